What follows belongs to an exercise in optimizing a design on an open flow for small area; a production flow would make more cautious choices. Where RTL was checked, it was by simulation tests only, not by an equivalence proof against the original. Runs are listed by start time; runs that overlapped did not see each other's results, and the first one shown may already differ from the original design. Some runs may be left out. An edit can pass the tests and still lose a function that they never use. Only the layout flow was run in runs 2, 3, 5 and 6; the RTL was not checked for function there.

### flow/design.v
`timescale 1ns / 1ps
module DOWN_CNT #(
  parameter MODULO = 10,
  parameter INIT_VAL = MODULO - 1,
  parameter BITS_NUM = $clog2(MODULO < INIT_VAL ? INIT_VAL : MODULO)
) (
  input CLK,
  input CLR,
  input CE,
  output reg [BITS_NUM-1:0] Q,
  output CEO
);
  always @(posedge CLK or posedge CLR) begin
    if (CLR)
      Q <= INIT_VAL;
    else begin
      if (CE) begin
        if ((|Q))
          Q <= Q - 1;
        else
          Q <= MODULO - 1;
      end
    end
  end
  assign CEO = CE & (~|Q);
endmodule
`timescale 1ns / 1ps
module SWITCH_DEBOUNCER #(
  parameter BITS_NUM = 4,
  parameter REPEAT_PRESC_CNT_MODULO = 100,
  parameter REPEAT_START_DELAY = REPEAT_PRESC_CNT_MODULO - 1
) (
  input CLK, 
  input CLR, 
  input CE,
  input REP_CE,
  input S_IN, 
  output KEY_EN, 
  output KEY_UP
);
  reg [BITS_NUM-1:0] P_OUT;
  wire repeat_presc_cnt_ceo;
  wire key_up_loc;
  wire key_up_repeat;
  localparam REP_BITS_NUM = $clog2(REPEAT_PRESC_CNT_MODULO < REPEAT_START_DELAY ? REPEAT_START_DELAY : REPEAT_PRESC_CNT_MODULO);
  reg [REP_BITS_NUM-1:0] repeat_presc_cnt_q;
  always @(posedge CLK or posedge CLR) begin
    if (CLR)
      repeat_presc_cnt_q <= REPEAT_START_DELAY;
    else begin
      if (key_up_loc)
        repeat_presc_cnt_q <= REPEAT_START_DELAY;  
      else if (REP_CE) begin
        if (|repeat_presc_cnt_q)
          repeat_presc_cnt_q <= repeat_presc_cnt_q - 1;
        else
          repeat_presc_cnt_q <= REPEAT_PRESC_CNT_MODULO - 1;
      end
    end
  end
  assign repeat_presc_cnt_ceo = REP_CE & (~|repeat_presc_cnt_q);
  always @(posedge CLK or posedge CLR) begin
    if (CLR)
      P_OUT <= {BITS_NUM{1'b0}};
    else begin
      if (CE)
        P_OUT <= {P_OUT[BITS_NUM-2:0], S_IN};  
    end
  end
  assign key_up_loc = ((&P_OUT[BITS_NUM-2:0]) & ~P_OUT[BITS_NUM-1] & CE); 
  assign key_up_repeat = ((&P_OUT[BITS_NUM-1:0]) & repeat_presc_cnt_ceo);
  assign KEY_UP = (key_up_loc | key_up_repeat);
  assign KEY_EN = (&P_OUT[BITS_NUM-1:0]);
endmodule
`timescale 1ns / 1ps
module RING_CNT #(
  parameter BITS_NUM = 8,
  parameter ACT_STATE = 1'b1
) (
  input CLK,
  input CLR,
  input CE,
  output reg [BITS_NUM-1:0] Q
);    
  always @(posedge CLK or posedge CLR) begin
    if (CLR)
      Q <= {BITS_NUM{~ACT_STATE}};
    else begin
      if (CE) begin
        if (ACT_STATE)
          Q <= {Q[BITS_NUM-2:0], ~|Q[BITS_NUM-2:0]};  
        else
          Q <= {Q[BITS_NUM-2:0], ~&Q[BITS_NUM-2:0]};  
      end
    end
  end
endmodule
`timescale 1ns / 1ps
module HEX_TO_7SEG(
  input [3:0] IN, 
  input DP, 
  output reg [7:0] Q
);
  always @(IN or DP) begin
    case(IN)
      4'h0: Q = {DP, 7'b1000000};
      4'h1: Q = {DP, 7'b1111001};
      4'h2: Q = {DP, 7'b0100100};
      4'h3: Q = {DP, 7'b0110000};
      4'h4: Q = {DP, 7'b0011001};
      4'h5: Q = {DP, 7'b0010010};
      4'h6: Q = {DP, 7'b0000010};
      4'h7: Q = {DP, 7'b1111000};
      4'h8: Q = {DP, 7'b0000000};
      4'h9: Q = {DP, 7'b0010000};
      4'hA: Q = {DP, 7'b0001000};
      4'hB: Q = {DP, 7'b0000011};
      4'hC: Q = {DP, 7'b1000110};
      4'hD: Q = {DP, 7'b0100001};
      4'hE: Q = {DP, 7'b0000110};
      4'hF: Q = {DP, 7'b0001110};
      default: Q = 8'b01111111;
    endcase 
  end
endmodule
`timescale 1ns / 1ps
module DISP_7SEG_DRV(
  input CLK, 
  input CLR, 
  input CE, 
  input [7:0] E,
  input [7:0] DP,
  input [31:0] IN, 
  output [7:0] EO,
  output [7:0] Q
);
  wire [7:0] zero_hot_q;
  reg [3:0] data;
  reg a_dp;
  RING_CNT #(
    .BITS_NUM(8),
    .ACT_STATE(0)
  ) zero_hot (
    .CLK(CLK),
    .CLR(CLR),
    .CE(CE),
    .Q(zero_hot_q)
  );
  HEX_TO_7SEG hex_to_7seg(
    .IN(data),
    .DP(a_dp),
    .Q(Q)
  );
  always @(posedge CLK) begin
    case (zero_hot_q)
      8'b11111110 : {a_dp, data} = {~DP[0], IN[3:0]};
      8'b11111101 : {a_dp, data} = {~DP[1], IN[7:4]};
      8'b11111011 : {a_dp, data} = {~DP[2], IN[11:8]};
      8'b11110111 : {a_dp, data} = {~DP[3], IN[15:12]};
      8'b11101111 : {a_dp, data} = {~DP[4], IN[19:16]};
      8'b11011111 : {a_dp, data} = {~DP[5], IN[23:20]};
      8'b10111111 : {a_dp, data} = {~DP[6], IN[27:24]};
      8'b01111111 : {a_dp, data} = {~DP[7], IN[31:28]};
      default: {a_dp, data} = {1'b0, 4'b1111};
    endcase
  end
  assign EO = ~(E & ~zero_hot_q);
endmodule
`timescale 1ns / 1ps
module INC_DEC_REG #(
  parameter BITS_NUM = 8
) (
  input CLK,
  input CLR,
  input INC_CE,
  input DEC_CE,
  output reg [BITS_NUM-1:0] Q
);
  always @(posedge CLK or posedge CLR) begin
    if (CLR)
      Q <= {BITS_NUM{1'b0}};
    else begin
      if (INC_CE)
        Q <= Q + 1;
      else if (DEC_CE)
        Q <= Q - 1;
      else
        Q <= Q;
    end
  end
endmodule
`timescale 1ns / 1ps
module DEMUX_1_4 #(
  parameter BITS_NUM = 1
) (
  input [BITS_NUM-1:0] X,
  input [1:0] SEL,
  output reg [BITS_NUM-1:0] Y0,
  output reg [BITS_NUM-1:0] Y1,
  output reg [BITS_NUM-1:0] Y2,
  output reg [BITS_NUM-1:0] Y3
);
  always @(X or SEL)
    case (SEL)
      2'b00   : {Y0, Y1, Y2, Y3} = {X, {3*BITS_NUM{1'b0}}};
      2'b01   : {Y0, Y1, Y2, Y3} = {{BITS_NUM{1'b0}}, X, {2*BITS_NUM{1'b0}}};
      2'b10   : {Y0, Y1, Y2, Y3} = {{2*BITS_NUM{1'b0}}, X, {BITS_NUM{1'b0}}};
      2'b11   : {Y0, Y1, Y2, Y3} = {{3*BITS_NUM{1'b0}}, X};
      default : {Y0, Y1, Y2, Y3} = {4*BITS_NUM{1'b0}};
    endcase
endmodule
`timescale 1ns / 1ps
module PWM_CHANNEL #(
  parameter ACT_STATE = 1,
  parameter FILL_FACTOR_MAX = 255,
  parameter FILL_FACTOR_BITS_NUM = $clog2(FILL_FACTOR_MAX)
) (
  input CLK,
  input CLR,
  input CE,
  input [FILL_FACTOR_BITS_NUM-1:0] FILL_FACTOR,
  output Q
);
  wire [FILL_FACTOR_BITS_NUM-1:0] pwm_cnt_q;
  DOWN_CNT #(
    .MODULO(FILL_FACTOR_MAX),
    .BITS_NUM(FILL_FACTOR_BITS_NUM)
  ) pwm_cnt (
    .CLK(CLK),
    .CLR(CLR),
    .CE(CE),
    .Q(pwm_cnt_q)
  );
  assign Q = ~CLR & (~ACT_STATE ^ (
    (pwm_cnt_q < FILL_FACTOR) | (FILL_FACTOR == FILL_FACTOR_MAX)
  ));
endmodule
`timescale 1ns / 1ps
module RGB_DRIVER #(
  parameter ACT_STATE = 1,
  parameter FILL_FACTOR_MAX = 255,
  parameter FILL_FACTOR_BITS_NUM = $clog2(FILL_FACTOR_MAX)
) (
  input CLK,
  input CLR,
  input CE,
  input [FILL_FACTOR_BITS_NUM-1:0] R_FILL_FACTOR,
  input [FILL_FACTOR_BITS_NUM-1:0] G_FILL_FACTOR,
  input [FILL_FACTOR_BITS_NUM-1:0] B_FILL_FACTOR,
  output R,
  output G,
  output B
);
  PWM_CHANNEL #(
    .ACT_STATE(ACT_STATE),
    .FILL_FACTOR_MAX(FILL_FACTOR_MAX)
  ) red_pwm_ch (
    .CLK(CLK),
    .CLR(CLR),
    .CE(CE),
    .FILL_FACTOR(R_FILL_FACTOR),
    .Q(R)
  );
  PWM_CHANNEL #(
    .ACT_STATE(ACT_STATE),
    .FILL_FACTOR_MAX(FILL_FACTOR_MAX)
  ) green_pwm_ch (
    .CLK(CLK),
    .CLR(CLR),
    .CE(CE),
    .FILL_FACTOR(G_FILL_FACTOR),
    .Q(G)
  );
  PWM_CHANNEL #(
    .ACT_STATE(ACT_STATE),
    .FILL_FACTOR_MAX(FILL_FACTOR_MAX)
  ) blue_pwm_ch (
    .CLK(CLK),
    .CLR(CLR),
    .CE(CE),
    .FILL_FACTOR(B_FILL_FACTOR),
    .Q(B)
  );
endmodule
`timescale 1ns / 1ps
module APP (
  input CLK,
  input CLR,
  input CE,
  input BTN_FILL_FACTOR_INC,
  input BTN_FILL_FACTOR_DEC,
  input BTN_SEL_INC,
  input BTN_SEL_DEC,
  output [7:0] DISP_7SEG_DATA,
  output [7:0] DISP_7SEG_EN,
  output RGB_R_CH,
  output RGB_G_CH,
  output RGB_B_CH
);
  parameter FILL_FACTOR_MAX = 255;
  parameter FILL_FACTOR_BITS_NUM = $clog2(FILL_FACTOR_MAX);
  parameter BTN_START_DELAY_MS = 1500;  
  parameter BTN_REPEAT_INTVAL_MS = 70;  
  parameter REFRESH_PRESC_MODULO = 100;  
  parameter RGB_PRESC_MODULO = 2;  
  parameter BLINK_PRESC_MODULO = 50000;  
  wire refresh_disp_btn_ceo;
  wire refresh_rgb_ceo;
  wire [FILL_FACTOR_BITS_NUM-1:0] rgb_r_fill_factor;
  wire [FILL_FACTOR_BITS_NUM-1:0] rgb_g_fill_factor;
  wire [FILL_FACTOR_BITS_NUM-1:0] rgb_b_fill_factor;
  wire btn_fill_fact_inc_act;
  wire btn_fill_fact_inc_ceo;
  wire btn_fill_fact_dec_act;
  wire btn_fill_fact_dec_ceo;
  wire btn_sel_inc_act;
  wire btn_sel_inc_ceo;
  wire btn_sel_dec_act;
  wire btn_sel_dec_ceo;
  wire mod_fill_factor_r_inc_ce;
  wire mod_fill_factor_r_dec_ce;
  wire mod_fill_factor_g_inc_ce;
  wire mod_fill_factor_g_dec_ce;
  wire mod_fill_factor_b_inc_ce;
  wire mod_fill_factor_b_dec_ce;
  wire [1:0] rgb_selected_color;
  wire blink_act_color_ce;
  wire blink_act_color;
  wire blink_act_color_r;
  wire blink_act_color_g;
  wire blink_act_color_b;
  DOWN_CNT #(
    .MODULO(REFRESH_PRESC_MODULO)
  ) refresh_disp_btn_cnt (
    .CLK(CLK),
    .CLR(CLR),
    .CE(CE),
    .CEO(refresh_disp_btn_ceo)
  );
  DOWN_CNT #(
    .MODULO(RGB_PRESC_MODULO)
  ) refresh_rgb_cnt (
    .CLK(CLK),
    .CLR(CLR),
    .CE(CE),
    .CEO(refresh_rgb_ceo)
  );
  DOWN_CNT #(
    .MODULO(BLINK_PRESC_MODULO)
  ) blink_dp_cnt (
    .CLK(CLK),
    .CLR(CLR),
    .CE(CE),
    .CEO(blink_act_color_ce)
  );
  DOWN_CNT #(
    .MODULO(2'd2)
  ) blink_cnt (
    .CLK(CLK),
    .CLR(CLR),
    .CE(blink_act_color_ce),
    .Q(blink_act_color)
  );
  SWITCH_DEBOUNCER #(
    .REPEAT_PRESC_CNT_MODULO(BTN_REPEAT_INTVAL_MS),
    .REPEAT_START_DELAY(BTN_START_DELAY_MS)
  ) btn_fill_fact_inc_debouncer (
    .CLK(CLK),
    .CLR(CLR),
    .CE(refresh_disp_btn_ceo),
    .REP_CE(refresh_disp_btn_ceo),
    .S_IN(BTN_FILL_FACTOR_INC),
    .KEY_EN(btn_fill_fact_inc_act),
    .KEY_UP(btn_fill_fact_inc_ceo)
  );
  SWITCH_DEBOUNCER #(
    .REPEAT_PRESC_CNT_MODULO(BTN_REPEAT_INTVAL_MS),
    .REPEAT_START_DELAY(BTN_START_DELAY_MS)
  ) btn_fill_fact_dec_debouncer (
    .CLK(CLK),
    .CLR(CLR),
    .CE(refresh_disp_btn_ceo),
    .REP_CE(refresh_disp_btn_ceo),
    .S_IN(BTN_FILL_FACTOR_DEC),
    .KEY_EN(btn_fill_fact_dec_act),
    .KEY_UP(btn_fill_fact_dec_ceo)
  );
  SWITCH_DEBOUNCER #(
    .REPEAT_PRESC_CNT_MODULO(BTN_REPEAT_INTVAL_MS),
    .REPEAT_START_DELAY(BTN_START_DELAY_MS)
  ) btn_sel_inc_debouncer (
    .CLK(CLK),
    .CLR(CLR),
    .CE(refresh_disp_btn_ceo),
    .REP_CE(1'b0),
    .S_IN(BTN_SEL_INC),
    .KEY_EN(btn_sel_inc_act),
    .KEY_UP(btn_sel_inc_ceo)
  );
  SWITCH_DEBOUNCER #(
    .REPEAT_PRESC_CNT_MODULO(BTN_REPEAT_INTVAL_MS),
    .REPEAT_START_DELAY(BTN_START_DELAY_MS)
  ) btn_sel_dec_debouncer (
    .CLK(CLK),
    .CLR(CLR),
    .CE(refresh_disp_btn_ceo),
    .REP_CE(1'b0),
    .S_IN(BTN_SEL_DEC),
    .KEY_EN(btn_sel_dec_act),
    .KEY_UP(btn_sel_dec_ceo)
  );
  INC_DEC_REG #(
    .BITS_NUM(2'd2)
  ) rgb_color_sel_reg (
    .CLK(CLK),
    .CLR(CLR),
    .INC_CE(btn_sel_inc_ceo & ~btn_sel_dec_act),
    .DEC_CE(btn_sel_dec_ceo & ~btn_sel_inc_act),
    .Q(rgb_selected_color)
  );
  DEMUX_1_4  #(
    .BITS_NUM(2'd2)
  ) mod_fill_factor_ce_demux (
    .X({btn_fill_fact_inc_ceo & ~btn_fill_fact_dec_act, btn_fill_fact_dec_ceo & ~btn_fill_fact_inc_act}),
    .SEL(rgb_selected_color),
    .Y1({mod_fill_factor_r_inc_ce, mod_fill_factor_r_dec_ce}),
    .Y2({mod_fill_factor_g_inc_ce, mod_fill_factor_g_dec_ce}),
    .Y3({mod_fill_factor_b_inc_ce, mod_fill_factor_b_dec_ce})
  );
  INC_DEC_REG #(
    .BITS_NUM(FILL_FACTOR_BITS_NUM)
  ) rgb_red_fill_factor_reg (
    .CLK(CLK),
    .CLR(CLR),
    .INC_CE(mod_fill_factor_r_inc_ce),
    .DEC_CE(mod_fill_factor_r_dec_ce),
    .Q(rgb_r_fill_factor)
  );
  INC_DEC_REG #(
    .BITS_NUM(FILL_FACTOR_BITS_NUM)
  ) rgb_green_fill_factor_reg (
    .CLK(CLK),
    .CLR(CLR),
    .INC_CE(mod_fill_factor_g_inc_ce),
    .DEC_CE(mod_fill_factor_g_dec_ce),
    .Q(rgb_g_fill_factor)
  );
  INC_DEC_REG #(
    .BITS_NUM(FILL_FACTOR_BITS_NUM)
  ) rgb_blue_fill_factor_reg (
    .CLK(CLK),
    .CLR(CLR),
    .INC_CE(mod_fill_factor_b_inc_ce),
    .DEC_CE(mod_fill_factor_b_dec_ce),
    .Q(rgb_b_fill_factor)
  );
  RGB_DRIVER #(
    .ACT_STATE(1'b1),
    .FILL_FACTOR_MAX(FILL_FACTOR_MAX)
  ) rgb_driver (
    .CLK(CLK),
    .CLR(CLR),
    .CE(refresh_rgb_ceo),
    .R_FILL_FACTOR(rgb_r_fill_factor),
    .G_FILL_FACTOR(rgb_g_fill_factor),
    .B_FILL_FACTOR(rgb_b_fill_factor),
    .R(RGB_R_CH),
    .G(RGB_G_CH),
    .B(RGB_B_CH)
  );
  DEMUX_1_4 blink_act_color_ce_demux (
    .X(blink_act_color),
    .SEL(rgb_selected_color),
    .Y1(blink_act_color_r),
    .Y2(blink_act_color_g),
    .Y3(blink_act_color_b)
  );
  DISP_7SEG_DRV disp_7seg_drv (
    .CLK(CLK),
    .CLR(CLR),
    .CE(refresh_disp_btn_ceo),
    .E(8'b00111111 & {8{CE}}),
    .DP({2'b0, {2{blink_act_color_r}}, {2{blink_act_color_g}}, {2{blink_act_color_b}}}),
    .IN({8'h00, rgb_r_fill_factor, rgb_g_fill_factor, rgb_b_fill_factor}),
    .EO(DISP_7SEG_EN),
    .Q(DISP_7SEG_DATA)
  );
endmodule
### flow/run.sh
#!/bin/bash
# synth_recipe.tcl (not shown) runs the flow's synth.tcl, then flattens the netlist and writes it again
# the make line also repeats each setting of config.mk as NAME=value (left out here)
make -C /OpenROAD-flow-scripts/flow DESIGN_CONFIG=/design/flow/config.mk WORK_HOME=/design/flow/orfs CLKGATE_MAP_FILE= SYNTH_SCRIPT=/design/flow/synth_recipe.tcl finish
### flow/config.mk
export PLATFORM = sky130hd
export DESIGN_NAME = APP
export DESIGN_NICKNAME = APP
export VERILOG_FILES = /design/flow/design.v
export SDC_FILE = /design/flow/constraint.sdc
export NUM_CORES = 4
export LEC_CHECK = 0
export CAP_MARGIN = 20
export CORE_MARGIN = 2
export CORE_UTILIZATION = 40
export SLEW_MARGIN = 20
### flow/constraint.sdc
create_clock -name core_clock -period 10.0 [get_ports {CLK}]
set_input_delay 2.0000 -clock core_clock [delete_from_list [all_inputs] [get_ports {CLK}]]
set_output_delay 2.0000 -clock core_clock [all_outputs]
set_load 0.01 [all_outputs]
==> results_dict.tcl, run 1 <==
set metrics [dict create \
    fillers 1899 \
    cts_setup_buffers 0 \
    synthTopCellsByArea "dfrtp_1 20%, dfstp_2 19%, ha_1 9.4%" \
    max_clock_freq_mhz 161.1 \
    firstDrtPassIters 5 \
    fp.dieH_um 143.8 \
    cp-start-kind "input port" \
    drtIter0Drc 256 \
    avgViaCountPerCell 5.122 \
    dp_hpwl_mm 11.33 \
    yosysWarnings 13 \
    cts_buffers 17 \
    yosys.area.top_type "dfrtp_1" \
    rsz0062_at_grt "no" \
    num_vias 5982 \
    holdWs_ns 0.4799 \
    ctsResizeCount 0 \
    critPathKind "input port to primary output" \
    ys_ff_latch 126 \
    cts_hold_buffers 0 \
    fin_area_um2 8914 \
    fin_nets 959 \
    antenna_found_initial 0 \
    multi_input_area_um2 4314 \
    drive_above_1_share_pct 13.62 \
    drc 0 \
    gp_congestion 0.7843 \
    synth-main-ff-cell "dfrtp_1" \
    synth_area_um2 7820 \
    cts_max_level 4 \
    ant_nets 0 \
    synth.top_cell.area_share_pct 20.16 \
    dpl_cell_area_um2 8308 \
    synth_cell_types 67 \
    core_area_um2 19330 \
    fin_crit_sh_pct 62.06 \
    syn_to_final_growth_pct 13.98 \
    slowest_delay_ns 0.57 \
    rrSetupSlack_ns 6.07 \
    crit_required_ns 8.00 \
    grt_start_max_net_pins 57 \
    ys_seq_area_share_pct 40.93 \
    cts.clk_slew.worst_paths_ns 0.05 \
    synth.most_common_cell "nand2_1" \
    clk_latency_ns 0.42 \
    grt_overflow 0 \
    maxCapViolCount 0 \
    cts.sinks 126 \
    cts_tree "built" \
    io_pins 26 \
    crit_arrival_ns 4.21 \
    layout.area.seq_um2 3201 \
    setup_tns_ns 0 \
    initial_core_util_pct 40.45 \
    synth_common_cells "136 x nand2_1, 73 x nor2_1, 63 x dfrtp_1" \
    synthArstFlopShare_pct 96.03 \
    row_count 51 \
    n_antenna_cell 0 \
    slowest_stage "clkdlybuf4s50_1" \
    worst_pin_slew_ns 0.8380 \
    cp_common_cell "clkdlybuf4s50_1" \
    wirelength_mm 16.03 \
    dieArea_um2 20680 \
    die_w_um 143.8 \
    end_kind "primary output" \
    status "finished clean" \
    path_cells "clkdlybuf4s50_1, inv_4, buf_4, o21ai_0, a21oi_1, clkdlybuf4s50_1" \
    synth_edf_count 0 \
    hold_viol 0 \
    setup_viol 0 \
    hold_path.class "register to register" \
    io_buffers 23 \
    grt_pass1_wl_mm 27.88 \
    grtUsageTotal_pct 16.88 \
    path_delay_family "buffers and inverters" \
    path_buf_inv 4 \
    drv_slew 0 \
    max-slew-margin-rel_pct 44.02 \
    netlist_instances 866 \
    crit_path_max_fanout 45 \
    final_core_utilization_pct 46.10 \
    skew_ns 0.008090 \
    synth.avg_cell_area_um2 9.030 \
    wl_per_cell_um 13.73 \
    grt_pass1_vias 5733 \
    min_period_ns 6.206 \
    clockBufferDepth 2 \
    cts-root-buf "clkbuf_16" \
]
-- cell families (layout without fill, tap and decap cells) --
| group | Yosys count | in the layout | share of synthesized area, % |
|---|---|---|---|
| DFF | 126 | 126 | 40.93 |
| other | 1 | 2 | 0.04795 |
| xor gates and xnor gates | 55 | 55 | 6.160 |
| adders and majority gates | 62 | 62 | 10.21 |
| AOI/OAI and AO/OA | 186 | 186 | 14.86 |
| buffers and inverters | 75 | 111 | 3.952 |
| muxes | 11 | 11 | 1.664 |
| and+or+nand+nor | 350 | 350 | 22.18 |
-- registers in the layout, indices dropped and copies added, names as in the netlist, 7 cells and up --
name / cells
rgb_driver.red_pwm_ch.pwm_cnt.Q: 8
rgb_driver.blue_pwm_ch.pwm_cnt.Q: 8
blink_dp_cnt.Q: 16
rgb_red_fill_factor_reg.Q: 8
btn_fill_fact_dec_debouncer.repeat_presc_cnt_q: 11
rgb_driver.green_pwm_ch.pwm_cnt.Q: 8
refresh_disp_btn_cnt.Q: 7
rgb_green_fill_factor_reg.Q: 8
btn_fill_fact_inc_debouncer.repeat_presc_cnt_q: 11
rgb_blue_fill_factor_reg.Q: 8
disp_7seg_drv.zero_hot.Q: 8
-- cell usage in the layout (no fill, tap or decap), drive strengths merged, types with 6 or more instances in the layout --
cell type and instances:
a21o 12, a21oi 51, a22oi 10, a31oi 10, clkbuf 23, clkdlybuf4s50 23, dfrtp 63, dfstp 58
ha 59, inv 51, mux2 7, nand2 137, nand2b 16, nand3 23, nand4 14, nor2 75
nor2b 16, nor3 23, nor4 8, o211ai 7, o21ai 53, o21bai 8, o31ai 10, or3 6
xnor2 37, xor2 18
-- path summary, 6_finish.rpt --
check | to | startpoint | cells after the start
max in group asynchronous | rgb_color_sel_reg.Q[1]$_DFFE_PP0P_ | CLR | 3
worst max-delay path | RGB_B_CH | CLR | 6
worst min register to register | register | register | 2
min in group asynchronous | blink_dp_cnt.Q[4]$_DFFE_PP0P_ | CLR | 2
worst min-delay path | register | register | 2
worst max register to register | rgb_green_fill_factor_reg.Q[7]$_DFFE_PP0P_ | register | 13
-- metal layers --
layer,share of wire (%),track usage (%)
met1,51,23.40
met2,47,26.59
met3,2.2,4.332
met4,0.74,3.870
met5,0,0
-- layout make-up --
cell class / count / share of cell area (%)
multi-input cells: 666 / 48.40
clock inverters: 9 / 1.207
flip-flops and latches: 126 / 35.91
repair buffers: 28 / 3.004
well taps: 265 / 3.720
clock buffers: 23 / 5.587
inverters: 51 / 2.176
-- worst register-to-register path: stages (launching register included) --
cell and delay [ns]:
dfrtp_1 0.40, inv_1 0.09, ha_1 0.17, nor2b_1 0.19, nand3_2 0.18, a2111oi_2 0.84
nand2_1 0.46, ha_1 0.42, a21oi_1 0.20, o211ai_1 0.14, o41ai_1 0.34, xnor2_1 0.22
nor2_4 0.05, xnor2_1 0.12
-- stage by stage --
stage,cells,worst slack (ns)
after detailed placement,1136,3.721
final,1168,3.794
after CTS,1168,3.722
after global placement,1136,3.742
after global routing,1168,3.547
after floorplan,867,2.876
Power of run 1 is not shown: the default activity estimate is doubtful for this run.
==> run 2: changes to the inputs <==
==> flow/design.v (replaced) <==
`timescale 1ns / 1ps
module APP (
  input CLK,
  input CLR,
  input CE,
  input BTN_FILL_FACTOR_INC,
  input BTN_FILL_FACTOR_DEC,
  input BTN_SEL_INC,
  input BTN_SEL_DEC,
  output [7:0] DISP_7SEG_DATA,
  output [7:0] DISP_7SEG_EN,
  output RGB_R_CH,
  output RGB_G_CH,
  output RGB_B_CH
);
  reg [6:0] pre;
  reg [2:0] dig;
  reg [6:0] grp;
  wire pre_end = pre[6] & pre[5] & pre[1] & pre[0];    
  wire tick = CE & pre_end;                             
  wire tick_rgb = CE & pre[0];                          
  wire grp_end = &grp;
  always @(posedge CLK or posedge CLR) begin
    if (CLR) begin
      pre <= 7'd0;
      dig <= 3'd0;
      grp <= 7'd2;
    end else begin
      if (CE)
        pre <= pre_end ? 7'd0 : pre + 7'd1;
      if (tick) begin
        dig <= dig + 3'd1;
        if (&dig)
          grp <= grp_end ? 7'd3 : grp + 7'd1;
      end
    end
  end
  wire blink = ~(grp[6] & (|grp[5:0] | dig[2]) & ~grp_end);
  wire init = ~|{grp[6:2], grp[0]};
  reg [2:0] d_fi, d_fd, d_si, d_sd;
  always @(posedge CLK or posedge CLR) begin
    if (CLR) begin
      d_fi <= 3'b000;
      d_fd <= 3'b000;
      d_si <= 3'b000;
      d_sd <= 3'b000;
    end else if (tick) begin
      d_fi <= {3{BTN_FILL_FACTOR_INC}} & {d_fi[1], d_fi[1] | d_fi[0], ~d_fi[2]};
      d_fd <= {3{BTN_FILL_FACTOR_DEC}} & {d_fd[1], d_fd[1] | d_fd[0], ~d_fd[2]};
      d_si <= {3{BTN_SEL_INC}} & {d_si[1], d_si[1] | d_si[0], ~d_si[2]};
      d_sd <= {3{BTN_SEL_DEC}} & {d_sd[1], d_sd[1] | d_sd[0], ~d_sd[2]};
    end
  end
  wire fi_en = d_fi[2] & ~d_fi[0];
  wire fd_en = d_fd[2] & ~d_fd[0];
  wire si_en = d_si[2] & ~d_si[0];
  wire sd_en = d_sd[2] & ~d_sd[0];
  wire fi_press = tick & d_fi[2] & d_fi[0];
  wire fd_press = tick & d_fd[2] & d_fd[0];
  wire si_press = tick & d_si[2] & d_si[0];
  wire sd_press = tick & d_sd[2] & d_sd[0];
  reg [10:0] rep_i, rep_d;
  wire rep_i_end = rep_i[10] & rep_i[8] & rep_i[7] & rep_i[6] & rep_i[4] & rep_i[3] & rep_i[2];  
  wire rep_d_end = rep_d[10] & rep_d[8] & rep_d[7] & rep_d[6] & rep_d[4] & rep_d[3] & rep_d[2];
  always @(posedge CLK or posedge CLR) begin
    if (CLR) begin
      rep_i <= 11'd0;
      rep_d <= 11'd0;
    end else begin
      if (~fi_en)
        rep_i <= 11'd0;
      else if (tick)
        rep_i <= rep_i_end ? 11'd1431 : rep_i + 11'd1;
      if (~fd_en)
        rep_d <= 11'd0;
      else if (tick)
        rep_d <= rep_d_end ? 11'd1431 : rep_d + 11'd1;
    end
  end
  wire fi_up = fi_press | (fi_en & tick & rep_i_end);
  wire fd_up = fd_press | (fd_en & tick & rep_d_end);
  reg [1:0] sel;
  wire sel_inc = si_press & ~sd_en;
  wire sel_dec = sd_press & ~si_en;
  always @(posedge CLK or posedge CLR) begin
    if (CLR)
      sel <= 2'd0;
    else if (sel_inc)
      sel <= sel + 2'd1;
    else if (sel_dec)
      sel <= sel - 2'd1;
  end
  wire ff_inc = fi_up & ~fd_en;
  wire ff_dec = fd_up & ~fi_en;
  reg [7:0] ff_r, ff_g, ff_b;
  always @(posedge CLK or posedge CLR) begin
    if (CLR) begin
      ff_r <= 8'd0;
      ff_g <= 8'd0;
      ff_b <= 8'd0;
    end else begin
      if (sel == 2'd1) begin
        if (ff_inc) ff_r <= ff_r + 8'd1;
        else if (ff_dec) ff_r <= ff_r - 8'd1;
      end
      if (sel == 2'd2) begin
        if (ff_inc) ff_g <= ff_g + 8'd1;
        else if (ff_dec) ff_g <= ff_g - 8'd1;
      end
      if (sel == 2'd3) begin
        if (ff_inc) ff_b <= ff_b + 8'd1;
        else if (ff_dec) ff_b <= ff_b - 8'd1;
      end
    end
  end
  reg [7:0] pwm;    
  wire pwm_end = &pwm[7:1];
  always @(posedge CLK or posedge CLR) begin
    if (CLR)
      pwm <= 8'd0;
    else if (tick_rgb)
      pwm <= pwm_end ? 8'd0 : pwm + 8'd1;
  end
  assign RGB_R_CH = ~CLR & (~pwm <= ff_r);
  assign RGB_G_CH = ~CLR & (~pwm <= ff_g);
  assign RGB_B_CH = ~CLR & (~pwm <= ff_b);
  assign DISP_7SEG_EN = {2'b11, ~({6{CE}} & {dig == 3'd6, dig == 3'd5, dig == 3'd4,
                                             dig == 3'd3, dig == 3'd2, dig == 3'd1})};
  reg [3:0] data;
  reg a_dp;
  always @(posedge CLK) begin
    case (dig)
      3'd1: {a_dp, data} <= {~(blink & (sel == 2'd3)), ff_b[3:0]};
      3'd2: {a_dp, data} <= {~(blink & (sel == 2'd3)), ff_b[7:4]};
      3'd3: {a_dp, data} <= {~(blink & (sel == 2'd2)), ff_g[3:0]};
      3'd4: {a_dp, data} <= {~(blink & (sel == 2'd2)), ff_g[7:4]};
      3'd5: {a_dp, data} <= {~(blink & (sel == 2'd1)), ff_r[3:0]};
      3'd6: {a_dp, data} <= {~(blink & (sel == 2'd1)), ff_r[7:4]};
      default: {a_dp, data} <= {~init, {4{init}}};
    endcase
  end
  localparam [15:0] SEG_A = 16'b0010_1000_0001_0010;
  localparam [15:0] SEG_B = 16'b1101_1000_0110_0000;
  localparam [15:0] SEG_C = 16'b1101_0000_0000_0100;
  localparam [15:0] SEG_D = 16'b1000_0100_1001_0010;
  localparam [15:0] SEG_E = 16'b0000_0010_1011_1010;
  localparam [15:0] SEG_F = 16'b0010_0000_1000_1110;
  localparam [15:0] SEG_G = 16'b0001_0000_1000_0011;
  assign DISP_7SEG_DATA = {a_dp, SEG_G[data], SEG_F[data], SEG_E[data], SEG_D[data],
                           SEG_C[data], SEG_B[data], SEG_A[data]};
endmodule
--- a/flow/config.mk
+++ b/flow/config.mk
@@ -9,3 +9,6 @@
 export CORE_MARGIN = 2
-export CORE_UTILIZATION = 40
+export CORE_UTILIZATION = 70
+export CTS_BUF_LIST = sky130_fd_sc_hd__clkbuf_8
+export CTS_CLUSTER_DIAMETER = 500
+export CTS_CLUSTER_SIZE = 100
 export SLEW_MARGIN = 20
==> run 2 against run 1 <==
Via count decreased by 14%; clock-buffer cell count fell by 14; clock skew increased by 0.0021 ns; synthesized cell count down 22%; critical path depth shrank 1; utilization rose by 32 points; non-clock buffer count fell by 2; setup slack improved by 0.24 ns.
==> results_dict.tcl, run 2 <==
set metrics [dict create \
    status "finished clean" \
    skew_ns 0.01020 \
    num_vias 5147 \
    syn_to_final_growth_pct 8.439 \
    rsz0062_at_grt "no" \
    firstDrtPassIters 8 \
    cts_setup_buffers 0 \
    gp_congestion 0.8885 \
    crit_path_max_fanout 82 \
    synth_common_cells "84 x dfrtp_1, 67 x nand2_1, 62 x ha_1" \
    crit_required_ns 8.00 \
    antenna_found_initial 0 \
    netlist_instances 679 \
    dp_hpwl_mm 10.17 \
    n_antenna_cell 0 \
    clk_latency_ns 0.38 \
    max_clock_freq_mhz 167.6 \
    min_period_ns 5.966 \
    max-slew-margin-rel_pct 45.39 \
    hold_path.class "register to register" \
    pre_cts_ws_ns 3.732 \
    ctsResizeCount 0 \
    maxCapViolCount 0 \
    wirelength_mm 14.00 \
    hold_viol 0 \
    die_w_um 98.09 \
    synth_area_um2 6197 \
    grt_start_max_net_pins 83 \
    synthTopCellsByArea "dfrtp_1 34%, ha_1 13%, mux2i_1 4.2%" \
    cts_hold_buffers 0 \
    drv_slew 0 \
    clockBufferDepth 2 \
    cts_tree "built" \
    synth.top_cell.area_share_pct 33.92 \
    ant_nets 0 \
    fin_crit_sh_pct 59.66 \
    fp.dieH_um 98.09 \
    numPlacedInstances 791 \
    initial_core_util_pct 71.76 \
    synth_cell_types 68 \
    grt_pass1_vias 4953 \
    critPathKind "input port to primary output" \
    worst_pin_slew_ns 0.8191 \
    cts_max_level 3 \
    cts_buffers 9 \
    yosys.area.top_type "dfrtp_1" \
    synthArstFlopShare_pct 94.44 \
    io_pins 26 \
    grtUsageTotal_pct 30.01 \
    final_cells 808 \
    setup_viol 0 \
    synth.avg_cell_area_um2 9.127 \
    row_count 34 \
    cts-root-buf "clkbuf_8" \
    setup_tns_ns 0 \
    synth-main-ff-cell "dfrtp_1" \
    synth_edf_count 0 \
    top_regs "rep_d x11, rep_i x11" \
    holdWs_ns 0.5081 \
    synth.most_common_cell "dfrtp_1" \
    avgViaCountPerCell 6.370 \
    dieArea_um2 9622 \
    worst_slack_ns 4.034 \
    grt_pass1_wl_mm 23.35 \
    wl_per_cell_um 17.32 \
    ys_ff_latch 90 \
    cts.clk_slew.worst_paths_ns 0.09 \
    cp-start-kind "input port" \
    yosysWarnings 1 \
    drc 0 \
    grt_overflow 0 \
    core_area_um2 8636 \
    ys_seq_area_share_pct 35.96 \
    crit_arrival_ns 3.97 \
    end_kind "primary output" \
    drive_above_1_share_pct 5.857 \
    cts.sinks 90 \
    layout_common_cells "84 x dfrtp_1, 67 x nand2_1, 62 x ha_1" \
    layout_commonest_cell "dfrtp_1" \
    drtIter0Drc 420 \
    fillers 600 \
    fin_nets 767 \
    io_buffers 23 \
]
## run 2: cell count changes after synthesis, moves of 10 or more
cell and change:
mux2i_1 +22, nand4_1 +10, xnor2_1 -15, nand2_1 -69, o21ai_0 -22, dfstp_2 -57
nand3_1 +10, nor3_1 -16, nor2_1 -24, dfrtp_1 +21
## run 2: layout make-up
type                       instances  area, um2  area share (%)
inverter                          45      170.2           2.532
clock buffer                       9      123.9           1.843
clock inverter                     7      100.1           1.489
sequential                        90       2228           33.16
multi-input combinational        523       3702           55.09
tap                              108      135.1           2.011
timing repair buffer              26      260.3           3.873
## run 2: metrics by stage
stage / utilization [%] / area, um2
after detailed placement: 75.05 / 6481
after floorplan: - / 6201
after global routing: 77.82 / 6720
after global placement: 75.05 / 6481
final: 77.82 / 6720
after CTS: 77.64 / 6705
## run 2: worst paths after layout
check,startpoint,to,slack (ns),cells past startpoint
max reg2reg,rep_i[6]$_DFFE_PP0P_,ff_g[7]$_DFFE_PP0P_,6.66,10
min in group asynchronous,CLR,ff_b[2]$_DFFE_PP0P_,1.80,2
min reg2reg,d_si[1]$_DFFE_PP0P_,d_si[2]$_DFFE_PP0P_,0.51,2
min,d_si[1]$_DFFE_PP0P_,d_si[2]$_DFFE_PP0P_,0.51,2
max,CLR,RGB_G_CH,4.03,5
max in group asynchronous,CLR,dig[0]$_DFFE_PP0P_,7.26,3
## run 2: layer usage
| layer | vias to the layer above | wire length, um | track usage [%] |
|---|---|---|---|
| met5 | - | 0 | 0 |
| met2 | 161 | 6557 | 48.26 |
| met1 | 2471 | 6227 | 40.89 |
| met3 | 38 | 806 | 5.011 |
| met4 | 0 | 405 | 11.97 |
| li1 | 2477 | - | - |
## run 2: cell families (layout without fill, tap and decap cells)
family | count (synthesis) | in the layout | synth area share (%)
AO/OA/AOI/OAI | 158 | 158 | 17.12
XOR/XNOR | 32 | 32 | 4.522
adder cells (fa/ha/maj) | 65 | 65 | 13.49
buffers and inverters | 67 | 87 | 4.361
flip-flops | 90 | 90 | 35.96
multiplexers | 32 | 32 | 5.653
other | 1 | 2 | 0.06051
AND/OR/NAND/NOR | 234 | 234 | 18.84
## run 2: worst max-delay path, stage by stage
cell and delay [ns]:
clkdlybuf4s50_1 0.41, clkinv_2 0.12, buf_6 0.60, o311a_1 0.29
clkdlybuf4s50_1 0.53
Power of run 2 is not shown: the default activity estimate is doubtful for this run.
==> run 3: changes to the inputs <==
==> flow/design.v (replaced) <==
`timescale 1ns / 1ps
module APP (
  input CLK,
  input CLR,
  input CE,
  input BTN_FILL_FACTOR_INC,
  input BTN_FILL_FACTOR_DEC,
  input BTN_SEL_INC,
  input BTN_SEL_DEC,
  output [7:0] DISP_7SEG_DATA,
  output [7:0] DISP_7SEG_EN,
  output RGB_R_CH,
  output RGB_G_CH,
  output RGB_B_CH
);
  reg [6:0] pre;
  reg [9:0] cnt;
  wire tick = CE & (&pre);          
  wire tick_rgb = CE & pre[0];      
  always @(posedge CLK or posedge CLR) begin
    if (CLR) begin
      pre <= 7'd28;
      cnt <= 10'd16;
    end else begin
      if (CE)
        pre <= (pre + 7'd1) | {2'b00, {3{&pre}}, 2'b00};
      if (tick)
        cnt <= (cnt + 10'd1) | {5'b0, {2{&cnt}}, 3'b0};
    end
  end
  wire [2:0] dig = cnt[2:0];
  wire blink = ~(cnt[9] & (|cnt[8:2]) & ~(&cnt[8:3]));
  wire init = ~|{cnt[9:5], cnt[3], cnt[0]};
  reg [10:0] ui, ud;
  wire ui_held = |ui[10:2];
  wire ud_held = |ud[10:2];
  wire ui_end = ui[10] & ui[8] & ui[7] & ui[6] & ui[5];    
  wire ud_end = ud[10] & ud[8] & ud[7] & ud[6] & ud[5];
  wire ui_up = tick & ((~ui_held & ui[1] & ui[0]) | ui_end);
  wire ud_up = tick & ((~ud_held & ud[1] & ud[0]) | ud_end);
  always @(posedge CLK or posedge CLR) begin
    if (CLR) begin
      ui <= 11'd0;
      ud <= 11'd0;
    end else if (tick) begin
      ui <= {11{BTN_FILL_FACTOR_INC}} & (ui_end ? 11'd1435 : ui + 11'd1);
      ud <= {11{BTN_FILL_FACTOR_DEC}} & (ud_end ? 11'd1435 : ud + 11'd1);
    end
  end
  reg [2:0] d_si, d_sd;
  always @(posedge CLK or posedge CLR) begin
    if (CLR) begin
      d_si <= 3'b000;
      d_sd <= 3'b000;
    end else if (tick) begin
      d_si <= {3{BTN_SEL_INC}} & {d_si[1], d_si[1] | d_si[0], ~d_si[2]};
      d_sd <= {3{BTN_SEL_DEC}} & {d_sd[1], d_sd[1] | d_sd[0], ~d_sd[2]};
    end
  end
  wire si_held = d_si[2] & ~d_si[0];
  wire sd_held = d_sd[2] & ~d_sd[0];
  wire si_press = tick & d_si[2] & d_si[0];
  wire sd_press = tick & d_sd[2] & d_sd[0];
  reg [1:0] sel;
  always @(posedge CLK or posedge CLR) begin
    if (CLR)
      sel <= 2'd0;
    else if (si_press & ~sd_held)
      sel <= sel + 2'd1;
    else if (sd_press & ~si_held)
      sel <= sel - 2'd1;
  end
  wire ff_inc = ui_up & ~ud_held;
  wire ff_dec = ud_up & ~ui_held;
  reg [7:0] ff_r, ff_g, ff_b;
  wire [7:0] cur = sel[1] ? (sel[0] ? ff_b : ff_g) : ff_r;
  wire [8:0] c;
  assign c[0] = ff_inc | ff_dec;
  genvar i;
  generate
    for (i = 0; i < 8; i = i + 1) begin : chain
      assign c[i+1] = c[i] & ~(cur[i] ^ ff_inc);
    end
  endgenerate
  wire [7:0] nxt = cur ^ c[7:0];
  always @(posedge CLK or posedge CLR) begin
    if (CLR) begin
      ff_r <= 8'd0;
      ff_g <= 8'd0;
      ff_b <= 8'd0;
    end else begin
      if (sel == 2'd1) ff_r <= nxt;
      if (sel == 2'd2) ff_g <= nxt;
      if (sel == 2'd3) ff_b <= nxt;
    end
  end
  reg [7:0] p;
  always @(posedge CLK or posedge CLR) begin
    if (CLR)
      p <= 8'd1;
    else if (tick_rgb)
      p <= (p + 8'd1) | {7'd0, &p};
  end
  wire [8:0] cr, cg, cb;
  assign cr[0] = 1'b0;
  assign cg[0] = 1'b0;
  assign cb[0] = 1'b0;
  generate
    for (i = 0; i < 8; i = i + 1) begin : cmp
      assign cr[i+1] = (p[i] & ff_r[i]) | (cr[i] & (p[i] | ff_r[i]));
      assign cg[i+1] = (p[i] & ff_g[i]) | (cg[i] & (p[i] | ff_g[i]));
      assign cb[i+1] = (p[i] & ff_b[i]) | (cb[i] & (p[i] | ff_b[i]));
    end
  endgenerate
  assign RGB_R_CH = ~CLR & cr[8];
  assign RGB_G_CH = ~CLR & cg[8];
  assign RGB_B_CH = ~CLR & cb[8];
  assign DISP_7SEG_EN = {2'b11, ~({6{CE}} & {dig == 3'd6, dig == 3'd5, dig == 3'd4,
                                             dig == 3'd3, dig == 3'd2, dig == 3'd1})};
  reg [3:0] data;
  reg a_dp;
  always @(posedge CLK) begin
    case (dig)
      3'd1: {a_dp, data} <= {~(blink & (sel == 2'd3)), ff_b[3:0]};
      3'd2: {a_dp, data} <= {~(blink & (sel == 2'd3)), ff_b[7:4]};
      3'd3: {a_dp, data} <= {~(blink & (sel == 2'd2)), ff_g[3:0]};
      3'd4: {a_dp, data} <= {~(blink & (sel == 2'd2)), ff_g[7:4]};
      3'd5: {a_dp, data} <= {~(blink & (sel == 2'd1)), ff_r[3:0]};
      3'd6: {a_dp, data} <= {~(blink & (sel == 2'd1)), ff_r[7:4]};
      default: {a_dp, data} <= {~init, {4{init}}};
    endcase
  end
  localparam [15:0] SEG_A = 16'b0010_1000_0001_0010;
  localparam [15:0] SEG_B = 16'b1101_1000_0110_0000;
  localparam [15:0] SEG_C = 16'b1101_0000_0000_0100;
  localparam [15:0] SEG_D = 16'b1000_0100_1001_0010;
  localparam [15:0] SEG_E = 16'b0000_0010_1011_1010;
  localparam [15:0] SEG_F = 16'b0010_0000_1000_1110;
  localparam [15:0] SEG_G = 16'b0001_0000_1000_0011;
  assign DISP_7SEG_DATA = {a_dp, SEG_G[data], SEG_F[data], SEG_E[data], SEG_D[data],
                           SEG_C[data], SEG_B[data], SEG_A[data]};
endmodule
==> flow/flow/run.sh (new file) <==
#!/bin/bash
# Standard ORFS layout with an area-oriented ABC mapping script, small port
# buffers and a clock tree without dummy loads.
set -euo pipefail
HERE=$(pwd)
rm -rf "$HERE/scripts_local"
cp -r "$FLOW_HOME/scripts" "$HERE/scripts_local"
cp "$HERE/flow/abc_area.script" "$HERE/scripts_local/abc_area.script"
bash standard.sh \
  SCRIPTS_DIR="$HERE/scripts_local" \
  ABC_AREA=1 \
  BUFFER_PORTS_ARGS="-buffer_cell sky130_fd_sc_hd__buf_1" \
  CTS_ARGS="-sink_clustering_enable -sink_clustering_size 100 -sink_clustering_max_diameter 500 -buf_list sky130_fd_sc_hd__clkbuf_8 -dont_use_dummy_load -repair_clock_nets" \
  finish > "$HERE/orfs_flow.log" 2>&1
==> flow/flow/abc_area.script (new file) <==
strash
dch -f
amap
topo
==> flow/standard.sh (new file) <==
#!/bin/bash
# synth_recipe.tcl (not shown) runs the flow's synth.tcl, then flattens the netlist and writes it again
# the make line also repeats each setting of config.mk as NAME=value (left out here)
make -C /OpenROAD-flow-scripts/flow DESIGN_CONFIG=/design/flow/config.mk WORK_HOME=/design/flow/orfs CLKGATE_MAP_FILE= SYNTH_SCRIPT=/design/flow/synth_recipe.tcl "${@:-finish}"
--- a/flow/config.mk
+++ b/flow/config.mk
@@ -9,6 +9,3 @@
 export CORE_MARGIN = 2
-export CORE_UTILIZATION = 70
-export CTS_BUF_LIST = sky130_fd_sc_hd__clkbuf_8
-export CTS_CLUSTER_DIAMETER = 500
-export CTS_CLUSTER_SIZE = 100
+export CORE_UTILIZATION = 50
 export SLEW_MARGIN = 20
removed: flow/run.sh
==> run 3 against run 2 <==
Still clean on timing, DRC and antenna; worst hold slack got worse by 0.039 ns; utilization decreased by 23 points; first-iteration DRC count decreased by 40%; final area decreased by 26%.
==> results_dict.tcl, run 3 <==
set metrics [dict create \
    setup_viol 0 \
    ant_nets 0 \
    wirelength_mm 11.52 \
    rrSetupSlack_ns 5.39 \
    initial_core_util_pct 50.84 \
    die_w_um 100.2 \
    clk_latency_ns 0.37 \
    ctsResizeCount 0 \
    cp-start-kind "input port" \
    yosysWarnings 1 \
    layout.area.seq_um2 2083 \
    core_area_um2 9109 \
    synth_edf_count 0 \
    worst_pin_slew_ns 0.7856 \
    synth_compound_area_share_pct 26.64 \
    synthArstFlopShare_pct 94.05 \
    cts.clk_slew.worst_paths_ns 0.07 \
    max_clock_freq_mhz 161.0 \
    fin_nets 609 \
    wl_per_cell_um 16.62 \
    top_regs "ud x11, ui x11, cnt x10" \
    syn_to_final_growth_pct 7.566 \
    antenna_found_initial 0 \
    crit_path_max_fanout 22 \
    status "finished clean" \
    maxCapViolCount 0 \
    io_pins 26 \
    grt_overflow 0 \
    synthTopCellsByArea "dfrtp_1 40%, o22ai_1 8.5%, clkinv_1 8.5%" \
    grt_pass1_wl_mm 19.41 \
    hold_path.class "register to register" \
    fillers 893 \
    synth_fa_ha_area_share_pct 4.864 \
    min_period_ns 6.210 \
    gp_congestion 0.9781 \
    layout_commonest_cell "clkinv_1" \
    drc 0 \
    yosys.area.top_type "dfrtp_1" \
    cts_tree "built" \
    rsz0062_at_grt "no" \
    avgViaCountPerCell 6.046 \
    netlist_instances 550 \
    n_antenna_cell 0 \
    layout_common_cells "104 x clkinv_1, 74 x dfrtp_1, 71 x nor2_1" \
    grt_pass1_vias 3935 \
    clockBufferDepth 2 \
    cts_hold_buffers 0 \
    synth.avg_cell_area_um2 8.419 \
    dp_hpwl_mm 8.338 \
    ys_seq_area_share_pct 44.99 \
    synthXorXnorAreaFrac_pct 0 \
    drive_above_1_share_pct 2.921 \
    setup_tns_ns 0 \
    drtIter0Drc 252 \
    end_kind "register" \
    cts_setup_buffers 0 \
    fp.dieH_um 100.2 \
    ys_ff_latch 84 \
    cts-root-buf "clkbuf_8" \
    row_count 35 \
    synth.area.mux_share_pct 0 \
    synth_cell_types 38 \
    synth_simple_gate_area_share_pct 14.43 \
    dieArea_um2 10050 \
    crit_arrival_ns 6.42 \
    cts_max_level 3 \
    cts.sinks 84 \
    synth.top_cell.area_share_pct 39.99 \
    grt_start_max_net_pins 80 \
    synth_area_um2 4631 \
    fin_crit_sh_pct 62.10 \
    critPathKind "input port to register" \
    hold_viol 0 \
    io_buffers 23 \
    skew_ns 0.03267 \
    multi_input_area_um2 2135 \
    synth_top_family_by_area "compound AO/OA/AOI/OAI gates" \
    firstDrtPassIters 6 \
    synth_common_cells "105 x clkinv_1, 74 x dfrtp_1, 71 x nor2_1" \
    num_vias 4190 \
    max-slew-margin-rel_pct 47.14 \
    cts_buffers 9 \
    crit_required_ns 10.21 \
    grtUsageTotal_pct 24.51 \
    synth.most_common_cell "clkinv_1" \
    drv_slew 0 \
    synth-main-ff-cell "dfrtp_1" \
]
-- run 3: changes by cell type after synthesis, sizes merged, moves of 22 or more --
| cell | before | now |
|---|---|---|
| ha | 62 | 18 |
| xnor2 | 22 | 0 |
| mux2i | 26 | 0 |
| nand2 | 68 | 37 |
| inv | 45 | 0 |
| clkinv | 0 | 105 |
| o22ai | 5 | 63 |
-- run 3: cell families after synthesis --
family                     Yosys count
and+or+nand+nor                    155
buffers and inverters              108
DFF                                 84
AOI/OAI and AO/OA                  184
adders and majority gates           18
other                                1
-- run 3: per-layer routing --
layer | vias up | GRT usage, % | share of wire [%]
met1 | 1984 | 33.15 | 46
met4 | 0 | 7.903 | 2.3
met2 | 114 | 39.39 | 47
met3 | 23 | 5.362 | 4.6
li1 | 2069 | - | -
met5 | - | 0 | 0
-- run 3: worst max-delay path, cell delays in order --
cell and delay [ns]:
buf_1 0.33, clkinv_1 0.16, nor2b_1 0.18, nand2_1 0.12, nor3b_1 0.28, nand2_1 0.49
clkinv_1 0.18, o211ai_1 0.28, o31ai_1 0.20, clkinv_1 0.14, nor2_1 0.18, o221ai_1 0.17
a221oi_1 0.37, o221ai_1 0.24, a221oi_1 0.35, clkinv_1 0.17, nor2_1 0.17, nor2_1 0.05
a21oi_1 0.23, o22ai_1 0.11
-- run 3: area by class of cell --
class / instances / area share, %
clock buffer: 9 / 2.487
multi-input combinational: 359 / 42.85
timing repair buffer: 25 / 2.110
sequential: 84 / 41.82
tap: 111 / 2.788
inverter: 105 / 7.938
-- run 3: through the flow --
step                hold WS [ns]  instances  setup slack [ns]  area, um2  utilization, %
CTS                       0.4717        693             3.876       4977           54.64
global route              0.4946        693             3.167       4981           54.68
detailed placement        0.4618        684             3.513       4853           53.28
finish                    0.4693        693             3.790       4981           54.68
global placement          0.4626        684             3.683       4853           53.28
floorplan                 0.4316        551             4.148       4634               -
-- run 3: path summary, 6_finish.rpt --
| kind | cells after the start | startpoint | endpoint |
|---|---|---|---|
| max reg2reg | 19 | pre[0]$_DFFE_PP0P_ | ff_g[7]$_DFFE_PP0N_ |
| min reg2reg | 1 | pre[5]$_DFFE_PP0P_ | pre[5]$_DFFE_PP0P_ |
| min | 1 | pre[5]$_DFFE_PP0P_ | pre[5]$_DFFE_PP0P_ |
| min in group asynchronous | 3 | CLR | p[7]$_DFFE_PP0P_ |
| max in group asynchronous | 3 | CLR | cnt[5]$_DFFE_PP0N_ |
| max | 20 | CE | ff_g[7]$_DFFE_PP0N_ |
Power of run 3 is not shown: the default activity estimate is doubtful for this run.
==> run 4: changes to the inputs <==
--- a/flow/design.v
+++ b/flow/design.v
@@ -19,2 +19,15 @@
   wire tick_rgb = CE & pre[0];      
+  wire [7:0] tp;
+  wire [10:0] tc;
+  assign tp[0] = CE;
+  assign tc[0] = tick;
+  genvar i;
+  generate
+    for (i = 0; i < 7; i = i + 1) begin : pre_chain
+      assign tp[i+1] = tp[i] & pre[i];
+    end
+    for (i = 0; i < 10; i = i + 1) begin : cnt_chain
+      assign tc[i+1] = tc[i] & cnt[i];
+    end
+  endgenerate
   always @(posedge CLK or posedge CLR) begin
@@ -24,6 +37,4 @@
     end else begin
-      if (CE)
-        pre <= (pre + 7'd1) | {2'b00, {3{&pre}}, 2'b00};
-      if (tick)
-        cnt <= (cnt + 10'd1) | {5'b0, {2{&cnt}}, 3'b0};
+      pre <= (pre ^ tp[6:0]) | {2'b00, {3{tp[7]}}, 2'b00};
+      cnt <= (cnt ^ tc[9:0]) | {5'b0, {2{tc[10]}}, 3'b0};
     end
@@ -40,2 +51,15 @@
   wire ud_up = tick & ((~ud_held & ud[1] & ud[0]) | ud_end);
+  wire [11:0] ti, td;
+  assign ti[0] = tick;
+  assign td[0] = tick;
+  generate
+    for (i = 0; i < 11; i = i + 1) begin : rep_chain
+      assign ti[i+1] = ti[i] & ui[i];
+      assign td[i+1] = td[i] & ud[i];
+    end
+  endgenerate
+  wire ui_ld = tick & ui_end;
+  wire ud_ld = tick & ud_end;
+  wire ui_clr = tick & ~BTN_FILL_FACTOR_INC;
+  wire ud_clr = tick & ~BTN_FILL_FACTOR_DEC;
   always @(posedge CLK or posedge CLR) begin
@@ -44,5 +68,5 @@
       ud <= 11'd0;
-    end else if (tick) begin
-      ui <= {11{BTN_FILL_FACTOR_INC}} & (ui_end ? 11'd1435 : ui + 11'd1);
-      ud <= {11{BTN_FILL_FACTOR_DEC}} & (ud_end ? 11'd1435 : ud + 11'd1);
+    end else begin
+      ui <= {11{~ui_clr}} & (((ui ^ ti[10:0]) & ~{4'b0, {2{ui_ld}}, 5'b0}) | {6'b0, {2{ui_ld}}, 1'b0, ui_ld, 1'b0});
+      ud <= {11{~ud_clr}} & (((ud ^ td[10:0]) & ~{4'b0, {2{ud_ld}}, 5'b0}) | {6'b0, {2{ud_ld}}, 1'b0, ud_ld, 1'b0});
     end
@@ -78,3 +102,2 @@
   assign c[0] = ff_inc | ff_dec;
-  genvar i;
   generate
@@ -97,2 +120,9 @@
   reg [7:0] p;
+  wire [8:0] tq;
+  assign tq[0] = tick_rgb;
+  generate
+    for (i = 0; i < 8; i = i + 1) begin : pwm_chain
+      assign tq[i+1] = tq[i] & p[i];
+    end
+  endgenerate
   always @(posedge CLK or posedge CLR) begin
@@ -100,4 +130,4 @@
       p <= 8'd1;
-    else if (tick_rgb)
-      p <= (p + 8'd1) | {7'd0, &p};
+    else
+      p <= (p ^ tq[7:0]) | {7'd0, tq[8]};
   end
==> flow/flow/abc_area.script (replaced) <==
strash
&get -n
&st
&dch -f -r
&nf -R 1000 -p -a
&put
==> run 4 against run 3 <==
Via count is 22% lower; setup slack improved by 0.84 ns; first-iteration DRC count shrank 21%; synthesized area down 4.5%; fmax increased by 16%; die area decreased by 4.3%; final area fell by 4.5%; sequential share of layout area is 2.0 points higher.
==> results_dict.tcl, run 4 <==
set metrics [dict create \
    firstDrtPassIters 4 \
    wl_met2_mm 4.462 \
    grt_overflow 0 \
    cts_max_level 3 \
    synth_common_cells "74 x dfrtp_1, 68 x nor2_1, 54 x ha_1" \
    cts-root-buf "clkbuf_8" \
    grt_pass1_vias 3203 \
    crit_path_max_fanout 15 \
    clk_latency_ns 0.35 \
    antenna_found_initial 0 \
    syn_to_final_growth_pct 7.553 \
    layout_commonest_cell "dfrtp_1" \
    cts.sinks 84 \
    cp-start-kind "input port" \
    drv_slew 0 \
    holdWs_ns 0.5161 \
    initial_core_util_pct 51.22 \
    skew_ns 0.01771 \
    synth_cell_types 40 \
    yosys.area.top_type "dfrtp_1" \
    final_core_utilization_pct 55.09 \
    setup_viol 0 \
    cts_tree "built" \
    reg2reg_depth 14 \
    drc 0 \
    wirelength_mm 9.259 \
    ant_nets 0 \
    worst_slack_ns 4.625 \
    min_from "d_si[1]$_DFFE_PP0N_" \
    num_vias 3278 \
    crit_required_ns 10.21 \
    rsz0062_at_grt "no" \
    io_pins 26 \
    synthTopCellsByArea "dfrtp_1 42%, ha_1 15%, nor2_1 5.8%" \
    top_layer "met4" \
    synth.most_common_cell "dfrtp_1" \
    hold_viol 0 \
    critPathKind "input port to register" \
    top_regs "ud x11, ui x11, cnt x10" \
    drive_above_1_share_pct 3.664 \
    end_kind "register" \
    drtIter0Drc 199 \
    core_area_um2 8636 \
    max-slew-margin-rel_pct 32.12 \
    status "finished clean" \
    cts_buffers 9 \
    path_cells "buf_1, nand4_1, or2_0, clkinv_1, ha_1, ha_1, ha_1, ha_1, ha_1, ha_1, ha_1, ha_1, ha_1, ha_1, nor2b_1" \
    io_buffers 23 \
    ys_ff_latch 84 \
    synth.top_cell.area_share_pct 41.87 \
    crit_arrival_ns 5.59 \
    row_count 34 \
    slowest_delay_ns 0.59 \
    dieArea_um2 9615 \
    timing.rr.end "ui[9]$_DFF_PP0_" \
    avgViaCountPerCell 5.731 \
    grtUsageTotal_pct 20.57 \
    clockBufferDepth 2 \
    ys_seq_area_share_pct 47.10 \
    cts_setup_buffers 0 \
    min_path_cells 2 \
    cts.clk_slew.worst_paths_ns 0.08 \
    cp_common_cell "ha_1" \
    rrSetupSlack_ns 6.11 \
    fin_nets 527 \
    netlist_instances 433 \
    maxCapViolCount 0 \
    dp_hpwl_mm 6.644 \
    layout_common_cells "74 x dfrtp_1, 68 x nor2_1, 54 x ha_1" \
    slowest_stage "or2_0" \
    path_buf_inv 2 \
    n_antenna_cell 0 \
    met1_length_mm 4.160 \
    worst_pin_slew_ns 1.010 \
    wl_per_cell_um 16.19 \
    fillers 786 \
    synthArstFlopShare_pct 94.05 \
    synth_edf_count 0 \
    fp.dieH_um 98.06 \
    gp_congestion 0.9284 \
    max_clock_freq_mhz 186.1 \
    cts_hold_buffers 0 \
    min_to "d_si[1]$_DFFE_PP0N_" \
    pre_cts_ws_ns 4.231 \
    path_delay_family "adder cells" \
    yosysWarnings 1 \
    grt_start_max_net_pins 50 \
    setup_tns_ns 0 \
    hold_path.class "register to register" \
    synth.avg_cell_area_um2 10.21 \
    ctsResizeCount 0 \
    synth-main-ff-cell "dfrtp_1" \
    r2r_start "pre[1]$_DFF_PP0_" \
    die_w_um 98.06 \
    fin_crit_sh_pct 53.75 \
    route.met3.wl_um 478 \
    grt_pass1_wl_mm 15.79 \
    synth_area_um2 4423 \
    min_period_ns 5.375 \
]
run 4: cell types whose count changed after synthesis, sizes merged, moves of 7 or more:
cell / previous run / this run
ha: 18 / 54
a21oi: 34 / 50
a211oi: 12 / 2
clkinv: 105 / 13
nand3: 12 / 5
nand2: 37 / 24
a221oi: 18 / 2
nor2b: 3 / 11
o22ai: 63 / 7
xnor2: 0 / 10
nor3b: 1 / 8
mux2i: 0 / 11
run 4: layout make-up:
cell class	count	area, um2	area share, %
sequential	84	2083	43.79
inverter	13	48.80	1.026
multi-input combinational	334	2272	47.76
timing repair buffer	24	93.84	1.973
tap	108	135.1	2.841
clock buffer	9	123.9	2.604
run 4: worst max-delay path by stage:
stage                     cells past startpoint  start  slack [ns]               end
after CTS                                    15     CE        4.61   ud[9]$_DFF_PP0_
after global placement                       15     CE        4.36   ud[9]$_DFF_PP0_
after global routing                         16     CE        4.30  ud[10]$_DFF_PP0_
after floorplan                              14     CE        4.98   ud[9]$_DFF_PP0_
final                                        15     CE        4.63   ui[9]$_DFF_PP0_
after detailed placement                     15     CE        4.23   ui[9]$_DFF_PP0_
run 4: routing by layer:
| layer | up-vias | GRT usage (%) |
|---|---|---|
| met5 | - | 0 |
| met4 | 0 | 6.303 |
| met3 | 11 | 4.080 |
| met1 | 1566 | 27.40 |
| li1 | 1627 | - |
| met2 | 74 | 34.09 |
run 4: logic make-up (layout without fill, tap and decap cells):
family                   after synthesis  count (layout)  synth area share (%)
flip-flops                            84              84                 47.10
AO/OA/AOI/OAI                        102             102                 14.23
other                                  1               2               0.08478
adder cells (fa/ha/maj)               54              54                 15.28
buffers and inverters                 16              46                 1.612
multiplexers                          12              12                 2.999
XOR/XNOR                              15              15                 2.970
AND/OR/NAND/NOR                      149             149                 15.73
run 4: worst register-to-register path, cell delays in order, from the launching register on:
cell and delay [ns]:
dfrtp_1 0.40, nand4_1 0.11, or2_0 0.59, clkinv_1 0.49
ha_1 0.32, ha_1 0.18, ha_1 0.18, ha_1 0.18
ha_1 0.19, ha_1 0.18, ha_1 0.18, ha_1 0.17
ha_1 0.18, ha_1 0.27, nor2b_1 0.13
run 4: metrics by stage:
step | area [um2] | instances
after floorplan | 4427 | 434
after global placement | 4633 | 563
after detailed placement | 4633 | 563
after CTS | 4757 | 572
after global routing | 4757 | 572
final | 4757 | 572
Power of run 4 is not shown: the default activity estimate is doubtful for this run.
==> run 5: changes to the inputs <==
--- a/flow/design.v
+++ b/flow/design.v
@@ -151,22 +151,93 @@
   reg a_dp;
-  always @(posedge CLK) begin
-    case (dig)
-      3'd1: {a_dp, data} <= {~(blink & (sel == 2'd3)), ff_b[3:0]};
-      3'd2: {a_dp, data} <= {~(blink & (sel == 2'd3)), ff_b[7:4]};
-      3'd3: {a_dp, data} <= {~(blink & (sel == 2'd2)), ff_g[3:0]};
-      3'd4: {a_dp, data} <= {~(blink & (sel == 2'd2)), ff_g[7:4]};
-      3'd5: {a_dp, data} <= {~(blink & (sel == 2'd1)), ff_r[3:0]};
-      3'd6: {a_dp, data} <= {~(blink & (sel == 2'd1)), ff_r[7:4]};
-      default: {a_dp, data} <= {~init, {4{init}}};
-    endcase
-  end
-  localparam [15:0] SEG_A = 16'b0010_1000_0001_0010;
-  localparam [15:0] SEG_B = 16'b1101_1000_0110_0000;
-  localparam [15:0] SEG_C = 16'b1101_0000_0000_0100;
-  localparam [15:0] SEG_D = 16'b1000_0100_1001_0010;
-  localparam [15:0] SEG_E = 16'b0000_0010_1011_1010;
-  localparam [15:0] SEG_F = 16'b0010_0000_1000_1110;
-  localparam [15:0] SEG_G = 16'b0001_0000_1000_0011;
-  assign DISP_7SEG_DATA = {a_dp, SEG_G[data], SEG_F[data], SEG_E[data], SEG_D[data],
-                           SEG_C[data], SEG_B[data], SEG_A[data]};
+  wire [3:0] mux_data;
+  wire mux_dp;
+  wire _00_;
+  wire _01_;
+  wire _02_;
+  wire _03_;
+  wire _04_;
+  wire _05_;
+  wire _06_;
+  wire _07_;
+  wire _08_;
+  wire _09_;
+  wire _10_;
+  wire _11_;
+  wire _12_;
+  wire _13_;
+  wire _14_;
+  wire _15_;
+  wire _16_;
+  wire _17_;
+  wire _18_;
+  wire _19_;
+  wire _20_;
+  wire _21_;
+  wire _22_;
+  wire _23_;
+  wire _24_;
+  wire _25_;
+  wire _26_;
+  wire _27_;
+  wire _28_;
+  wire _29_;
+  assign _00_ = (~(cnt[0])&~(cnt[2])&(cnt[1]));
+  assign _01_ = (~(cnt[0])&(cnt[2])&(cnt[1]));
+  assign _02_ = (~(ff_b[6])&~(_01_)) | (~(ff_b[6])&~(ff_r[6])) | (~(_00_)&~(_01_)) | (~(_00_)&~(ff_r[6]));
+  assign _03_ = (~(cnt[2])&~(cnt[1])&(cnt[0]));
+  assign _04_ = (~(cnt[0])&~(cnt[1])&(cnt[2]));
+  assign _05_ = (~(ff_b[2])&~(_04_)) | (~(ff_b[2])&~(ff_g[6])) | (~(_03_)&~(_04_)) | (~(_03_)&~(ff_g[6]));
+  assign _06_ = (~(cnt[3])&~(cnt[6]));
+  assign _07_ = (~(cnt[5])&~(cnt[8])&~(cnt[7])&~(cnt[2]));
+  assign _08_ = (~(_06_)) | (~(_07_));
+  assign _09_ = (~(cnt[0])&~(cnt[9])&~(cnt[1])&~(_08_));
+  assign _10_ = (~(cnt[1])&(cnt[2])&(cnt[0]));
+  assign _11_ = (~(cnt[2])&(cnt[1])&(cnt[0]));
+  assign _12_ = (~(ff_r[2])&~(_11_)&~(_09_)) | (~(ff_r[2])&~(ff_g[2])&~(_09_)) | (~(_10_)&~(_11_)&~(_09_)) | (~(_10_)&~(ff_g[2])&~(_09_));
+  assign mux_data[2] = (~(_02_)) | (~(_05_)) | (~(_12_));
+  assign _13_ = (~(ff_b[5])&~(_04_)) | (~(ff_b[5])&~(ff_g[5])) | (~(_00_)&~(_04_)) | (~(_00_)&~(ff_g[5]));
+  assign _14_ = (~(ff_b[1])&~(_11_)) | (~(ff_b[1])&~(ff_g[1])) | (~(_03_)&~(_11_)) | (~(_03_)&~(ff_g[1]));
+  assign _15_ = (~(ff_r[5])&~(_10_)&~(_09_)) | (~(ff_r[5])&~(ff_r[1])&~(_09_)) | (~(_01_)&~(_10_)&~(_09_)) | (~(_01_)&~(ff_r[1])&~(_09_));
+  assign mux_data[1] = (~(_13_)) | (~(_14_)) | (~(_15_));
+  assign _16_ = (~(ff_g[4])&~(_10_)) | (~(ff_g[4])&~(ff_r[0])) | (~(_04_)&~(_10_)) | (~(_04_)&~(ff_r[0]));
+  assign _17_ = (~(ff_b[4])&~(_03_)) | (~(ff_b[4])&~(ff_b[0])) | (~(_00_)&~(_03_)) | (~(_00_)&~(ff_b[0]));
+  assign _18_ = (~(ff_r[4])&~(_11_)&~(_09_)) | (~(ff_r[4])&~(ff_g[0])&~(_09_)) | (~(_01_)&~(_11_)&~(_09_)) | (~(_01_)&~(ff_g[0])&~(_09_));
+  assign mux_data[0] = (~(_16_)) | (~(_17_)) | (~(_18_));
+  assign _19_ = (~(cnt[3])) | (~(cnt[6]));
+  assign _20_ = (~(cnt[5])) | (~(cnt[8])) | (~(cnt[7])) | (~(cnt[4]));
+  assign _21_ = (~(_19_)&~(_20_)) | (~(cnt[4])&~(_08_)) | (~(cnt[9]));
+  assign _22_ = (~(sel[1])&~(_01_)&~(_10_));
+  assign _23_ = (~(sel[0])&~(_04_)&~(_11_));
+  assign _24_ = (~(sel[1])) | (~(sel[0]));
+  assign _25_ = (~(_00_)&~(_03_)&~(_24_));
+  assign _26_ = (~(_22_)&~(_23_)&~(_25_));
+  assign mux_dp = (~(_21_)&~(_09_)) | (~(_26_)&~(_09_));
+  assign _27_ = (~(ff_r[7])&~(_10_)) | (~(ff_r[7])&~(ff_r[3])) | (~(_01_)&~(_10_)) | (~(_01_)&~(ff_r[3]));
+  assign _28_ = (~(ff_b[7])&~(_11_)) | (~(ff_b[7])&~(ff_g[3])) | (~(_00_)&~(_11_)) | (~(_00_)&~(ff_g[3]));
+  assign _29_ = (~(ff_b[3])&~(_04_)&~(_09_)) | (~(ff_b[3])&~(ff_g[7])&~(_09_)) | (~(_03_)&~(_04_)&~(_09_)) | (~(_03_)&~(ff_g[7])&~(_09_));
+  assign mux_data[3] = (~(_27_)) | (~(_28_)) | (~(_29_));
+  always @(posedge CLK)
+    {a_dp, data} <= {mux_dp, mux_data};
+  wire [3:0] d = data;
+  wire n02 = ~(d[0] & ~d[1]);
+  wire n03 = ~((d[1] | d[2]) & d[0]);
+  wire n04 = ~(d[2] & n02);
+  wire n05 = ~((d[2] & n02) | n03);
+  wire n06 = ~(d[3] & n04);
+  wire n07 = ~((~d[0] & d[1] & n06) | n05);
+  wire n08 = d[2] & ~d[1];
+  wire n09 = ~(d[3] ^ n08);
+  wire n10 = ~(d[0] | ~d[1] | d[2]);
+  wire n11 = ~((d[3] | n10) & n06);
+  wire n12 = ~((d[0] | n08) & ~d[3]);
+  wire n13 = ~((d[3] & n04) | n03);
+  wire [6:0] seg;
+  assign seg[6] = n07 & n09;
+  assign seg[5] = (d[0] | n10) & n09;
+  assign seg[4] = ~((d[2] | n02) & n12);
+  assign seg[3] = ~((~d[1] & n12) | ~n07);
+  assign seg[2] = ~n11;
+  assign seg[1] = ~((n07 & n11) | seg[5]);
+  assign seg[0] = ~((n03 & n12) | n13);
+  assign DISP_7SEG_DATA = {a_dp, seg};
 endmodule
--- a/flow/flow/run.sh
+++ b/flow/flow/run.sh
@@ -12,3 +12,3 @@
   BUFFER_PORTS_ARGS="-buffer_cell sky130_fd_sc_hd__buf_1" \
-  CTS_ARGS="-sink_clustering_enable -sink_clustering_size 100 -sink_clustering_max_diameter 500 -buf_list sky130_fd_sc_hd__clkbuf_8 -dont_use_dummy_load -repair_clock_nets" \
+  CTS_ARGS="-sink_clustering_enable -sink_clustering_size 100 -sink_clustering_max_diameter 500 -buf_list \"sky130_fd_sc_hd__clkbuf_4 sky130_fd_sc_hd__clkbuf_8\" -dont_use_dummy_load -repair_clock_nets" \
   finish > "$HERE/orfs_flow.log" 2>&1
==> run 5 against run 4 <==
The run now fails in clock tree synthesis; synthesized cell count is 2.8% lower; synthesized area is 3.2% lower.
==> results_dict.tcl, run 5 <==
set metrics [dict create \
    status "aborted with a tool error" \
    lastStage "clock tree synthesis" \
    first-error "[ERROR STA-0564] clock_tree_synthesis positional arguments not supported." \
    synth-main-ff-cell "dfrtp_1" \
    initial_core_util_pct 51.83 \
    synth_simple_gate_area_share_pct 16.52 \
    synth_top_family_by_area "simple AND/OR/NAND/NOR gates" \
    synth_edf_count 0 \
    io_pins 26 \
    die_w_um 96.53 \
    synth_cell_types 37 \
    synth.most_common_cell "dfrtp_1" \
    ys_ff_latch 84 \
    fp.dieH_um 96.53 \
    synth.area.mux_share_pct 1.637 \
    synthXorXnorAreaFrac_pct 3.888 \
    synth_area_um2 4280 \
    row_count 33 \
    synth.avg_cell_area_um2 10.17 \
    yosysWarnings 1 \
    yosys.area.top_type "dfrtp_1" \
    io_buffers 23 \
    netlist_instances 421 \
    gp_congestion 0.9145 \
    synthTopCellsByArea "dfrtp_1 43%, ha_1 14%, nor2_1 6.3%" \
    synth_compound_area_share_pct 13.39 \
    numPlacedInstances 548 \
    synthArstFlopShare_pct 94.05 \
    synth_common_cells "74 x dfrtp_1, 72 x nor2_1, 48 x a21oi_1, 48 x ha_1, 25 x nand2_1" \
    dp_hpwl_mm 6.280 \
    synth_fa_ha_area_share_pct 14.50 \
    ys_seq_area_share_pct 48.67 \
    dpl_cell_area_um2 4487 \
    synth.top_cell.area_share_pct 43.26 \
]
## run 5: through the flow
stage               utilization (%)  setup WS [ns]
floorplan                         -          5.211
global placement              54.33          4.396
detailed placement            54.33          4.244
## run 5: worst min-delay path by stage
stage / endpoint / slack, ns / cells past startpoint
2_1_floorplan: pre[0]$_DFF_PP0_ / 0.47 / 1
3_3_place_gp: pre[5]$_DFF_PP0_ / 0.49 / 1
3_5_place_dp: pre[0]$_DFF_PP0_ / 0.49 / 1
## run 5: cells by family after synthesis
| kind of cell | after synthesis |
|---|---|
| AOI/OAI and AO/OA | 95 |
| DFF | 84 |
| xor gates and xnor gates | 19 |
| and+or+nand+nor | 153 |
| muxes | 7 |
| buffers and inverters | 12 |
| adders and majority gates | 50 |
| other | 1 |
==> run 6: changes to the inputs <==
--- a/flow/flow/run.sh
+++ b/flow/flow/run.sh
@@ -12,3 +12,3 @@
   BUFFER_PORTS_ARGS="-buffer_cell sky130_fd_sc_hd__buf_1" \
-  CTS_ARGS="-sink_clustering_enable -sink_clustering_size 100 -sink_clustering_max_diameter 500 -buf_list \"sky130_fd_sc_hd__clkbuf_4 sky130_fd_sc_hd__clkbuf_8\" -dont_use_dummy_load -repair_clock_nets" \
+  CTS_ARGS="-sink_clustering_enable -sink_clustering_size 100 -sink_clustering_max_diameter 500 -buf_list {sky130_fd_sc_hd__clkbuf_4 sky130_fd_sc_hd__clkbuf_8} -dont_use_dummy_load -repair_clock_nets" \
   finish > "$HERE/orfs_flow.log" 2>&1
==> run 6 against run 5 <==
The run now finishes clean; synthesized cell count unchanged; synthesized area did not move.
==> results_dict.tcl, run 6 <==
set metrics [dict create \
    status "finished clean" \
    gp_congestion 0.9145 \
    wl_per_cell_um 15.52 \
    maxCapViolCount 0 \
    slowest_delay_ns 0.47 \
    layout_commonest_cell "dfrtp_1" \
    holdWs_ns 0.5074 \
    drive_above_1_share_pct 3.761 \
    synth.most_common_cell "dfrtp_1" \
    antenna_found_initial 0 \
    hold_path.class "register to register" \
    crit_path_max_fanout 14 \
    core_area_um2 8258 \
    cts-root-buf "clkbuf_8" \
    drc 0 \
    synth_fa_ha_area_share_pct 14.50 \
    synth_compound_area_share_pct 13.39 \
    initial_core_util_pct 51.83 \
    cts_tree "built" \
    critPathKind "input port to register" \
    synthTopCellsByArea "dfrtp_1 43%, ha_1 14%, nor2_1 6.3%" \
    grtUsageTotal_pct 20.67 \
    synth.top_cell.area_share_pct 43.26 \
    synthXorXnorAreaFrac_pct 3.888 \
    path_cells "buf_1, nand4_1, or3_1, clkinv_1, ha_1, ha_1, ha_1, ha_1, ha_1, ha_1, ha_1, ha_1, ha_1, ha_1, or2_0" \
    dp_hpwl_mm 6.280 \
    min_period_ns 5.192 \
    synth-main-ff-cell "dfrtp_1" \
    ys_ff_latch 84 \
    synth_edf_count 0 \
    max-slew-margin-rel_pct 42.94 \
    synthArstFlopShare_pct 94.05 \
    yosys.area.top_type "dfrtp_1" \
    grt_pass1_wl_mm 14.68 \
    firstDrtPassIters 4 \
    num_vias 3166 \
    cts_hold_buffers 0 \
    path_delay_family "adder cells" \
    rsz0062_at_grt "no" \
    fin_nets 509 \
    io_pins 26 \
    drtIter0Drc 195 \
    path_buf_inv 2 \
    slowest_stage "or3_1" \
    cp-start-kind "input port" \
    synth_cell_types 37 \
    cts.sinks 84 \
    ys_seq_area_share_pct 48.67 \
    wirelength_mm 8.646 \
    fillers 744 \
    synth.avg_cell_area_um2 10.17 \
    fin_crit_sh_pct 51.92 \
    top_regs "ud x11, ui x11, cnt x10" \
    hold_viol 0 \
    layout_common_cells "74 x dfrtp_1, 72 x nor2_1, 48 x a21oi_1, 48 x ha_1, 25 x nand2_1" \
    fp.dieH_um 96.53 \
    yosysWarnings 1 \
    grt_overflow 0 \
    cts_setup_buffers 0 \
    crit_required_ns 10.22 \
    grt_pass1_vias 3024 \
    cts_buffers 9 \
    io_buffers 23 \
    max_clock_freq_mhz 192.6 \
    synth_top_family_by_area "simple AND/OR/NAND/NOR gates" \
    ant_nets 0 \
    cts_max_level 3 \
    end_kind "register" \
    grt_start_max_net_pins 68 \
    skew_ns 0.02599 \
    netlist_instances 421 \
    row_count 33 \
    worst_pin_slew_ns 0.8480 \
    avgViaCountPerCell 5.684 \
    n_antenna_cell 0 \
    synth_simple_gate_area_share_pct 16.52 \
    synth_area_um2 4280 \
    dieArea_um2 9317 \
    cp_common_cell "ha_1" \
    ctsResizeCount 0 \
    syn_to_final_growth_pct 7.834 \
    cts.clk_slew.worst_paths_ns 0.08 \
    setup_tns_ns 0 \
    synth_common_cells "74 x dfrtp_1, 72 x nor2_1, 48 x a21oi_1, 48 x ha_1, 25 x nand2_1" \
    clk_latency_ns 0.36 \
    clockBufferDepth 2 \
    setup_viol 0 \
    die_w_um 96.53 \
    drv_slew 0 \
    crit_arrival_ns 5.41 \
    synth.area.mux_share_pct 1.637 \
]
run 6: cell counts after synthesis:
No cell type changed its count.
run 6: worst paths after layout:
check / cells after the start / end / start / slack (ns)
worst max-delay path: 15 / cnt[3]$_DFF_PP0_ / CE / 4.81
worst min-delay path: 1 / pre[5]$_DFF_PP0_ / pre[5]$_DFF_PP0_ / 0.51
worst min register to register: 1 / pre[5]$_DFF_PP0_ / pre[5]$_DFF_PP0_ / 0.51
min in group asynchronous: 2 / pre[0]$_DFF_PP0_ / CLR / 1.63
worst max register to register: 14 / cnt[3]$_DFF_PP0_ / pre[0]$_DFF_PP0_ / 6.31
max in group asynchronous: 3 / cnt[3]$_DFF_PP0_ / CLR / 7.23
run 6: cells by family after synthesis:
kind of cell             count (synthesis)
buffers and inverters                   12
AND/OR/NAND/NOR                        153
AO/OA/AOI/OAI                           95
flip-flops                              84
multiplexers                             7
other                                    1
XOR/XNOR                                19
adder cells (fa/ha/maj)                 50
run 6: final cells by class:
cell class / instances / area [um2] / share of cell area, %
clock buffers: 9 / 123.9 / 2.684
inverters: 9 / 33.78 / 0.7319
multi-input cells: 326 / 2150 / 46.57
flip-flops and latches: 84 / 2083 / 45.13
well taps: 105 / 131.4 / 2.846
repair buffers: 24 / 93.84 / 2.033
run 6: worst reg2reg max path, delay by kind of cell, from the launching register on:
kind	cells	cell delay, ns
fa+ha+maj	10	1.93
buf+inv	1	0.45
flops	1	0.39
simple gates	3	0.77
run 6: per-layer routing:
metal,wire [um],global-route usage (%),part of all wire (%),vias up
met3,490,5.043,5.7,10
met1,4129,28.77,48,1501
met2,3904,32.29,45,82
met4,121,5.986,1.4,0
met5,0,0,0,-
li1,-,-,-,1573
run 6: per-stage QoR:
step           setup slack [ns]  instances  util [%]  cell area, um2
6_report                  4.808        557     55.89            4616
5_1_grt                   4.574        557     55.89            4616
4_1_cts                   4.593        557     55.83            4611
3_5_place_dp              4.244        548     54.33            4487
3_3_place_gp              4.396        548     54.33            4487
2_1_floorplan             5.211        422         -            4284
Power of run 6 is not shown: the default activity estimate is doubtful for this run.
==> run 7: changes to the inputs <==
--- a/flow/design.v
+++ b/flow/design.v
@@ -74,2 +74,45 @@
   reg [2:0] d_si, d_sd;
+  wire [2:0] n_si, n_sd;
+  wire [1:0] nsel;
+  wire _c00_;
+  wire _c01_;
+  wire _c02_;
+  wire _c03_;
+  wire _c04_;
+  wire _c05_;
+  wire _c06_;
+  wire _c07_;
+  wire _c08_;
+  wire _c09_;
+  wire _c10_;
+  wire _c11_;
+  wire _c12_;
+  wire _c13_;
+  wire _c14_;
+  wire _c15_;
+  assign _c00_ = (~(BTN_SEL_INC));
+  assign _c01_ = (~(d_si[2]));
+  assign _c02_ = (~(d_si[0]));
+  assign _c03_ = (~(BTN_SEL_DEC));
+  assign _c04_ = (~(d_sd[2]));
+  assign _c05_ = (~(d_sd[0]));
+  assign _c06_ = (~(BTN_SEL_INC)) | (~(tick));
+  assign n_si[0] = (~(_c06_)&~(d_si[2])) | (~(_c02_)&~(tick));
+  assign _c07_ = (~(tick)) | (~(BTN_SEL_DEC));
+  assign n_sd[0] = (~(_c07_)&~(d_sd[2])) | (~(tick)&~(_c05_));
+  assign _c08_ = (~(_c01_)) | (~(tick)) | (~(d_sd[2])) | (~(d_sd[0]));
+  assign _c09_ = (~(_c04_)&~(d_sd[0])) | (~(d_si[2])) | (~(d_si[0])) | (~(tick));
+  assign _c10_ = (~(_c08_)) | (~(_c09_));
+  assign nsel[0] = ((sel[0])&~(_c10_)) | (~(sel[0])&(_c10_));
+  assign _c11_ = (~(tick)&~(d_sd[1])) | (~(d_sd[0])&~(d_sd[1]));
+  assign n_sd[1] = (~(tick)&~(_c11_)) | (~(_c03_)&~(_c11_));
+  assign _c12_ = (~(_c08_)&~(sel[0])) | (~(_c09_)&(sel[0]));
+  assign nsel[1] = ((sel[1])&~(_c12_)) | (~(sel[1])&(_c12_));
+  assign _c13_ = (~(d_si[0])&~(d_si[1])) | (~(tick)&~(d_si[1]));
+  assign n_si[1] = (~(_c00_)&~(_c13_)) | (~(tick)&~(_c13_));
+  assign _c14_ = (~(tick)) | (~(BTN_SEL_DEC)) | (~(d_sd[1]));
+  assign n_sd[2] = (~(tick)&~(_c04_)) | (~(_c14_));
+  assign _c15_ = (~(BTN_SEL_INC)) | (~(tick)) | (~(d_si[1]));
+  assign n_si[2] = (~(_c01_)&~(tick)) | (~(_c15_));
+  reg [1:0] sel;
   always @(posedge CLK or posedge CLR) begin
@@ -78,5 +121,7 @@
       d_sd <= 3'b000;
-    end else if (tick) begin
-      d_si <= {3{BTN_SEL_INC}} & {d_si[1], d_si[1] | d_si[0], ~d_si[2]};
-      d_sd <= {3{BTN_SEL_DEC}} & {d_sd[1], d_sd[1] | d_sd[0], ~d_sd[2]};
+      sel <= 2'd0;
+    end else begin
+      d_si <= n_si;
+      d_sd <= n_sd;
+      sel <= nsel;
     end
@@ -85,13 +130,2 @@
   wire sd_held = d_sd[2] & ~d_sd[0];
-  wire si_press = tick & d_si[2] & d_si[0];
-  wire sd_press = tick & d_sd[2] & d_sd[0];
-  reg [1:0] sel;
-  always @(posedge CLK or posedge CLR) begin
-    if (CLR)
-      sel <= 2'd0;
-    else if (si_press & ~sd_held)
-      sel <= sel + 2'd1;
-    else if (sd_press & ~si_held)
-      sel <= sel - 2'd1;
-  end
   wire ff_inc = ui_up & ~ud_held;
==> run 7 against run 6 <==
Via count is 2.1% lower; register-to-register slack better by 0.31 ns; utilization is 0.18 points lower; sequential cell count stayed put; sequential share of layout area is 0.37 points higher; fmax is 9.7% higher; critical path type unchanged; worst hold slack worse by 0.0074 ns; still clean on timing, DRC and antenna.
==> results_dict.tcl, run 7 <==
set metrics [dict create \
    grt_overflow 0 \
    drc 0 \
    cts.sinks 84 \
    path_delay_family "adder cells" \
    gp_congestion 0.8885 \
    critPathKind "input port to register" \
    io_buffers 23 \
    synth_area_um2 4237 \
    synth_common_cells "74 x dfrtp_1, 52 x nand2_1, 45 x ha_1" \
    clockBufferDepth 2 \
    firstDrtPassIters 5 \
    grt_pass1_wl_mm 14.53 \
    min_period_ns 4.734 \
    drtIter0Drc 202 \
    fin_crit_sh_pct 47.34 \
    die_w_um 96.05 \
    drive_above_1_share_pct 3.820 \
    top_regs "ud x11, ui x11, cnt x10" \
    status "finished clean" \
    synth_cell_types 35 \
    grt_start_max_net_pins 80 \
    hold_viol 0 \
    synth_edf_count 0 \
    layout_common_cells "74 x dfrtp_1, 52 x nand2_1, 45 x ha_1" \
    fin_nets 499 \
    netlist_instances 413 \
    io_pins 26 \
    max_clock_freq_mhz 211.2 \
    antenna_found_initial 0 \
    end_kind "register" \
    crit_required_ns 10.22 \
    cp-start-kind "input port" \
    grt_pass1_vias 2949 \
    min_from "pre[0]$_DFF_PP0_" \
    fp.dieH_um 96.05 \
    syn_to_final_growth_pct 8.063 \
    synth.avg_cell_area_um2 10.26 \
    setup_viol 0 \
    wirelength_mm 8.531 \
    cts_hold_buffers 0 \
    dieArea_um2 9226 \
    cts.clk_slew.worst_paths_ns 0.07 \
    cp_common_cell "ha_1" \
    path_cells "buf_1, nand4_1, clkinv_1, ha_1, ha_1, ha_1, ha_1, ha_1, ha_1, ha_1, ha_1, ha_1, ha_1, or2_0" \
    cts_buffers 9 \
    synth.top_cell.area_share_pct 43.71 \
    grtUsageTotal_pct 20.52 \
    cts_max_level 3 \
    path_buf_inv 2 \
    max-slew-margin-rel_pct 38.16 \
    cp-startpoint "CE" \
    reg2reg_depth 13 \
    maxCapViolCount 0 \
    skew_ns 0.01547 \
    ant_nets 0 \
    core_area_um2 8217 \
    clk_latency_ns 0.34 \
    synthArstFlopShare_pct 94.05 \
    layout_commonest_cell "dfrtp_1" \
    synthTopCellsByArea "dfrtp_1 44%, ha_1 13%, o21ai_0 4.6%" \
    rsz0062_at_grt "no" \
    crit_path_max_fanout 9 \
    setup_tns_ns 0 \
    row_count 33 \
    dp_hpwl_mm 6.210 \
    worst_pin_slew_ns 0.9192 \
    worst-path-stages 14 \
    cts_tree "built" \
    avgViaCountPerCell 5.635 \
    crit_arrival_ns 4.96 \
    cts-root-buf "clkbuf_8" \
    ctsResizeCount 0 \
    ys_seq_area_share_pct 49.17 \
    drv_slew 0 \
    num_vias 3099 \
    min_path_cells 1 \
    yosys.area.top_type "dfrtp_1" \
    wl_per_cell_um 15.51 \
    initial_core_util_pct 51.56 \
    synth.most_common_cell "dfrtp_1" \
    rrSetupSlack_ns 6.62 \
    cts_setup_buffers 0 \
    r2r_start "pre[3]$_DFF_PP1_" \
    n_antenna_cell 0 \
    hold_path.class "register to register" \
    yosysWarnings 1 \
    slowest_delay_ns 0.31 \
    slowest_stage "clkinv_1" \
    synth-main-ff-cell "dfrtp_1" \
    ys_ff_latch 84 \
]
-- run 7: cell types whose count changed in the layout (fill, tap and decap cells not counted), sizes merged, moves of 3 or more --
| cell | previous run | this run |
|---|---|---|
| a21oi | 48 | 9 |
| nor2 | 72 | 40 |
| o21ai | 9 | 39 |
| nand2 | 25 | 52 |
| mux2i | 7 | 0 |
| o22a | 0 | 6 |
| clkinv | 8 | 4 |
| a22oi | 10 | 13 |
| ha | 48 | 45 |
-- run 7: metrics by stage --
stage / cells / utilization [%] / worst slack, ns / hold WS, ns / cell area [um2]
2_1_floorplan: 414 / - / 5.303 / 0.4584 / 4240
3_3_place_gp: 541 / 54.16 / 4.952 / 0.4697 / 4451
3_5_place_dp: 541 / 54.16 / 4.901 / 0.4787 / 4451
4_1_cts: 550 / 55.67 / 5.264 / 0.5010 / 4574
5_1_grt: 550 / 55.72 / 4.987 / 0.5205 / 4578
6_report: 550 / 55.72 / 5.266 / 0.5000 / 4578
-- run 7: area by class of cell --
cell class	instances	area [um2]
well taps	105	131.4
flip-flops and latches	84	2083
multi-input cells	322	2116
repair buffers	25	105.1
clock buffers	9	123.9
inverters	5	18.77
fillers	737	3638
-- run 7: metal layers --
metal,global-route usage [%],vias up,wire [um]
met3,5.403,7,449
met4,4.881,0,76
met5,0,-,0
li1,-,1559,-
met2,31.13,79,3783
met1,29.45,1454,4220
-- run 7: kinds of logic after synthesis --
family	share of synthesized area (%)
compound gates	14.35
xor+xnor	4.135
fa+ha+maj	13.29
buf+inv	0.9746
flops	49.17
other cells	0.08852
simple gates	17.99
-- run 7: path summary, 6_finish.rpt --
kind | end
worst min register to register | pre[0]$_DFF_PP0_
worst min-delay path | pre[0]$_DFF_PP0_
max in group asynchronous | ui[6]$_DFF_PP0_
worst max register to register | ff_r[7]$_DFFE_PP0N_
min in group asynchronous | p[7]$_DFF_PP0_
worst max-delay path | cnt[3]$_DFF_PP0_
Power of run 7 is not shown: the default activity estimate is doubtful for this run.
==> run 8: changes to the inputs <==
--- a/flow/flow/run.sh
+++ b/flow/flow/run.sh
@@ -1,3 +1,4 @@
 #!/bin/bash
-# Standard ORFS layout with an area-oriented ABC mapping script, small port
+# Standard ORFS layout with an area-oriented ABC mapping script (no adder
+# extraction before it), small port
 # buffers and a clock tree without dummy loads.
@@ -8,2 +9,6 @@
 cp "$HERE/flow/abc_area.script" "$HERE/scripts_local/abc_area.script"
+# Leave adders and counters to ABC instead of mapping them to half/full
+# adder cells first (registers are not affected).
+sed -i 's/^  extract_fa {\*}\[dont_use_extract_fa_args\]/  # extract_fa skipped/' "$HERE/scripts_local/synth.tcl"
+grep -q "extract_fa skipped" "$HERE/scripts_local/synth.tcl"
 bash standard.sh \
==> flow/flow/abc_area.script (replaced) <==
strash
&get -n
&st
&dch -f
&nf -R 1000
&put
==> run 8 against run 7 <==
Worst hold slack worse by 0.0044 ns; sequential cell count unchanged; synthesized cell count rose by 9.7%; global-route usage grew 1.2 points; critical path depth unchanged; non-clock buffer count did not move; setup slack got worse by 0.59 ns; final cell count is 7.3% higher; sequential share of layout area increased by 0.91 points; critical path type unchanged; critical endpoint is now ff_g[7]$_DFFE_PP0N_; highest routed layer unchanged.
==> results_dict.tcl, run 8 <==
set metrics [dict create \
    status "finished clean" \
    worst_slack_ns 4.673 \
    grt_pass1_vias 3177 \
    reg2reg_depth 13 \
    drv_slew 0 \
    firstDrtPassIters 5 \
    setup_tns_ns 0 \
    timing.rr.end "ff_g[7]$_DFFE_PP0N_" \
    drtIter0Drc 269 \
    ctsResizeCount 0 \
    grtUsageTotal_pct 21.73 \
    end_kind "register" \
    netlist_instances 453 \
    cts-root-buf "clkbuf_8" \
    rsz0062_at_grt "no" \
    dieArea_um2 9037 \
    slowest_stage "or3_1" \
    fin_nets 494 \
    syn_to_final_growth_pct 8.238 \
    setup_viol 0 \
    synth.most_common_cell "nand2_1" \
    fin_crit_sh_pct 53.27 \
    wirelength_mm 9.005 \
    cts.sinks 84 \
    io_buffers 23 \
    min_to "pre[1]$_DFF_PP0_" \
    fp.dieH_um 95.07 \
    fillers 745 \
    max_clock_freq_mhz 187.7 \
    n_antenna_cell 0 \
    synthTopCellsByArea "dfrtp_1 45%, nand2_1 6.8%, o21ai_0 5.6%" \
    final_cells 590 \
    synth_area_um2 4146 \
    hold_viol 0 \
    synth.avg_cell_area_um2 9.153 \
    cp_common_cell "nand2_1" \
    layout.area.seq_um2 2083 \
    grt_start_max_net_pins 80 \
    r2r_start "pre[0]$_DFF_PP0_" \
    dp_hpwl_mm 6.308 \
    min_period_ns 5.327 \
    clk_latency_ns 0.34 \
    avgViaCountPerCell 5.832 \
    top_regs "ud x11, ui x11, cnt x10" \
    layout_common_cells "75 x nand2_1, 74 x dfrtp_1, 46 x o21ai_0" \
    multi_input_area_um2 2014 \
    ys_ff_latch 84 \
    drive_above_1_share_pct 3.505 \
    yosys.area.top_type "dfrtp_1" \
    ys_seq_area_share_pct 50.24 \
    slowest_delay_ns 0.57 \
    core_area_um2 8134 \
    cts.clk_slew.worst_paths_ns 0.08 \
    synth_edf_count 0 \
    drc 0 \
    critPathKind "input port to register" \
    crit_required_ns 10.20 \
    crit_path_max_fanout 18 \
    grt_overflow 0 \
    layout_commonest_cell "nand2_1" \
    rrSetupSlack_ns 6.32 \
    worst_pin_slew_ns 0.8922 \
    crit_arrival_ns 5.53 \
    cts_hold_buffers 0 \
    cts_buffers 9 \
    ant_nets 0 \
    maxCapViolCount 0 \
    synth-main-ff-cell "dfrtp_1" \
    cts_max_level 3 \
    final_core_utilization_pct 55.18 \
    num_vias 3441 \
    clockBufferDepth 2 \
    min_from "pre[1]$_DFF_PP0_" \
    io_pins 26 \
    hold_path.class "register to register" \
    initial_core_util_pct 50.98 \
    wl_per_cell_um 15.26 \
    grt_pass1_wl_mm 15.31 \
    numPlacedInstances 581 \
    cts_setup_buffers 0 \
    synth.top_cell.area_share_pct 44.66 \
    pre_cts_ws_ns 4.292 \
    skew_ns 0.02258 \
    die_w_um 95.07 \
    cts_tree "built" \
    row_count 33 \
    synth_common_cells "75 x nand2_1, 74 x dfrtp_1, 46 x o21ai_0" \
    synthArstFlopShare_pct 94.05 \
    yosysWarnings 1 \
    max-slew-margin-rel_pct 39.97 \
    antenna_found_initial 0 \
    gp_congestion 0.8559 \
    path_cells "buf_1, and4_1, and4_1, nand2_1, or3_1, o21ai_0, nand2_1, o31ai_1, nand2_1, nor2_1, nand2_1, nor2_1, xor2_1, o21ai_0" \
    synth_cell_types 41 \
    min_path_cells 1 \
    cp-start-kind "input port" \
]
[run 8: logic make-up after synthesis]
| logic type | Yosys count | share of synthesized area, % |
|---|---|---|
| other cells | 1 | 0.09044 |
| mux | 1 | 0.2716 |
| xor+xnor | 35 | 7.393 |
| simple gates | 185 | 20.49 |
| buf+inv | 11 | 1.267 |
| compound gates | 136 | 20.25 |
| flops | 84 | 50.24 |
[run 8: worst max-delay path by stage]
stage / start / endpoint / slack, ns / depth (start not counted)
floorplan: CE / ff_g[7]$_DFFE_PP0N_ / 5.26 / 14
global placement: CE / ff_g[7]$_DFFE_PP0N_ / 4.37 / 14
detailed placement: CE / ff_b[7]$_DFFE_PP0P_ / 4.29 / 14
CTS: CE / ff_b[7]$_DFFE_PP0P_ / 4.67 / 14
global route: CE / ff_r[7]$_DFFE_PP0N_ / 4.25 / 14
finish: CE / ff_g[7]$_DFFE_PP0N_ / 4.67 / 14
[run 8: critical path: cells and delay by family]
family / cells / cell delay, ns
AOI/OAI and AO/OA: 3 / 0.56
xor gates and xnor gates: 1 / 0.21
buffers and inverters: 1 / 0.43
and+or+nand+nor: 9 / 2.32
[run 8: final cells by class]
| class | instances | area share [%] |
|---|---|---|
| multi-input cells | 359 | 44.88 |
| well taps | 105 | 2.927 |
| flip-flops and latches | 84 | 46.42 |
| inverters | 8 | 0.6691 |
| repair buffers | 25 | 2.342 |
| clock buffers | 9 | 2.760 |
[run 8: per-stage QoR]
step           hold slack, ns  cell area [um2]
2_1_floorplan          0.4552             4150
3_3_place_gp           0.4827             4360
3_5_place_dp           0.4819             4360
4_1_cts                0.4962             4484
5_1_grt                0.5136             4488
6_report               0.4956             4488
[run 8: routing by layer]
metal | GRT usage, % | share of wire [%] | up-vias | wire [um]
met5 | 0 | 0 | - | 0
met4 | 9.420 | 2.5 | 0 | 223
met3 | 4.111 | 4.7 | 21 | 422
met2 | 31.98 | 44 | 94 | 3928
met1 | 31.37 | 49 | 1615 | 4431
li1 | - | - | 1711 | -
Power of run 8 is not shown: the default activity estimate is doubtful for this run.
==> run 9: changes to the inputs <==
--- a/flow/design.v
+++ b/flow/design.v
@@ -44,2 +44,3 @@
   wire init = ~|{cnt[9:5], cnt[3], cnt[0]};
+  wire start = ~|{cnt[9:5], cnt[3:0]} & ~tick;
   reg [10:0] ui, ud;
@@ -62,9 +63,6 @@
   wire ud_ld = tick & ud_end;
-  wire ui_clr = tick & ~BTN_FILL_FACTOR_INC;
-  wire ud_clr = tick & ~BTN_FILL_FACTOR_DEC;
-  always @(posedge CLK or posedge CLR) begin
-    if (CLR) begin
-      ui <= 11'd0;
-      ud <= 11'd0;
-    end else begin
+  wire ui_clr = (tick & ~BTN_FILL_FACTOR_INC) | start;
+  wire ud_clr = (tick & ~BTN_FILL_FACTOR_DEC) | start;
+  always @(posedge CLK) begin
+    begin
       ui <= {11{~ui_clr}} & (((ui ^ ti[10:0]) & ~{4'b0, {2{ui_ld}}, 5'b0}) | {6'b0, {2{ui_ld}}, 1'b0, ui_ld, 1'b0});
@@ -117,12 +115,6 @@
   reg [1:0] sel;
-  always @(posedge CLK or posedge CLR) begin
-    if (CLR) begin
-      d_si <= 3'b000;
-      d_sd <= 3'b000;
-      sel <= 2'd0;
-    end else begin
-      d_si <= n_si;
-      d_sd <= n_sd;
-      sel <= nsel;
-    end
+  always @(posedge CLK) begin
+    d_si <= n_si & {3{~start}};
+    d_sd <= n_sd & {3{~start}};
+    sel <= nsel & {2{~start}};
   end
==> run 9 against run 8 <==
First-iteration DRC count down 29%; clock skew down 0.0049 ns; clock-buffer cell count unchanged; final cell count up 0.51%; global-route usage up 0.70 points; via count up 1.9%; critical path type unchanged; still clean on timing, DRC and antenna; sequential cell count unchanged.
==> results_dict.tcl, run 9 <==
set metrics [dict create \
    fin_nets 500 \
    row_count 32 \
    synthTopCellsByArea "dfrtp_1 27%, dfxtp_1 17%, nand2_1 6.9%" \
    final_core_utilization_pct 56.41 \
    layout_common_cells "75 x nand2_1, 50 x o21ai_0, 44 x dfrtp_1" \
    io_buffers 23 \
    layout.area.seq_um2 1933 \
    synth_area_um2 4076 \
    rsz0062_at_grt "no" \
    netlist_instances 460 \
    numPlacedInstances 584 \
    firstDrtPassIters 5 \
    end_kind "register" \
    min_period_ns 5.379 \
    wl_per_cell_um 15.63 \
    dp_hpwl_mm 6.650 \
    crit_path_max_fanout 15 \
    max_clock_freq_mhz 185.9 \
    crit_arrival_ns 5.58 \
    cts_max_level 3 \
    ys_ff_latch 84 \
    drtIter0Drc 191 \
    yosysWarnings 1 \
    grtUsageTotal_pct 22.43 \
    skew_ns 0.01770 \
    fillers 764 \
    synth_cell_types 42 \
    synth.top_cell.area_share_pct 27.01 \
    synth.avg_cell_area_um2 8.862 \
    io_pins 26 \
    synth_edf_count 0 \
    synthArstFlopShare_pct 58.33 \
    avgViaCountPerCell 5.912 \
    crit_required_ns 10.20 \
    drv_slew 0 \
    cp-start-kind "input port" \
    hold_viol 0 \
    gp_congestion 0.8741 \
    layout_commonest_cell "nand2_1" \
    yosys.area.top_type "dfrtp_1" \
    cts.clk_slew.worst_paths_ns 0.08 \
    grt_start_max_net_pins 50 \
    syn_to_final_growth_pct 8.042 \
    top_regs "ud x11, ui x11, cnt x10" \
    grt_pass1_wl_mm 15.73 \
    reg2reg_depth 12 \
    synth-main-ff-cell "dfrtp_1" \
    antenna_found_initial 0 \
    cts_buffers 9 \
    clockBufferDepth 2 \
    cts_setup_buffers 0 \
    initial_core_util_pct 52.21 \
    ctsResizeCount 0 \
    rrSetupSlack_ns 6.19 \
    cts.sinks 84 \
    fin_crit_sh_pct 53.79 \
    setup_viol 0 \
    final_cells 593 \
    timing.rr.end "ff_b[7]$_DFFE_PP0P_" \
    maxCapViolCount 0 \
    drc 0 \
    worst_pin_slew_ns 0.8578 \
    hold_path.class "register to register" \
    r2r_start "pre[3]$_DFF_PP1_" \
    dieArea_um2 8891 \
    num_vias 3506 \
    synth_common_cells "75 x nand2_1, 50 x o21ai_0, 44 x dfrtp_1" \
    min_from "ud[10]$_DFF_P_" \
    grt_overflow 0 \
    ant_nets 0 \
    n_antenna_cell 0 \
    clk_latency_ns 0.35 \
    wirelength_mm 9.266 \
    setup_tns_ns 0 \
    multi_input_area_um2 2098 \
    drive_above_1_share_pct 3.259 \
    min_to "ud[10]$_DFF_P_" \
    die_w_um 94.29 \
    fp.dieH_um 94.29 \
    cts_tree "built" \
    min_path_cells 1 \
    cts-root-buf "clkbuf_8" \
    critPathKind "input port to register" \
    ys_seq_area_share_pct 47.42 \
    core_area_um2 7807 \
    grt_pass1_vias 3369 \
    cts_hold_buffers 0 \
    synth.most_common_cell "nand2_1" \
    max-slew-margin-rel_pct 42.75 \
    status "finished clean" \
]
run 9: cell types whose count changed in the layout (fill, tap and decap cells not counted), sizes merged, moves of 3 or more:
cell   delta
nand4     +5
and2      +3
nor2     -10
a21oi     +3
dfrtp    -30
o22ai     -5
dfxtp    +30
o21ai     +4
xnor2     +5
or2       +3
run 9: layout make-up:
class	count	share of cell area [%]
clock buffers	9	2.813
inverters	7	0.6250
multi-input cells	367	47.64
flip-flops and latches	84	43.89
well taps	102	2.898
repair buffers	24	2.131
run 9: routing by layer:
metal	part of all wire (%)	routed length (um)	track usage [%]	vias up
met5	0	0	0	-
met1	46	4287	29.71	1637
li1	-	-	-	1746
met4	1.8	168	9.179	0
met3	5.8	538	3.291	19
met2	46	4272	36.79	104
run 9: per-stage QoR:
stage | hold WS (ns) | setup WS (ns) | instance area, um2
detailed placement | 0.4665 | 4.272 | 4279
CTS | 0.4889 | 4.645 | 4403
finish | 0.4827 | 4.621 | 4404
global route | 0.4971 | 4.126 | 4404
global placement | 0.4643 | 4.397 | 4279
floorplan | 0.4430 | 5.110 | 4080
run 9: worst max path at each step:
stage                     start             endpoint  slack (ns)  cells after the start
final                        CE  ff_b[7]$_DFFE_PP0P_        4.62                     14
after floorplan              CE  ff_b[7]$_DFFE_PP0P_        5.11                     12
after global placement       CE  ff_b[7]$_DFFE_PP0P_        4.40                     14
after global routing         CE  ff_b[7]$_DFFE_PP0P_        4.13                     14
after detailed placement     CE  ff_b[7]$_DFFE_PP0P_        4.27                     14
after CTS                    CE  ff_b[7]$_DFFE_PP0P_        4.64                     14
run 9: cells by family (layout without fill, tap and decap cells):
| kind of cell | after synthesis | in the layout | share of synthesized area, % |
|---|---|---|---|
| buffers and inverters | 10 | 40 | 1.197 |
| other | 1 | 2 | 0.09199 |
| AO/OA/AOI/OAI | 138 | 138 | 20.84 |
| flip-flops | 84 | 84 | 47.42 |
| multiplexers | 1 | 1 | 0.2456 |
| XOR/XNOR | 39 | 39 | 8.379 |
| AND/OR/NAND/NOR | 187 | 187 | 21.82 |
run 9: worst max-delay path, stage by stage:
cell	delay [ns]
buf_1	0.35
and3_1	0.29
nand2_1	0.08
nor2_1	0.55
buf_4	0.31
nand2_1	0.11
o21ai_0	0.19
nand2_1	0.11
o21ai_0	0.47
nand4_1	0.28
nor3_1	0.36
nand2_1	0.12
xnor2_1	0.23
o21ai_0	0.11
Power of run 9 is not shown: the default activity estimate is doubtful for this run.
==> run 10: changes to the inputs <==
--- a/flow/design.v
+++ b/flow/design.v
@@ -44,3 +44,4 @@
   wire init = ~|{cnt[9:5], cnt[3], cnt[0]};
-  wire start = ~|{cnt[9:5], cnt[3:0]} & ~tick;
+  wire first = ~|{cnt[9:5], cnt[3:0]};
+  wire start = first & ~tick;
   reg [10:0] ui, ud;
@@ -134,4 +135,4 @@
   wire [7:0] nxt = cur ^ c[7:0];
-  always @(posedge CLK or posedge CLR) begin
-    if (CLR) begin
+  always @(posedge CLK) begin
+    if (start) begin
       ff_r <= 8'd0;
@@ -170,5 +171,5 @@
   endgenerate
-  assign RGB_R_CH = ~CLR & cr[8];
-  assign RGB_G_CH = ~CLR & cg[8];
-  assign RGB_B_CH = ~CLR & cb[8];
+  assign RGB_R_CH = ~CLR & ~first & cr[8];
+  assign RGB_G_CH = ~CLR & ~first & cg[8];
+  assign RGB_B_CH = ~CLR & ~first & cb[8];
   assign DISP_7SEG_EN = {2'b11, ~({6{CE}} & {dig == 3'd6, dig == 3'd5, dig == 3'd4,
==> run 10 against run 9 <==
Synthesized area fell by 3.6%; first-iteration DRC count rose by 54%; fmax fell by 1.4%; non-clock buffer count rose by 3; die area fell by 3.4%; critical endpoint is now ff_r[7]$_SDFFE_PP0N_.
==> results_dict.tcl, run 10 <==
set metrics [dict create \
    rsz0062_at_grt "no" \
    multi_input_area_um2 2073 \
    syn_to_final_growth_pct 8.880 \
    crit_required_ns 10.18 \
    max_clock_freq_mhz 183.3 \
    cts_setup_buffers 0 \
    layout_common_cells "66 x a21oi_1, 59 x dfxtp_1, 51 x o21ai_0" \
    synth_cell_types 41 \
    antenna_found_initial 0 \
    wirelength_mm 9.010 \
    drv_slew 0 \
    synth.top_cell.area_share_pct 30.04 \
    final_cells 590 \
    yosysWarnings 1 \
    fillers 733 \
    wl_per_cell_um 15.27 \
    cts_max_level 3 \
    holdWs_ns 0.4769 \
    initial_core_util_pct 51.14 \
    fin_nets 497 \
    maxCapViolCount 0 \
    firstDrtPassIters 6 \
    synth_common_cells "66 x a21oi_1, 59 x dfxtp_1, 51 x o21ai_0" \
    grt_pass1_vias 3097 \
    row_count 32 \
    hold_path.class "register to register" \
    cts.sinks 84 \
    grt_pass1_wl_mm 15.32 \
    fin_area_um2 4280 \
    clk_latency_ns 0.34 \
    dpl_cell_area_um2 4156 \
    min_period_ns 5.454 \
    status "finished clean" \
    critPathKind "input port to register" \
    use_met3_pct 3.173 \
    synth.avg_cell_area_um2 8.659 \
    cts-root-buf "clkbuf_8" \
    n_antenna_cell 0 \
    dieArea_um2 8588 \
    ant_nets 0 \
    max-slew-margin-rel_pct 35.40 \
    top_usage_layer "met1" \
    io_pins 26 \
    synth_area_um2 3931 \
    die_w_um 92.67 \
    cts_tree "built" \
    synth_edf_count 0 \
    top_regs "ud x11, ui x11, cnt x10" \
    dp_hpwl_mm 6.452 \
    grt_start_max_net_pins 29 \
    crit_arrival_ns 5.64 \
    gr-usage-met2_pct 32.48 \
    layout_commonest_cell "a21oi_1" \
    ctsResizeCount 0 \
    fin_crit_sh_pct 54.54 \
    numPlacedInstances 581 \
    io_buffers 23 \
    crit_path_max_fanout 24 \
    worst_pin_slew_ns 0.9671 \
    cp-start-kind "input port" \
    layout.area.seq_um2 1813 \
    cts_hold_buffers 0 \
    grtUsageTotal_pct 22.27 \
    netlist_instances 454 \
    cts.clk_slew.worst_paths_ns 0.08 \
    hold_viol 0 \
    gp_congestion 0.8257 \
    avgViaCountPerCell 5.903 \
    clockBufferDepth 2 \
    drtIter0Drc 294 \
    setup_tns_ns 0 \
    grt_overflow 0 \
    drc 0 \
    core_area_um2 7687 \
    synth-main-ff-cell "dfxtp_1" \
    cts_buffers 9 \
    num_vias 3483 \
    met1_usage_pct 33.45 \
    skew_ns 0.02631 \
    fp.dieH_um 92.67 \
    synth.most_common_cell "a21oi_1" \
    yosys.area.top_type "dfxtp_1" \
    ys_seq_area_share_pct 46.12 \
    drive_above_1_share_pct 3.689 \
    end_kind "register" \
    setup_viol 0 \
    synthTopCellsByArea "dfxtp_1 30%, dfrtp_1 13%, a21oi_1 8.4%" \
    synthArstFlopShare_pct 29.76 \
    ys_ff_latch 84 \
]
[run 10: worst max-delay path: stages]
cell	delay, ns
buf_1	0.30
and3_1	0.31
and3_1	0.26
and3_1	0.24
and2_0	0.15
buf_4	0.25
nand4_1	0.26
o21ai_0	0.18
nand2_1	0.26
o21ai_0	0.41
nand3_1	0.17
nor2_1	0.22
nand2_1	0.12
nor2_1	0.14
xor2_1	0.24
a21oi_1	0.10
[run 10: path summary, 6_finish.rpt]
kind / slack [ns] / to / cells past startpoint / from
max: 4.55 / ff_r[7]$_SDFFE_PP0N_ / 16 / CE
min: 0.48 / d_sd[2]$_DFF_P_ / 2 / d_sd[1]$_DFF_P_
max reg2reg: 6.17 / ff_r[7]$_SDFFE_PP0N_ / 15 / pre[0]$_DFF_PP0_
min reg2reg: 0.48 / d_sd[2]$_DFF_P_ / 2 / d_sd[1]$_DFF_P_
max in group asynchronous: 7.81 / pre[0]$_DFF_PP0_ / 2 / CLR
min in group asynchronous: 1.76 / cnt[3]$_DFF_PP0_ / 2 / CLR
[run 10: per-stage QoR]
stage                     util (%)  setup WS (ns)
after CTS                    55.68          4.562
after global routing         55.68          4.018
after global placement       54.07          4.327
after detailed placement     54.07          4.210
after floorplan                  -          4.689
final                        55.68          4.546
[run 10: logic make-up after synthesis]
family	count (synthesis)	synth area share, %
AO/OA/AOI/OAI	169	25.30
AND/OR/NAND/NOR	154	19.19
multiplexers	1	0.2546
flip-flops	84	46.12
buffers and inverters	10	1.241
other	1	0.09539
XOR/XNOR	35	7.798
[run 10: cell type report]
| class | count | area share, % |
|---|---|---|
| Multi-Input combinational cell | 361 | 48.44 |
| Tap cell | 102 | 2.982 |
| Timing Repair Buffer | 27 | 2.719 |
| Inverter | 7 | 0.6139 |
| Sequential cell | 84 | 42.36 |
| Clock buffer | 9 | 2.894 |
[run 10: per-layer routing]
metal  wire length [um]  vias up
li1                   -     1757
met1               4455     1608
met2               3888      103
met3                531       15
met4                135        0
met5                  0        -
Power of run 10 is not shown: the default activity estimate is doubtful for this run.
==> run 11: changes to the inputs <==
--- a/flow/config.mk
+++ b/flow/config.mk
@@ -7,5 +7,6 @@
 export LEC_CHECK = 0
-export CAP_MARGIN = 20
+export CAP_MARGIN = 0
 export CORE_MARGIN = 2
 export CORE_UTILIZATION = 50
-export SLEW_MARGIN = 20
+export GPL_TIMING_DRIVEN = 0
+export SLEW_MARGIN = 0
==> run 11 against run 10 <==
Synthesized area unchanged; final area shrank 0.18%; sequential share of layout area up 0.074 points; sequential cell count unchanged; largest cell class unchanged; final cell count decreased by 0.17%; synthesized cell count stayed put; setup slack got worse by 0.90 ns; clock skew increased by 0.0043 ns; worst hold slack better by 0.0080 ns.
==> results_dict.tcl, run 11 <==
set metrics [dict create \
    status "finished clean" \
    crit_arrival_ns 6.55 \
    worst_pin_slew_ns 1.186 \
    setup_tns_ns 0 \
    top_regs "ud x11, ui x11, cnt x10" \
    core_area_um2 7687 \
    slowest_delay_ns 0.93 \
    min_period_ns 6.354 \
    end_kind "register" \
    rsz0062_at_grt "no" \
    min_path_cells 2 \
    num_vias 3497 \
    fp.dieH_um 92.67 \
    die_w_um 92.67 \
    synth_compound_area_share_pct 25.30 \
    max-slew-margin-rel_pct 20.89 \
    cts_setup_buffers 0 \
    timing.rr.end "ff_g[7]$_SDFFE_PP0N_" \
    fillers 738 \
    synth_simple_gate_area_share_pct 19.19 \
    synth.avg_cell_area_um2 8.659 \
    cts_hold_buffers 0 \
    drtIter0Drc 238 \
    grt_start_max_net_pins 29 \
    synth.most_common_cell "a21oi_1" \
    synthArstFlopShare_pct 29.76 \
    hold_path.class "register to register" \
    layout_common_cells "66 x a21oi_1, 59 x dfxtp_1, 51 x o21ai_0" \
    synthTopCellsByArea "dfxtp_1 30%, dfrtp_1 13%, a21oi_1 8.4%" \
    cts.clk_slew.worst_paths_ns 0.09 \
    min_from "d_sd[1]$_DFF_P_" \
    wirelength_mm 9.080 \
    dieArea_um2 8588 \
    row_count 32 \
    firstDrtPassIters 6 \
    gp_congestion 0.8296 \
    cp-start-kind "input port" \
    reg2reg_depth 14 \
    yosysWarnings 1 \
    crit_path_max_fanout 24 \
    netlist_instances 454 \
    clockBufferDepth 2 \
    r2r_start "pre[0]$_DFF_PP0_" \
    ant_nets 0 \
    slowest_stage "and2_0" \
    synth_cell_types 41 \
    skew_ns 0.03057 \
    drive_above_1_share_pct 3.491 \
    fin_crit_sh_pct 63.54 \
    wl_per_cell_um 15.42 \
    path_cells "buf_1, and3_1, and3_1, and3_1, and2_0, nand4_1, o21ai_0, nand2_1, o21ai_0, nand3_1, nor2_1, nand2_1, nor2_1, xor2_1, a21oi_1" \
    synth_area_um2 3931 \
    synth.area.mux_share_pct 0.2546 \
    synthXorXnorAreaFrac_pct 7.798 \
    ctsResizeCount 0 \
    avgViaCountPerCell 5.937 \
    ys_ff_latch 84 \
    n_antenna_cell 0 \
    setup_viol 0 \
    synth-main-ff-cell "dfxtp_1" \
    yosys.area.top_type "dfxtp_1" \
    synth.top_cell.area_share_pct 30.04 \
    multi_input_area_um2 2073 \
    grt_overflow 0 \
    cts.sinks 84 \
    min_to "d_sd[2]$_DFF_P_" \
    syn_to_final_growth_pct 8.689 \
    clk_latency_ns 0.35 \
    cp-startpoint "CE" \
    io_pins 26 \
    cts_max_level 3 \
    cp_common_cell "and3_1" \
    fin_nets 496 \
    synth_common_cells "66 x a21oi_1, 59 x dfxtp_1, 51 x o21ai_0" \
    grt_pass1_wl_mm 15.33 \
    grtUsageTotal_pct 22.23 \
    critPathKind "input port to register" \
    antenna_found_initial 0 \
    grt_pass1_vias 3177 \
    max_clock_freq_mhz 157.4 \
    io_buffers 23 \
    cts_buffers 9 \
    drv_slew 0 \
    drc 0 \
    synth_top_family_by_area "compound AO/OA/AOI/OAI gates" \
    ys_seq_area_share_pct 46.12 \
    rrSetupSlack_ns 5.26 \
    dp_hpwl_mm 6.278 \
    maxCapViolCount 0 \
    crit_required_ns 10.19 \
    layout.area.seq_um2 1813 \
    synth_fa_ha_area_share_pct 0 \
    hold_viol 0 \
    initial_core_util_pct 51.14 \
    synth_edf_count 0 \
    cts_tree "built" \
    layout_commonest_cell "a21oi_1" \
    cts-root-buf "clkbuf_8" \
]
-- run 11: cell counts after synthesis --
Identical to the previous run, type by type.
-- run 11: cell type report --
| type | instances | area share (%) |
|---|---|---|
| inverter | 7 | 0.6149 |
| clock buffer | 9 | 2.899 |
| timing repair buffer | 23 | 2.020 |
| buffer | 3 | 0.5271 |
| tap | 102 | 2.987 |
| sequential | 84 | 42.43 |
| multi-input combinational | 361 | 48.52 |
-- run 11: logic make-up (layout without fill, tap and decap cells) --
group           count (synthesis)  after routing
simple gates                  154            154
xor+xnor                       35             35
flops                          84             84
compound gates                169            169
mux                             1              1
buf+inv                        10             42
other cells                     1              2
-- run 11: per-layer routing --
| layer | up-vias | routed length, um | share of wire, % | track usage [%] |
|---|---|---|---|---|
| li1 | 1756 | - | - | - |
| met1 | 1664 | 4421 | 49 | 30.27 |
| met2 | 69 | 4212 | 46 | 36.25 |
| met3 | 8 | 347 | 3.8 | 3.499 |
| met4 | 0 | 98 | 1.1 | 7.475 |
| met5 | - | 0 | 0 | 0 |
-- run 11: per-stage QoR --
stage          hold WS [ns]  cells  setup slack [ns]  util, %  instance area [um2]
2_1_floorplan        0.4476    455             4.689        -                 3935
3_3_place_gp         0.4556    580             3.359    53.97                 4149
3_5_place_dp         0.4758    580             3.234    53.97                 4149
4_1_cts              0.4888    589             3.612    55.58                 4273
5_1_grt              0.5063    589             3.020    55.58                 4273
6_report             0.4849    589             3.646    55.58                 4273
-- run 11: worst max-delay path: cells and delay by family --
| kind | cells | cell delay [ns] |
|---|---|---|
| xor gates and xnor gates | 1 | 0.26 |
| and+or+nand+nor | 10 | 3.13 |
| AOI/OAI and AO/OA | 3 | 0.81 |
| buffers and inverters | 1 | 0.33 |
-- run 11: worst max-delay path by stage --
stage / endpoint / slack [ns]
CTS: ff_g[7]$_SDFFE_PP0N_ / 3.61
global placement: ff_r[7]$_SDFFE_PP0N_ / 3.36
global route: ff_g[7]$_SDFFE_PP0N_ / 3.02
finish: ff_g[7]$_SDFFE_PP0N_ / 3.65
detailed placement: ff_g[7]$_SDFFE_PP0N_ / 3.23
floorplan: ff_g[7]$_SDFFE_PP0N_ / 4.69
Power of run 11 is not shown: the default activity estimate is doubtful for this run.
==> run 12: changes to the inputs <==
--- a/flow/config.mk
+++ b/flow/config.mk
@@ -7,3 +7,3 @@
 export LEC_CHECK = 0
-export CAP_MARGIN = 0
+export CAP_MARGIN = 20
 export CORE_MARGIN = 2
@@ -11,2 +11,2 @@
 export GPL_TIMING_DRIVEN = 0
-export SLEW_MARGIN = 0
+export SLEW_MARGIN = 20
==> run 12 against run 11 <==
Still clean; die area unchanged; non-clock buffer count increased by 1; synthesized area unchanged; first-iteration DRC count decreased by 15%; register-to-register slack improved by 0.36 ns.
==> results_dict.tcl, run 12 <==
set metrics [dict create \
    skew_ns 0.02802 \
    grtUsageTotal_pct 22.39 \
    crit_required_ns 10.20 \
    cts.sinks 84 \
    synth_edf_count 0 \
    synth.top_cell.area_share_pct 30.04 \
    cp-start-kind "input port" \
    antenna_found_initial 0 \
    multi_input_area_um2 2073 \
    core_area_um2 7687 \
    io_pins 26 \
    grt_start_max_net_pins 29 \
    synth-main-ff-cell "dfxtp_1" \
    setup_viol 0 \
    synth_cell_types 41 \
    grt_pass1_vias 3228 \
    ys_seq_area_share_pct 46.12 \
    drive_above_1_share_pct 3.689 \
    n_antenna_cell 0 \
    gp_congestion 0.8296 \
    cts.clk_slew.worst_paths_ns 0.08 \
    syn_to_final_growth_pct 8.816 \
    ys_ff_latch 84 \
    crit_path_max_fanout 24 \
    drv_slew 0 \
    drtIter0Drc 202 \
    max-slew-margin-rel_pct 33.55 \
    drc 0 \
    crit_arrival_ns 6.20 \
    avgViaCountPerCell 5.973 \
    cts_hold_buffers 0 \
    cts-root-buf "clkbuf_8" \
    cts_max_level 3 \
    ctsResizeCount 0 \
    cts_buffers 9 \
    layout_commonest_cell "a21oi_1" \
    hold_viol 0 \
    grt_overflow 0 \
    fillers 741 \
    wl_per_cell_um 15.40 \
    status "finished clean" \
    grt_pass1_wl_mm 15.35 \
    synthArstFlopShare_pct 29.76 \
    synth.most_common_cell "a21oi_1" \
    worst_pin_slew_ns 0.9948 \
    synthTopCellsByArea "dfxtp_1 30%, dfrtp_1 13%, a21oi_1 8.4%" \
    netlist_instances 454 \
    row_count 32 \
    fp.dieH_um 92.67 \
    top_regs "ud x11, ui x11, cnt x10" \
    cts_setup_buffers 0 \
    yosysWarnings 1 \
    io_buffers 23 \
    rsz0062_at_grt "no" \
    clk_latency_ns 0.36 \
    initial_core_util_pct 51.14 \
    setup_tns_ns 0 \
    layout.area.seq_um2 1813 \
    synth_common_cells "66 x a21oi_1, 59 x dfxtp_1, 51 x o21ai_0" \
    min_period_ns 6.005 \
    dp_hpwl_mm 6.327 \
    firstDrtPassIters 8 \
    end_kind "register" \
    num_vias 3524 \
    critPathKind "input port to register" \
    wirelength_mm 9.088 \
    fin_crit_sh_pct 60.05 \
    synth_area_um2 3931 \
    max_clock_freq_mhz 166.5 \
    hold_path.class "register to register" \
    die_w_um 92.67 \
    ant_nets 0 \
    fin_nets 497 \
    clockBufferDepth 2 \
    maxCapViolCount 0 \
    dieArea_um2 8588 \
    yosys.area.top_type "dfxtp_1" \
    layout_common_cells "66 x a21oi_1, 59 x dfxtp_1, 51 x o21ai_0" \
    synth.avg_cell_area_um2 8.659 \
    cts_tree "built" \
]
==> run 12: final timing paths <==
path / from / endpoint / slack (ns) / cells after the start
hold / removal: d_si[1]$_DFF_P_ / d_si[2]$_DFF_P_ / 0.49 / 2
hold reg to reg: d_si[1]$_DFF_P_ / d_si[2]$_DFF_P_ / 0.49 / 2
max in group asynchronous: CLR / p[1]$_DFF_PP0_ / 7.80 / 2
setup reg to reg: pre[0]$_DFF_PP0_ / ff_g[7]$_SDFFE_PP0N_ / 5.62 / 14
min in group asynchronous: CLR / pre[1]$_DFF_PP0_ / 1.76 / 2
setup / recovery: CE / ff_g[7]$_SDFFE_PP0N_ / 4.00 / 15
==> run 12: final cells by class <==
class	count	share of cell area, %
Clock buffer	9	2.896
Buffer	3	0.5265
Multi-Input combinational cell	361	48.46
Tap cell	102	2.983
Inverter	7	0.6142
Sequential cell	84	42.38
Timing Repair Buffer	24	2.135
==> run 12: metrics by stage <==
stage	cells	hold WS [ns]	setup slack (ns)	instance area, um2	util [%]
2_1_floorplan	455	0.4476	4.689	3935	-
3_3_place_gp	580	0.4556	3.359	4149	53.97
3_5_place_dp	581	0.4749	3.591	4154	54.04
4_1_cts	590	0.4890	3.957	4278	55.65
5_1_grt	590	0.5176	3.470	4278	55.65
6_report	590	0.4913	3.995	4278	55.65
==> run 12: critical path, cell delays in order <==
cell	delay (ns)
buf_1	0.33
and3_1	0.32
and3_1	0.26
and3_1	0.23
and2_1	0.70
nand4_1	0.36
o21ai_0	0.21
nand2_1	0.28
o21ai_0	0.45
nand3_1	0.19
nor2_1	0.23
nand2_1	0.13
nor2_1	0.14
xor2_1	0.26
a21oi_1	0.10
==> run 12: cell families (layout without fill, tap and decap cells) <==
logic type | after synthesis | in the layout | synth area share, %
simple gates | 154 | 154 | 19.19
flops | 84 | 84 | 46.12
compound gates | 169 | 169 | 25.30
other cells | 1 | 2 | 0.09539
xor+xnor | 35 | 35 | 7.798
mux | 1 | 1 | 0.2546
buf+inv | 10 | 43 | 1.241
==> run 12: metal layers <==
metal	global-route usage (%)	up-vias	wire length, um
li1	-	1762	-
met1	30.71	1679	4364
met2	35.40	73	4173
met3	4.475	10	445
met4	7.843	0	105
met5	0	-	0
Power of run 12 is not shown: the default activity estimate is doubtful for this run.
==> run 13: changes to the inputs <==
--- a/flow/flow/run.sh
+++ b/flow/flow/run.sh
@@ -17,2 +17,3 @@
   BUFFER_PORTS_ARGS="-buffer_cell sky130_fd_sc_hd__buf_1" \
+  MIN_BUF_CELL_AND_PORTS="sky130_fd_sc_hd__buf_1 A X" \
   CTS_ARGS="-sink_clustering_enable -sink_clustering_size 100 -sink_clustering_max_diameter 500 -buf_list {sky130_fd_sc_hd__clkbuf_4 sky130_fd_sc_hd__clkbuf_8} -dont_use_dummy_load -repair_clock_nets" \
==> run 13 against run 12 <==
Largest cell class unchanged; synthesized cell count stayed put; routed wire length shrank 0.64%; critical path depth increased by 1; still clean on timing, DRC and antenna; non-clock buffer count unchanged.
==> results_dict.tcl, run 13 <==
set metrics [dict create \
    drtIter0Drc 199 \
    cp-start-kind "input port" \
    end_kind "register" \
    synth_edf_count 0 \
    synth_cell_types 41 \
    skew_ns 0.02394 \
    cts.sinks 84 \
    synth.most_common_cell "a21oi_1" \
    grt_pass1_wl_mm 15.28 \
    initial_core_util_pct 51.26 \
    num_vias 3490 \
    clockBufferDepth 2 \
    syn_to_final_growth_pct 9.001 \
    cts_tree "built" \
    path_buf_inv 2 \
    cts-root-buf "clkbuf_8" \
    path_cells "buf_1, and3_1, and3_1, and3_1, and2_0, buf_6, nand4_1, o21ai_0, nand2_1, o21ai_0, nand3_1, nor2_1, nand2_1, nor2_1, xor2_1, a21oi_1" \
    io_pins 26 \
    path_delay_family "simple AND/OR/NAND/NOR gates" \
    avgViaCountPerCell 5.915 \
    synth_common_cells "66 x a21oi_1, 59 x dfxtp_1, 51 x o21ai_0" \
    ys_ff_latch 84 \
    cp_common_cell "and3_1" \
    layout_commonest_cell "a21oi_1" \
    worst_pin_slew_ns 1.022 \
    max-slew-margin-rel_pct 31.65 \
    grt_overflow 0 \
    status "finished clean" \
    maxCapViolCount 0 \
    min_period_ns 5.866 \
    min_from "d_si[1]$_DFF_P_" \
    crit_path_max_fanout 15 \
    firstDrtPassIters 5 \
    fin_nets 497 \
    yosysWarnings 1 \
    wirelength_mm 9.030 \
    synth-main-ff-cell "dfxtp_1" \
    drv_slew 0 \
    drive_above_1_share_pct 3.074 \
    synthArstFlopShare_pct 29.76 \
    hold_path.class "register to register" \
    crit_required_ns 10.20 \
    slowest_stage "and2_0" \
    cts_buffers 9 \
    yosys.area.top_type "dfxtp_1" \
    row_count 32 \
    ys_seq_area_share_pct 46.25 \
    drc 0 \
    cts_setup_buffers 0 \
    setup_tns_ns 0 \
    clk_latency_ns 0.36 \
    antenna_found_initial 0 \
    dieArea_um2 8565 \
    rsz0062_at_grt "no" \
    grt_pass1_vias 3196 \
    gp_congestion 0.8300 \
    cp-startpoint "CE" \
    die_w_um 92.55 \
    r2r_start "pre[0]$_DFF_PP0_" \
    wl_per_cell_um 15.31 \
    netlist_instances 454 \
    synth_area_um2 3920 \
    critPathKind "input port to register" \
    top_regs "ud x11, ui x11, cnt x10" \
    cts.clk_slew.worst_paths_ns 0.08 \
    ant_nets 0 \
    core_area_um2 7647 \
    synth.avg_cell_area_um2 8.634 \
    setup_viol 0 \
    grt_start_max_net_pins 29 \
    fp.dieH_um 92.55 \
    cts_hold_buffers 0 \
    n_antenna_cell 0 \
    max_clock_freq_mhz 170.5 \
    grtUsageTotal_pct 22.29 \
    hold_viol 0 \
    synthTopCellsByArea "dfxtp_1 30%, dfrtp_1 13%, a21oi_1 8.4%" \
    crit_arrival_ns 6.07 \
    synth.top_cell.area_share_pct 30.13 \
    cts_max_level 3 \
    ctsResizeCount 0 \
    dp_hpwl_mm 6.331 \
    slowest_delay_ns 0.48 \
    layout_common_cells "66 x a21oi_1, 59 x dfxtp_1, 50 x o21ai_0" \
    fin_crit_sh_pct 58.66 \
    io_buffers 23 \
]
run 13: final timing paths:
check / to / slack [ns] / cells after the start
setup / recovery: ff_r[7]$_SDFFE_PP0N_ / 4.13 / 16
hold / removal: d_si[2]$_DFF_P_ / 0.48 / 2
setup reg to reg: ff_r[7]$_SDFFE_PP0N_ / 5.77 / 15
hold reg to reg: d_si[2]$_DFF_P_ / 0.48 / 2
max in group asynchronous: cnt[3]$_DFF_PP0_ / 7.81 / 2
min in group asynchronous: pre[6]$_DFF_PP0_ / 1.75 / 2
run 13: layout make-up:
type,instances,area [um2]
Buffer,3,11.26
Clock buffer,9,123.9
Fill cell,725,3374
Inverter,7,26.28
Multi-Input combinational cell,361,2073
Sequential cell,84,1813
Tap cell,102,127.6
Timing Repair Buffer,24,97.59
run 13: kinds of logic after synthesis:
| logic type | after synthesis | share of synthesized area [%] |
|---|---|---|
| xor gates and xnor gates | 35 | 7.820 |
| muxes | 1 | 0.2554 |
| other | 1 | 0.09566 |
| DFF | 84 | 46.25 |
| and+or+nand+nor | 154 | 19.25 |
| buffers and inverters | 10 | 0.9577 |
| AOI/OAI and AO/OA | 169 | 25.38 |
run 13: per-stage QoR:
step / instance area [um2] / std cells / hold slack (ns) / utilization [%] / worst slack, ns
after floorplan: 3924 / 455 / 0.4476 / - / 4.689
after global placement: 4138 / 580 / 0.4601 / 54.11 / 3.394
after detailed placement: 4149 / 581 / 0.4634 / 54.25 / 3.779
after CTS: 4273 / 590 / 0.4749 / 55.87 / 4.148
after global routing: 4273 / 590 / 0.5171 / 55.87 / 3.642
final: 4273 / 590 / 0.4757 / 55.87 / 4.134
run 13: per-layer routing:
metal  part of all wire [%]  track usage, %  vias up
li1                       -               -     1754
met4                    2.1           8.831        0
met2                     45           34.98       84
met1                     49           30.68     1634
met5                      0               0        -
met3                    3.7           3.906       18
run 13: worst register-to-register path, cell delays in order, from the launching register on:
cell and delay [ns]:
dfrtp_1 0.42, and3_1 0.27, and3_1 0.26, and3_1 0.23
and2_0 0.48, buf_6 0.24, nand4_1 0.23, o21ai_0 0.18
nand2_1 0.27, o21ai_0 0.45, nand3_1 0.19, nor2_1 0.24
nand2_1 0.13, nor2_1 0.14, xor2_1 0.26, a21oi_1 0.11
Power of run 13 is not shown: the default activity estimate is doubtful for this run.
==> run 14: changes to the inputs <==
--- a/flow/flow/run.sh
+++ b/flow/flow/run.sh
@@ -3,3 +3,4 @@
 # extraction before it), small port
-# buffers and a clock tree without dummy loads.
+# buffers (also for synthesis pass-through buffers) and a clock tree
+# without dummy loads.
 set -euo pipefail
--- a/flow/config.mk
+++ b/flow/config.mk
@@ -7,3 +7,3 @@
 export LEC_CHECK = 0
-export CAP_MARGIN = 20
+export CAP_MARGIN = 0
 export CORE_MARGIN = 2
@@ -11,2 +11,2 @@
 export GPL_TIMING_DRIVEN = 0
-export SLEW_MARGIN = 20
+export SLEW_MARGIN = 0
==> run 14 against run 13 <==
Critical endpoint unchanged; setup slack got worse by 0.40 ns; first-iteration DRC count increased by 14%; still clean; clock-buffer cell count is the same; die area did not move; synthesized area unchanged; critical path type unchanged.
==> results_dict.tcl, run 14 <==
set metrics [dict create \
    status "finished clean" \
    synth.avg_cell_area_um2 8.634 \
    cts-root-buf "clkbuf_8" \
    crit_arrival_ns 6.47 \
    fp.dieH_um 92.55 \
    clockBufferDepth 2 \
    layout.area.seq_um2 1813 \
    drtIter0Drc 226 \
    grt_pass1_vias 3160 \
    io_buffers 23 \
    cts_setup_buffers 0 \
    yosys.area.top_type "dfxtp_1" \
    skew_ns 0.02392 \
    synthXorXnorAreaFrac_pct 7.820 \
    synth_simple_gate_area_share_pct 19.25 \
    fillers 727 \
    row_count 32 \
    initial_core_util_pct 51.26 \
    top_regs "ud x11, ui x11, cnt x10" \
    clk_latency_ns 0.36 \
    max-slew-margin-rel_pct 20.23 \
    crit_required_ns 10.21 \
    drive_above_1_share_pct 2.875 \
    synth.area.mux_share_pct 0.2553 \
    n_antenna_cell 0 \
    synthTopCellsByArea "dfxtp_1 30%, dfrtp_1 13%, a21oi_1 8.4%" \
    synth-main-ff-cell "dfxtp_1" \
    multi_input_area_um2 2073 \
    dieArea_um2 8565 \
    die_w_um 92.55 \
    cp_common_cell "and3_1" \
    cp-start-kind "input port" \
    synth_cell_types 41 \
    worst_pin_slew_ns 1.196 \
    cts_buffers 9 \
    grtUsageTotal_pct 22.09 \
    slowest_delay_ns 0.94 \
    syn_to_final_growth_pct 8.714 \
    avgViaCountPerCell 5.915 \
    cts_max_level 3 \
    antenna_found_initial 0 \
    cts.clk_slew.worst_paths_ns 0.08 \
    layout_commonest_cell "a21oi_1" \
    grt_start_max_net_pins 29 \
    maxCapViolCount 0 \
    ys_seq_area_share_pct 46.25 \
    min_period_ns 6.263 \
    hold_path.class "register to register" \
    grt_overflow 0 \
    num_vias 3484 \
    fin_nets 496 \
    core_area_um2 7647 \
    path_buf_inv 1 \
    synth.top_cell.area_share_pct 30.13 \
    setup_viol 0 \
    wl_per_cell_um 15.18 \
    yosysWarnings 1 \
    synth_compound_area_share_pct 25.38 \
    path_cells "buf_1, and3_1, and3_1, and3_1, and2_0, nand4_1, o21ai_0, nand2_1, o21ai_0, nand3_1, nor2_1, nand2_1, nor2_1, xor2_1, a21oi_1" \
    crit_path_max_fanout 24 \
    fin_crit_sh_pct 62.63 \
    synth_edf_count 0 \
    netlist_instances 454 \
    dp_hpwl_mm 6.312 \
    firstDrtPassIters 4 \
    ctsResizeCount 0 \
    gp_congestion 0.8300 \
    critPathKind "input port to register" \
    wirelength_mm 8.943 \
    rsz0062_at_grt "no" \
    path_delay_family "simple AND/OR/NAND/NOR gates" \
    setup_tns_ns 0 \
    max_clock_freq_mhz 159.7 \
    synth_common_cells "66 x a21oi_1, 59 x dfxtp_1, 51 x o21ai_0" \
    synthArstFlopShare_pct 29.76 \
    hold_viol 0 \
    cts_hold_buffers 0 \
    cts.sinks 84 \
    synth_area_um2 3920 \
    grt_pass1_wl_mm 15.07 \
    drc 0 \
    io_pins 26 \
    layout_common_cells "66 x a21oi_1, 59 x dfxtp_1, 51 x o21ai_0" \
    ant_nets 0 \
    end_kind "register" \
    slowest_stage "and2_0" \
    cts_tree "built" \
    drv_slew 0 \
    synth_fa_ha_area_share_pct 0 \
    synth.most_common_cell "a21oi_1" \
    ys_ff_latch 84 \
    synth_top_family_by_area "compound AO/OA/AOI/OAI gates" \
]
## run 14: kinds of logic (layout without fill, tap and decap cells)
logic type	Yosys count	after routing
compound gates	169	169
simple gates	154	154
flops	84	84
xor+xnor	35	35
buf+inv	10	42
other cells	1	2
mux	1	1
## run 14: tightest hold or removal path, delay by kind of cell (launching register included)
family	cells	cell delay, ns
AOI/OAI and AO/OA	1	0.05
DFF	1	0.31
and+or+nand+nor	1	0.06
## run 14: final cells by class
type / instances / share of cell area (%)
buffer: 3 / 0.2642
clock buffer: 9 / 2.907
inverter: 7 / 0.6166
multi-input combinational: 361 / 48.65
sequential: 84 / 42.54
tap: 102 / 2.995
timing repair buffer: 23 / 2.026
## run 14: path summary, 6_finish.rpt
kind                                  startpoint              endpoint  slack (ns)  cells past startpoint
worst max register to register  pre[0]$_DFF_PP0_  ff_r[7]$_SDFFE_PP0N_        5.36                     14
max in group asynchronous                    CLR        p[1]$_DFF_PP0_        7.83                      2
min in group asynchronous                    CLR      cnt[5]$_DFF_PP0_        1.75                      2
worst max-delay path                          CE  ff_r[7]$_SDFFE_PP0N_        3.74                     15
worst min-delay path             d_si[1]$_DFF_P_       d_si[2]$_DFF_P_        0.47                      2
worst min register to register   d_si[1]$_DFF_P_       d_si[2]$_DFF_P_        0.47                      2
## run 14: metrics by stage
stage	hold slack [ns]	setup WS, ns	instance area [um2]	std cells	utilization (%)
after floorplan	0.4476	4.689	3924	455	-
after global placement	0.4601	3.394	4138	580	54.11
after detailed placement	0.4632	3.343	4138	580	54.11
after CTS	0.4747	3.722	4262	589	55.73
after global routing	0.5150	3.165	4262	589	55.73
final	0.4682	3.737	4262	589	55.73
## run 14: layer usage
layer  vias up  GRT usage (%)  part of all wire, %
li1       1756              -                    -
met1      1637          29.53                   47
met2        81          35.71                   46
met3        10          4.719                  5.3
met4         0          7.338                  1.3
met5         -              0                    0
Power of run 14 is not shown: the default activity estimate is doubtful for this run.

[port drivers added, routing unchanged]
How much do the figures lean on ideal ports? The routed layouts below were timed once more, with nothing changed but the port constraints. Step 1 (the two cells are an assumption about what drives the block):
set clk [get_ports {CLK}]
set_driving_cell -lib_cell sky130_fd_sc_hd__clkbuf_16 $clk
set_driving_cell -lib_cell sky130_fd_sc_hd__buf_2 [delete_from_list [all_inputs] $clk]
Step 2, shift: input delay + t, output delay - t, t = (earliest + latest rising clock arrival at the registers) / 2. This alone moves slack from input paths to output paths. Three values: ideal, step 1, step 2; two values: the first two.
run	t, ns	setup WS [ns]	hold WS [ns]	worst setup path at the end	pins driven straight from the clock port
run 1	0.458	3.794 / 3.772 / 3.772	0.480 / 0.480 / 0.480	input to output	1
run 2	0.411	4.034 / 4.010 / 4.010	0.508 / 0.508 / 0.508	input to output	1
run 3	0.385	3.790 / 3.788 / 3.403	0.469 / 0.469 / 0.469	input to register	1
run 4	0.377	4.625 / 4.639 / 4.262	0.516 / 0.516 / 0.516	input to register	1
run 6	0.374	4.808 / 4.818 / 4.444	0.507 / 0.507 / 0.507	input to register	1
run 7	0.363	5.266 / 5.268 / 4.905	0.500 / 0.500 / 0.500	input to register	1
run 8	0.365	4.673 / 4.685 / 4.320	0.496 / 0.496 / 0.496	input to register	1
run 9	0.369	4.621 / 4.628 / 4.259	0.483 / 0.483 / 0.483	input to register	1
run 10	0.362	4.546 / 4.556 / 4.194	0.477 / 0.477 / 0.477	input to register	1
run 11	0.373	3.646 / 3.655 / 3.282	0.485 / 0.485 / 0.485	input to register	1
run 12	0.378	3.995 / 4.003 / 3.625	0.491 / 0.491 / 0.491	input to register	1
run 13	0.378	4.134 / 4.145 / 3.767	0.476 / 0.476 / 0.476	input to register	1
run 14	0.379	3.737 / 3.743 / 3.364	0.468 / 0.468 / 0.468	input to register	1
After both steps setup and hold are still met in every run listed. For run 3, which loses most, drivers alone change the setup slack by -0.002 ns; drivers and shift together by -0.387 ns.
